This is an optimization exercise on Yosys and OpenROAD, whose aim is small area, not a production implementation. RTL that was checked went through simulation tests only; none was proved equivalent to the original. Order is by start time. A run may have started before the one above it ended, and the first run may already hold edits. Not every run is shown, and edits may drop behaviour that the tests do not exercise. Only the layout flow was run in runs 6 and 11; the RTL was not checked for function there. Power and IR drop assume default switching activity.

==> design.v <==
module remessagizer
  ( CLK, RESET,
    packet, packetValid,
    message, messageValid );
   input               CLK;
   input               RESET;
   input [7:0]         packet;
   input               packetValid;
   output [7:0]        message;
   output reg          messageValid;
   localparam R    = 216;       
   localparam NTAP = 7;         
   reg [2:0]           hp;       
   reg                 indata;   
   reg [3:0]           prem;     
   reg [7:0]           mrem;     
   wire                dbyte  = packetValid & indata;
   wire                hbyte  = packetValid & ~indata & (hp == 3'd4) & (mrem == 8'd0);
   wire                wr     = dbyte | hbyte;           
   wire                done   = dbyte & (mrem == 8'd1);   
   always @(posedge CLK) begin
      if (RESET)
        mrem <= 8'd0;
      else if (hbyte)
        mrem <= packet;
      else if (dbyte)
        mrem <= mrem - 8'd1;
   end
   always @(posedge CLK) begin
      if (RESET | ~packetValid) begin
         hp <= 3'd0;
         indata <= 1'b0;
      end else if (~indata) begin
         hp <= hp + 3'd1;
         if (hp == 3'd5)
           prem <= packet[3:0];
         if (hp == 3'd7)
           indata <= 1'b1;
      end else begin
         prem <= prem - 4'd1;
         if (prem == 4'd1) begin
            indata <= 1'b0;
            hp <= 3'd4;
         end
      end
   end
   reg [7:0]           p_w;      
   reg [7:0]           h;        
   reg [4:0]           cnt;      
   reg [7:0]           drem;     
   wire                attap   = (h[4:0] == 5'd0);
   wire                start   = ~messageValid & (cnt != 5'd0) & attap;
   wire                consume = start | messageValid;
   wire                sweep   = (p_w <= h);    
   reg [8*R-1:0]       ring;
   wire [8*R-1:0]      ring_t;   
   wire [8*NTAP-1:0]   tapv;
   wire [7:0]          tapval = tapv[8*h[7:5] +: 8];
   assign message = messageValid ? tapval : 8'd0;
   genvar j;
   generate
      for (j = 0; j < R; j = j + 1) begin : st
         localparam P = (j + R - 1) % R;         
         wire [7:0] prev = ring_t[8*P +: 8];
         wire       clr;
         if (P % 32 == 0 && P / 32 < NTAP) begin : tap
            if (P == 0)
              assign clr = (consume & (h[7:5] == 3'd0)) | sweep;
            else
              assign clr = consume & (h[7:5] == P / 32);
            assign tapv[8*(P/32) +: 8] = prev;
         end else begin : notap
            assign clr = 1'b0;
         end
         wire       we = wr & (p_w == P);
         wire [7:0] nxt = (prev & {8{~clr}}) | (packet & {8{we}});
         assign ring_t[8*j +: 8] = ring[8*j +: 8] ^ {8{j % 2 == 1}};
         always @(posedge CLK)
           ring[8*j +: 8] <= nxt ^ {8{j % 2 == 1}};
      end
   endgenerate
   always @(posedge CLK) begin
      if (RESET) begin
         messageValid <= 1'b0;
         cnt <= 5'd0;
         p_w <= 8'd0;
         h <= 8'd0;
      end else begin
         cnt <= cnt + {4'd0, done} - {4'd0, start};
         if (start) begin
            drem <= tapval;
            messageValid <= 1'b1;
         end else if (messageValid) begin
            drem <= drem - 8'd1;
            if (drem == 8'd1)
              messageValid <= 1'b0;
         end
         if (~wr)
           p_w <= (p_w == R - 1) ? 8'd0 : p_w + 8'd1;
         if (~consume)
           h <= (h == R - 1) ? 8'd0 : h + 8'd1;
      end
   end
endmodule
==> run.sh <==
#!/bin/bash
# synth_recipe.tcl (not shown) runs the flow's synth.tcl, then flattens the netlist and writes it again
# the make line also repeats each setting of config.mk as NAME=value (left out here)
make -C /OpenROAD-flow-scripts/flow DESIGN_CONFIG=/design/flow/config.mk WORK_HOME=/design/flow/orfs CLKGATE_MAP_FILE= SYNTH_SCRIPT=/design/flow/synth_recipe.tcl finish
==> config.mk <==
export PLATFORM = sky130hd
export DESIGN_NAME = remessagizer
export DESIGN_NICKNAME = remessagizer
export VERILOG_FILES = /design/flow/design.v
export SDC_FILE = /design/flow/constraint.sdc
export NUM_CORES = 4
export LEC_CHECK = 0
export CAP_MARGIN = 20
export CORE_MARGIN = 10
export CORE_UTILIZATION = 40
export SLEW_MARGIN = 20
==> constraint.sdc <==
create_clock -name core_clock -period 10.0 [get_ports {CLK}]
set_input_delay 2.0000 -clock core_clock [delete_from_list [all_inputs] [get_ports {CLK}]]
set_output_delay 2.0000 -clock core_clock [all_outputs]
set_load 0.01 [all_outputs]
==> run_results.csv, run 1 <==
group,metric,value,unit
status,outcome,"finished clean",
clock_network,cts_tree,"done",
setup_path,required,8000,ps
logic_synthesis,syn_area_per_cell,11.39,um2
timing,rsz0062_at_grt,"no",
finish,diodes,0,
detailed_routing,viasPerCell,5.334,
logic_synthesis,synth_compound_area_share,18.92,%
pwr,p_per_area,251.1,mW/mm2
placement,gp_congestion,0.8725,
global_routing,use_met1,25.54,%
die,chipHeight,370.9,um
clock_network,cts_buffers,167,
setup_path,arrival,4160,ps
logic_synthesis,synth_xor_area_share,0.4268,%
finish,multiInputGateArea,0.01231,mm2
logic_synthesis,synth_largest_area_cell,"dfxtp_1",
logic_synthesis,synth_edf_count,12,
flow_run,maxCapViolations,0,
timing,timing.fmax,162.4,MHz
die,die_w,370.9,um
logic_synthesis,synth_fa_ha_area_share,0.8283,%
global_routing,grt_pass1_wl,199900,um
logic_synthesis,synth_area_leaders,"dfxtp_1, a21oi_1, o21ai_0, nor2_1, nand2_1",
timing,tns,0,ps
logic_synthesis,synth_top_family_by_area,"compound AO/OA/AOI/OAI gates",
global_routing,grt.total_usage,18.68,%
setup_path,cp-end-kind,"primary output",
logic_synthesis,ys_types,58,
finish,fillers,11230,
global_routing,grtUsageMet3,3.940,%
setup_path,cp_max_fo,15,
timing,period_needed,6156,ps
placement,place_area,0.05045,mm2
pwr,ir_worst_vdd,0.2627,mV
logic_synthesis,syn_nets,4368,
global_routing,antenna_found_initial,1,
pwr,p_total,14.04,mW
global_routing,met2_usage,29.12,%
global_routing,grt_max_degree,109,
timing,worst_slew_pin_slew,1183,ps
detailed_routing,route.detailed.drc,0,
logic_synthesis,synth_seq_area_share,72.36,%
logic_synthesis,ys_ff_latch,1774,
clock_network,ctsHoldBuffers,0,
min_path,min_path_type,"reg2reg",
clock_network,clk_pin_slew,60,ps
logic_synthesis,async_flop_share,0,%
clock_network,cts_max_level,4,
clock_network,post-cts-setup-buffer-count,0,
detailed_routing,drtIter0Drc,3034,
clock_network,ctsResizeCount,0,
die,ios,20,
detailed_routing,wl,131400,um
timing,hold_viol_final,0,
timing,fin_hold_ws,358.0,ps
timing,slew_violations,0,
die,core,0.1220,mm2
placement,dp_hpwl,70120,um
die,initial_core_util,40.35,%
logic_synthesis,synth.top_cell.area_share,71.63,%
finish,finalNetCount,4356,
clock_network,insertion_delay,780,ps
die,fp.dieArea,0.1376,mm2
clock_network,cts_root_buffer,"clkbuf_16",
logic_synthesis,synth_warnings,1,
clock_network,cts.sinks,1774,
pwr,leakage,20.69,nW
global_routing,gr-total-overflow,0,
logic_synthesis,netlist_area,0.04925,mm2
placement,portBuffers,19,
placement,place_inst,5768,
setup_path,crit_type,"reg2out",
detailed_routing,ant_nets,0,
placement,pre_cts_ws,4407,ps
timing,timing.final.crit_share,61.56,%
timing,setup_viol,0,
timing,finClkSkew,25.97,ps
logic_synthesis,muxShareOfSynthArea,0.6301,%
finish,finalNonFillerCells,6068,
finish,area_growth,13.58,%
detailed_routing,wire_per_inst,21.66,um
setup_path,worstSetupStartpointType,"flop",
global_routing,busiest_layer,"met2",
logic_synthesis,synthSimpleGateAreaFrac,3.935,%
logic_synthesis,syn_inst,4325,
global_routing,grt_pass1_vias,32370,
detailed_routing,num_vias,32370,
finish,layout-drive-gt1-share,8.373,%
finish,final_area,0.05594,mm2
timing,setup_ws,3844,ps
clock_network,clk_path_buf_depth,3,
die,fp-row-count,128,
detailed_routing,dr.pass1.iters,5,
finish,regArea,0.03563,mm2
finish,finish.utilization,45.84,%
timing,slew_headroom,21.15,%
logic_synthesis,dominantRegCellSynth,"dfxtp_1",
-- registers in the layout (all words and copies together) (netlist names) --
register / count
messageValid: 1
prem: 4
drem: 8
mrem: 8
ring: 1728
h: 8
indata: 1
hp: 3
p_w: 8
cnt: 5
-- cell usage after synthesis, types with 18 or more instances --
library cell / instances
nand2_1: 153
nor2b_1: 18
buf_2: 87
a21oi_1: 807
dfxtp_1: 1762
a21oi_2: 31
a22oi_1: 56
nor2_1: 166
inv_1: 27
o21ai_1: 83
clkbuf_1: 89
buf_6: 43
ha_1: 31
o21ai_0: 801
-- where the power goes --
part / internal (mW) / switching (mW) / total (mW)
Combinational: 0.150 / 0.237 / 0.386
Sequential: 7.33 / 0.0890 / 7.42
Clock: 3.54 / 2.69 / 6.24
-- layout by cell type (no fill, tap or decap), drive strengths merged, types with 3 or more instances in the layout --
master and count:
ha 31, nand3 14, nor3 14, clkbuf 238, nor2b 18, dfxtp 1762
clkinvlp 4, a22oi 56, mux4 8, a21o 4, inv 41, a21oi 838
clkinv 37, nand2b 6, o21ai 884, clkdlybuf4s50 19, nor4 6, a221o 8
mux2i 4, and4 3, or3 3, nand2 161, edfxtp 12, mux2 8
or4 3, nand4 4, xor2 8, and2 16, bufinv 6, buf 26
nor2 166, xnor2 16
-- final timing paths --
| path | depth (start not counted) | start | slack, ps | to |
|---|---|---|---|---|
| worst max-delay path | 6 | h[5]$_SDFFE_PP0N_ | 3840 | message[7] |
| worst min-delay path | 1 | ring[1193]$_DFF_P_ | 360 | ring[1201]$_DFF_P_ |
| worst max register to register | 5 | indata$_SDFF_PN0_ | 6290 | ring[265]$_DFF_P_ |
| worst min register to register | 1 | ring[1193]$_DFF_P_ | 360 | ring[1201]$_DFF_P_ |
-- layer usage --
metal  routed length, um  share of wire (%)
met2               58450                 44
met4                3804                2.9
met5                  13             0.0099
met1               59900                 46
met3                9250                7.0
-- area by class of cell --
cell class	count	share of cell area [%]
Multi-Input combinational cell	2298	22.00
Clock inverter	61	1.118
Timing Repair Buffer	45	0.7247
Tap cell	1625	3.635
Inverter	27	0.1812
Clock buffer	238	8.634
Sequential cell	1774	63.70
-- cell families after synthesis --
group | after synthesis
adders and majority gates | 32
and+or+nand+nor | 426
AOI/OAI and AO/OA | 1796
muxes | 20
DFF | 1774
buffers and inverters | 253
xor gates and xnor gates | 24
-- worst max-delay path: stages, from the launching register on --
cell and delay, ps:
dfxtp_1 890, inv_1 470, nor2_1 630, a221o_1 330
o21ai_0 300, nor2b_1 200, clkdlybuf4s50_1 550
==> run 2, diff against run 1 <==
--- a/design.v
+++ b/design.v
@@ -10,4 +10,6 @@
    output reg          messageValid;
-   localparam R    = 216;       
-   localparam NTAP = 7;         
+   localparam R    = 210;         
+   localparam D    = 4;           
+   localparam S    = 32;          
+   localparam NTAP = (R + S - 1) / S;
    reg [2:0]           hp;       
@@ -46,3 +48,33 @@
    end
+   reg [8*D-1:0]       dl;
+   reg [D-1:0]         f;
+   reg [D-1:0]         dd;       
+   wire [8*D-1:0]      age;
+   wire [D-1:0]        pend;
+   assign age  = {dl[8*D-1:8], packet};
+   assign pend = {f[D-1:1], wr};
    reg [7:0]           p_w;      
+   wire                portok = (p_w % D == 0);
+   wire                wnow   = portok & (pend != 0);
+   reg [D-1:0]         sel;      
+   reg [7:0]           wdata;
+   integer             i;
+   always @* begin
+      sel = 0;
+      for (i = 0; i < D; i = i + 1)
+        if (pend[i])
+          sel = 1 << i;
+      wdata = 8'd0;
+      for (i = 0; i < D; i = i + 1)
+        wdata = wdata | (age[8*i +: 8] & {8{sel[i]}});
+   end
+   always @(posedge CLK) begin
+      dl[8*D-1:8] <= age[8*D-9:0];
+      f[D-1:1] <= pend[D-2:0] & ~(sel[D-2:0] & {(D-1){wnow}});
+      dd[D-1:1] <= {dd[D-2:1], done};
+      if (RESET) begin
+         f[D-1:1] <= 0;
+         dd[D-1:1] <= 0;
+      end
+   end
    reg [7:0]           h;        
@@ -50,3 +82,4 @@
    reg [7:0]           drem;     
-   wire                attap   = (h[4:0] == 5'd0);
+   wire [7:0]          tapno   = h / S;
+   wire                attap   = (h % S == 0);
    wire                start   = ~messageValid & (cnt != 5'd0) & attap;
@@ -57,3 +90,3 @@
    wire [8*NTAP-1:0]   tapv;
-   wire [7:0]          tapval = tapv[8*h[7:5] +: 8];
+   wire [7:0]          tapval = tapv[8*tapno +: 8];
    assign message = messageValid ? tapval : 8'd0;
@@ -62,19 +95,25 @@
       for (j = 0; j < R; j = j + 1) begin : st
-         localparam P = (j + R - 1) % R;         
+         localparam P   = (j + R - 1) % R;       
+         localparam INV = ((P / D) % 2 == 1);    
          wire [7:0] prev = ring_t[8*P +: 8];
-         wire       clr;
-         if (P % 32 == 0 && P / 32 < NTAP) begin : tap
-            if (P == 0)
-              assign clr = (consume & (h[7:5] == 3'd0)) | sweep;
-            else
-              assign clr = consume & (h[7:5] == P / 32);
-            assign tapv[8*(P/32) +: 8] = prev;
-         end else begin : notap
-            assign clr = 1'b0;
+         assign ring_t[8*j +: 8] = ring[8*j +: 8] ^ {8{INV}};
+         if (P % D == 0) begin : port
+            wire       clr;
+            if (P % S == 0) begin : tap
+               if (P == 0)
+                 assign clr = (consume & (tapno == 0)) | sweep;
+               else
+                 assign clr = consume & (tapno == P / S);
+               assign tapv[8*(P/S) +: 8] = prev;
+            end else begin : notap
+               assign clr = 1'b0;
+            end
+            wire       we = wnow & (p_w == P);
+            wire [7:0] nxt = (prev & {8{~clr}}) | (wdata & {8{we}});
+            always @(posedge CLK)
+              ring[8*j +: 8] <= nxt ^ {8{INV}};
+         end else begin : plain
+            always @(posedge CLK)
+              ring[8*j +: 8] <= ring[8*P +: 8];
          end
-         wire       we = wr & (p_w == P);
-         wire [7:0] nxt = (prev & {8{~clr}}) | (packet & {8{we}});
-         assign ring_t[8*j +: 8] = ring[8*j +: 8] ^ {8{j % 2 == 1}};
-         always @(posedge CLK)
-           ring[8*j +: 8] <= nxt ^ {8{j % 2 == 1}};
       end
@@ -88,3 +127,3 @@
       end else begin
-         cnt <= cnt + {4'd0, done} - {4'd0, start};
+         cnt <= cnt + {4'd0, dd[D-1]} - {4'd0, start};
          if (start) begin
@@ -97,3 +136,3 @@
          end
-         if (~wr)
+         if (~wnow)
            p_w <= (p_w == R - 1) ? 8'd0 : p_w + 8'd1;
--- a/config.mk
+++ b/config.mk
@@ -10,2 +10,4 @@
 export CORE_UTILIZATION = 40
+export CTS_CLUSTER_DIAMETER = 60
+export CTS_CLUSTER_SIZE = 30
 export SLEW_MARGIN = 20
==> run 2 against run 1 <==
Against the previous run: still clean on timing, DRC and antenna; first-iteration DRC count shrank 50%; sequential power is 1% lower; sequential share of layout area up 14 points; die area is 16% lower; non-clock buffer count did not move; sequential cell count fell by 18; clock skew up 5.8 ps; clock-buffer cell count fell by 150; synthesized area is 17% lower; final cell count fell by 31%; critical path type unchanged; critical endpoint unchanged; largest cell class unchanged; largest power group unchanged; highest routed layer is now met4.
==> run_results.csv, run 2 <==
group,metric,value,unit
status,outcome,"finished clean",
pwr,p_per_area,254.5,mW/mm2
detailed_routing,route.detailed.drc,0,
finish,finalNetCount,2829,
pwr,clkPwrFrac,33.3,%
pwr,power_frac_comb,3.2,%
clock_network,clk_pin_slew,110,ps
timing,slew_violations,0,
min_path,hold_depth,0,
logic_synthesis,synth_seq_area_share,86.13,%
logic_synthesis,synth.most_common_cell,"dfxtp_1",
detailed_routing,viasPerCell,4.421,
global_routing,use_met1,19.03,%
min_path,min_path_type,"reg2reg",
finish,layout-drive-gt1-share,6.918,%
finish,largest-register,"ring",
timing,setup_viol,0,
min_path,hold_end,"ring[500]$_DFF_P_",
setup_path,crit_type,"reg2out",
detailed_routing,drtIter0Drc,1505,
pwr,p_seq_share,63.5,%
placement,dp_hpwl,46370,um
logic_synthesis,synth_warnings,1,
setup_path,r2r_slack,6710,ps
die,ios,20,
logic_synthesis,ys_types,60,
timing,slew_headroom,23.92,%
pwr,ir_worst_vdd,0.1662,mV
global_routing,busiest_layer,"met2",
finish,area_growth,10.89,%
min_path,hp-start,"ring[492]$_DFF_P_",
setup_path,rr_endpoint,"cnt[4]$_SDFF_PP0_",
setup_path,required,8000,ps
clock_network,clk_path_buf_depth,3,
logic_synthesis,synth_edf_count,12,
global_routing,grtUsageMet3,2.273,%
die,initial_core_util,40.25,%
setup_path,cp_max_fo,26,
detailed_routing,wl,77500,um
finish,final_common_cell,"dfxtp_1",
flow_run,maxCapViolations,0,
timing,worst_slew_pin_slew,1141,ps
placement,gp_congestion,0.7843,
logic_synthesis,dominantRegCellSynth,"dfxtp_1",
pwr,switchingPower,2.479,mW
pwr,p_total,11.56,mW
logic_synthesis,ys_ff_latch,1756,
pwr,switching_share,21.45,%
placement,portBuffers,19,
global_routing,gr-total-overflow,0,
pwr,p_int,9.078,mW
logic_synthesis,synth_largest_area_cell,"dfxtp_1",
setup_path,reg2reg_depth,14,
clock_network,cts_root_buffer,"clkbuf_16",
die,fp-row-count,117,
detailed_routing,ant_nets,0,
finish,diodes,0,
detailed_routing,dr.pass1.iters,6,
timing,tns,0,ps
timing,rsz0062_at_grt,"no",
clock_network,cts.sinks,1756,
logic_synthesis,syn_nets,2780,
setup_path,arrival,3280,ps
logic_synthesis,netlist_area,0.04095,mm2
setup_path,r2r-start,"cnt[3]$_SDFF_PP0_",
timing,period_needed,5276,ps
timing,timing.fmax,189.5,MHz
clock_network,ctsResizeCount,0,
finish,reg.largest.list,"ring: 1680 flops, dl: 24 flops",
global_routing,grt_max_degree,33,
placement,place_inst,4073,
setup_path,slowest_delay,670,ps
pwr,leakage,17.45,nW
timing,finClkSkew,31.76,ps
global_routing,met2_usage,20.06,%
die,fp.dieArea,0.1156,mm2
detailed_routing,wire_per_inst,18.45,um
clock_network,cts_tree,"done",
finish,finish.utilization,44.63,%
setup_path,crit_slowest_cell,"dfxtp_1",
setup_path,path_cells,"buf_4 > mux4_2 > a21oi_1 > and2_1 > clkdlybuf4s50_1",
die,core,0.1017,mm2
setup_path,cp-end-kind,"primary output",
logic_synthesis,synth.top_cell.area_share,85.25,%
clock_network,post-cts-setup-buffer-count,0,
die,chipHeight,340.0,um
logic_synthesis,syn_area_per_cell,14.96,um2
logic_synthesis,synth_area_leaders,"dfxtp_1, a21oi_1, o21ai_0, ha_1, edfxtp_1",
timing,timing.final.crit_share,52.76,%
global_routing,antenna_found_initial,1,
finish,largest_reg_flops,1680,
timing,hold_viol_final,0,
logic_synthesis,async_flop_share,0,%
global_routing,grt_pass1_vias,17870,
logic_synthesis,synthTopCellsByCount,"dfxtp_1, a21oi_1, o21ai_0",
finish,final_cell_mix,"dfxtp_1, a21oi_1, o21ai_0",
detailed_routing,num_vias,18570,
die,die_w,340.0,um
clock_network,cts_max_level,3,
global_routing,grt_pass1_wl,114700,um
finish,finalNonFillerCells,4201,
clock_network,cts_buffers,79,
logic_synthesis,syn_inst,2737,
global_routing,grt.total_usage,13.14,%
clock_network,insertion_delay,660,ps
clock_network,ctsHoldBuffers,0,
setup_path,worstSetupStartpointType,"flop",
-- run 2: cell count changes in the layout (fill, tap and decap cells not counted), moves of 55 or more --
cell,change
clkbuf_16,-90
o21ai_0,-620
a21oi_1,-571
o22ai_1,+55
nor2_1,-83
nand2_1,-76
o21ai_1,-78
-- run 2: area by class of cell --
cell class,instances,area (um2)
fill,8968,56330
sequential,1756,35270
multi-input combinational,864,5285
clock buffer,88,2082
tap,1368,1712
clock inverter,40,523.0
timing repair buffer,45,385.4
inverter,40,150.1
-- run 2: cell families (layout without fill, tap and decap cells) --
logic type | count (synthesis) | after routing | synth area share [%]
flip-flops | 1756 | 1756 | 86.13
AND/OR/NAND/NOR | 239 | 239 | 2.768
adder cells (fa/ha/maj) | 32 | 32 | 0.9960
XOR/XNOR | 26 | 26 | 0.5561
AO/OA/AOI/OAI | 549 | 549 | 7.769
multiplexers | 18 | 18 | 0.4980
buffers and inverters | 117 | 213 | 1.280
-- run 2: critical path, delay by kind of cell, from the launching register on --
family	cells	cell delay (ps)
multiplexers	1	380
buffers and inverters	2	940
AO/OA/AOI/OAI	1	420
flip-flops	1	670
AND/OR/NAND/NOR	1	190
-- run 2: worst max-delay path by stage --
stage / from / to
floorplan: h[6]$_SDFFE_PP0N_ / message[0]
global placement: packetValid / ring[1390]$_DFF_P_
detailed placement: packetValid / ring[1069]$_DFF_P_
CTS: h[6]$_SDFFE_PP0N_ / message[7]
global route: h[6]$_SDFFE_PP0N_ / message[7]
finish: h[6]$_SDFFE_PP0N_ / message[7]
-- run 2: power by group through the flow --
| stage | Sequential, mW | Combinational (mW) | Clock, mW |
|---|---|---|---|
| after floorplan | 7.45 | 0.252 | 0 |
| after global placement | 7.49 | 0.367 | 0 |
| after detailed placement | 7.49 | 0.374 | 0 |
| after CTS | 7.34 | 0.377 | 3.94 |
| after global routing | 7.36 | 0.425 | 4.20 |
| final | 7.33 | 0.374 | 3.85 |
-- run 2: metrics by stage --
stage                     setup slack (ps)  area, um2  hold slack (ps)
after global placement                4789      42790            309.5
final                                 4724      45410            317.0
after global routing                  4568      45410            325.2
after CTS                             4682      45410            322.9
after floorplan                       6260      40950            309.6
after detailed placement              4824      42810            312.1
-- run 2: routing by layer --
metal | up-vias | part of all wire [%]
met3 | 108 | 4.2
met5 | - | 0
met4 | 0 | 2.4
met1 | 8994 | 50
met2 | 317 | 43
li1 | 9153 | -
==> run 3, diff against run 2 <==
--- a/config.mk
+++ b/config.mk
@@ -10,4 +10,5 @@
 export CORE_UTILIZATION = 40
-export CTS_CLUSTER_DIAMETER = 60
-export CTS_CLUSTER_SIZE = 30
+export CTS_BUF_LIST = sky130_fd_sc_hd__clkbuf_8
+export CTS_CLUSTER_DIAMETER = 50
+export CTS_CLUSTER_SIZE = 18
 export SLEW_MARGIN = 20
==> run 3 against run 2 <==
Against the previous run: clock-buffer cell count increased by 34; setup slack got worse by 140 ps; critical path depth unchanged; first-iteration DRC count decreased by 4.4%; global-route usage about the same; non-clock buffer count unchanged; routed wire length increased by 0.15%; sequential cell count unchanged; maximum frequency decreased by 2.5%; via count increased by 0.95%; hold slack got worse by 5.3 ps; highest routed layer unchanged.
==> run_results.csv, run 3 <==
group,metric,value,unit
flow_run,maxCapViolations,0,
clock_network,cts_tree,"done",
die,fp-row-count,117,
placement,gp_congestion,0.7843,
min_path,min_path_type,"reg2reg",
detailed_routing,ant_nets,0,
global_routing,grt.total_usage,13.14,%
timing,period_needed,5413,ps
setup_path,cp_num_buf_inv,2,
die,chipHeight,340.0,um
detailed_routing,viasPerCell,4.434,
timing,slew_headroom,23.09,%
detailed_routing,dr.pass1.iters,7,
clock_network,clk_pin_slew,100,ps
logic_synthesis,netlist_area,0.04095,mm2
timing,setup_ws,4587,ps
logic_synthesis,ys_ff_latch,1756,
finish,largest-register,"ring",
setup_path,r2r_slack,6710,ps
die,ios,20,
global_routing,grt_pass1_vias,18220,
setup_path,crit_family,"buffers and inverters",
clock_network,cts_max_level,3,
clock_network,clk_path_buf_depth,3,
timing,hold_viol_final,0,
detailed_routing,wl,77620,um
global_routing,antenna_found_initial,2,
setup_path,rr_endpoint,"cnt[4]$_SDFF_PP0_",
clock_network,ctsResizeCount,0,
clock_network,cts.sinks,1756,
placement,place_inst,4073,
clock_network,cts_buffers,116,
detailed_routing,drtIter0Drc,1439,
die,fp.dieArea,0.1156,mm2
logic_synthesis,synth_edf_count,12,
logic_synthesis,dominantRegCellSynth,"dfxtp_1",
logic_synthesis,syn_inst,2737,
setup_path,worstSetupStartpointType,"flop",
logic_synthesis,synthTopCellsByCount,"dfxtp_1, a21oi_1, o21ai_0",
setup_path,slowest_delay,680,ps
timing,tns,0,ps
finish,layout-drive-gt1-share,7.590,%
die,core,0.1017,mm2
setup_path,cp-end-kind,"primary output",
placement,portBuffers,19,
finish,fillers,9027,
setup_path,cp_max_fo,26,
die,initial_core_util,40.25,%
clock_network,post-cts-setup-buffer-count,0,
logic_synthesis,async_flop_share,0,%
finish,finalNonFillerCells,4228,
global_routing,grt_pass1_wl,114800,um
logic_synthesis,synth.top_cell.area_share,85.25,%
finish,largest_reg_flops,1680,
setup_path,crit_slowest_cell,"dfxtp_1",
clock_network,insertion_delay,760,ps
global_routing,gr-total-overflow,0,
global_routing,grt_max_degree,33,
min_path,hp-start,"ring[651]$_DFF_P_",
min_path,hold_end,"ring[659]$_DFF_P_",
logic_synthesis,synth_area_leaders,"dfxtp_1, a21oi_1, o21ai_0, ha_1, edfxtp_1",
logic_synthesis,ys_types,60,
finish,area_growth,9.416,%
timing,setup_viol,0,
placement,dp_hpwl,46370,um
status,outcome,"finished clean",
setup_path,arrival,3410,ps
die,die_w,340.0,um
timing,rsz0062_at_grt,"no",
setup_path,required,8000,ps
logic_synthesis,syn_area_per_cell,14.96,um2
timing,timing.fmax,184.7,MHz
logic_synthesis,syn_nets,2780,
pwr,p_per_area,244.6,mW/mm2
logic_synthesis,synth_seq_area_share,86.13,%
finish,reg.largest.list,"ring: 1680 flops, dl: 24 flops",
setup_path,r2r-start,"cnt[3]$_SDFF_PP0_",
timing,worst_slew_pin_slew,1154,ps
logic_synthesis,synth.most_common_cell,"dfxtp_1",
min_path,hold_depth,0,
pwr,leakage,17.24,nW
timing,finClkSkew,35.19,ps
detailed_routing,route.detailed.drc,0,
setup_path,crit_type,"reg2out",
detailed_routing,wire_per_inst,18.36,um
logic_synthesis,synth_largest_area_cell,"dfxtp_1",
clock_network,cts_root_buffer,"clkbuf_8",
logic_synthesis,synth_warnings,1,
clock_network,ctsHoldBuffers,0,
finish,final_cell_mix,"dfxtp_1, a21oi_1, o21ai_0",
placement,pre_cts_ws,4824,ps
finish,final_common_cell,"dfxtp_1",
setup_path,reg2reg_depth,14,
pwr,ir_worst_vdd,0.1148,mV
detailed_routing,num_vias,18750,
setup_path,path_cells,"buf_4 > mux4_2 > a21oi_1 > and2_1 > clkdlybuf4s50_1",
timing,timing.final.crit_share,54.13,%
finish,finalNetCount,2866,
timing,slew_violations,0,
## run 3: cell counts after synthesis
Identical to the previous run, type by type.
## run 3: worst max-delay path by stage
stage / start / end / depth (start not counted)
floorplan: h[6]$_SDFFE_PP0N_ / message[0] / 6
global placement: packetValid / ring[1390]$_DFF_P_ / 6
detailed placement: packetValid / ring[1069]$_DFF_P_ / 6
CTS: h[6]$_SDFFE_PP0N_ / message[7] / 5
global route: h[6]$_SDFFE_PP0N_ / message[7] / 5
finish: h[6]$_SDFFE_PP0N_ / message[7] / 5
## run 3: area by class of cell
| class | count | area (um2) | area share [%] |
|---|---|---|---|
| Clock inverter | 32 | 321.6 | 0.7176 |
| Clock buffer | 122 | 1679 | 3.747 |
| Timing Repair Buffer | 45 | 385.4 | 0.8600 |
| Multi-Input combinational cell | 864 | 5285 | 11.79 |
| Sequential cell | 1756 | 35270 | 78.72 |
| Inverter | 40 | 150.1 | 0.3351 |
| Tap cell | 1368 | 1712 | 3.820 |
| Antenna cell | 1 | 2.502 | 0.005585 |
## run 3: metal layers
layer	wire length [um]	global-route usage, %	share of wire [%]	vias up
met2	33350	19.90	43	336
met1	38820	18.90	50	9080
met4	2244	4.433	2.9	0
met3	3202	2.257	4.1	136
met5	0	0	0	-
li1	-	-	-	9197
## run 3: worst reg2reg max path: stages (launching register included)
cell,delay [ps]
dfxtp_1,320
inv_1,80
ha_1,140
or4b_2,660
nand2_1,100
nor2_1,40
buf_4,220
ha_1,290
inv_1,30
ha_1,200
fa_1,440
a21oi_1,170
nor2_1,60
or3_1,330
a21oi_1,140
## run 3: logic make-up (layout without fill, tap and decap cells)
logic type / Yosys count / after routing / share of synthesized area (%)
AO/OA/AOI/OAI: 549 / 549 / 7.769
AND/OR/NAND/NOR: 239 / 239 / 2.768
XOR/XNOR: 26 / 26 / 0.5561
multiplexers: 18 / 18 / 0.4980
buffers and inverters: 117 / 239 / 1.280
adder cells (fa/ha/maj): 32 / 32 / 0.9960
flip-flops: 1756 / 1756 / 86.13
other: 0 / 1 / 0
## run 3: power breakdown
part	switching (mW)	internal, mW	total (mW)
clock	2.04	1.22	3.25
sequential	0.0951	7.24	7.33
combinational	0.207	0.169	0.375
total	2.34	8.62	11.0
## run 3: stage by stage
stage,area (um2),hold WS [ps],utilization [%],power [mW]
2_1_floorplan,40950,309.6,-,7.701
4_1_cts,44810,308.2,44.04,11.06
6_report,44810,311.7,44.04,10.96
5_1_grt,44810,310.2,44.04,11.39
3_5_place_dp,42810,312.1,42.07,7.869
3_3_place_gp,42790,309.5,42.06,7.858
==> run 4, diff against run 3 <==
--- a/config.mk
+++ b/config.mk
@@ -11,4 +11,4 @@
 export CTS_BUF_LIST = sky130_fd_sc_hd__clkbuf_8
-export CTS_CLUSTER_DIAMETER = 50
-export CTS_CLUSTER_SIZE = 18
+export CTS_CLUSTER_DIAMETER = 80
+export CTS_CLUSTER_SIZE = 20
 export SLEW_MARGIN = 20
==> run 4 against run 3 <==
Against the previous run: global-route usage barely moved; highest routed layer unchanged; largest cell class unchanged; routed wire length is 0.47% lower; power shrank 3.9%; still clean; synthesized cell count unchanged; maximum frequency down 1.1%; hold slack lost 12 ps; sequential power about the same; critical path depth stayed put.
==> run_results.csv, run 4 <==
group,metric,value,unit
timing,hold_viol_final,0,
finish,final_common_cell,"dfxtp_1",
logic_synthesis,synth.top_cell.area_share,85.25,%
detailed_routing,wire_per_inst,18.45,um
timing,slew_violations,0,
timing,setup_viol,0,
detailed_routing,route.detailed.drc,0,
die,ios,20,
clock_network,ctsHoldBuffers,0,
detailed_routing,top_layer_used,"met4",
pwr,p_per_area,238.0,mW/mm2
global_routing,grt_pass1_vias,18090,
logic_synthesis,ys_types,60,
logic_synthesis,synth_top_family_by_area,"compound AO/OA/AOI/OAI gates",
flow_run,maxCapViolations,0,
status,outcome,"finished clean",
logic_synthesis,synth_warnings,1,
timing,worst_slew_pin_slew,1135,ps
die,initial_core_util,40.25,%
clock_network,cts.sinks,1756,
clock_network,post-cts-setup-buffer-count,0,
logic_synthesis,synth_fa_ha_area_share,0.9960,%
detailed_routing,wl,77260,um
clock_network,cts_max_level,3,
timing,tns,0,ps
die,core,0.1017,mm2
logic_synthesis,ys_ff_latch,1756,
detailed_routing,viasPerCell,4.447,
global_routing,grt.total_usage,13.11,%
timing,timing.final.crit_share,54.73,%
detailed_routing,ant_nets,0,
logic_synthesis,syn_nets,2780,
setup_path,arrival,3470,ps
logic_synthesis,async_flop_share,0,%
global_routing,gr-total-overflow,0,
logic_synthesis,dominantRegCellSynth,"dfxtp_1",
detailed_routing,dr.pass1.iters,5,
timing,rsz0062_at_grt,"no",
logic_synthesis,synth_seq_area_share,86.13,%
setup_path,required,8000,ps
finish,regArea,0.03527,mm2
min_path,min_path_type,"reg2reg",
clock_network,cts_buffers,97,
finish,fillers,9090,
logic_synthesis,muxShareOfSynthArea,0.4980,%
logic_synthesis,synth_largest_area_cell,"dfxtp_1",
logic_synthesis,synth_xor_area_share,0.5560,%
logic_synthesis,synth_edf_count,12,
detailed_routing,drtIter0Drc,1413,
setup_path,worstSetupStartpointType,"flop",
setup_path,crit_type,"reg2out",
setup_path,cp_max_fo,26,
placement,gp_congestion,0.7843,
finish,largest-register,"ring",
global_routing,grt_pass1_wl,114600,um
finish,final_cell_mix,"dfxtp_1, a21oi_1, o21ai_0",
logic_synthesis,syn_area_per_cell,14.96,um2
clock_network,cts_root_buffer,"clkbuf_8",
logic_synthesis,synth.most_common_cell,"dfxtp_1",
finish,finish.utilization,43.50,%
timing,finClkSkew,42.33,ps
logic_synthesis,syn_inst,2737,
pwr,ir_worst_vdd,0.1091,mV
logic_synthesis,netlist_area,0.04095,mm2
detailed_routing,num_vias,18620,
logic_synthesis,synth_compound_area_share,7.769,%
global_routing,grt_max_degree,33,
clock_network,clk_pin_slew,120,ps
die,chipHeight,340.0,um
placement,portBuffers,19,
die,fp-row-count,117,
logic_synthesis,synth_area_leaders,"dfxtp_1, a21oi_1, o21ai_0, ha_1, edfxtp_1",
detailed_routing,wl_met3,3201,um
clock_network,insertion_delay,760,ps
detailed_routing,wirelength_met1,39030,um
finish,largest_reg_flops,1680,
pwr,leakage,16.94,nW
setup_path,cp-end-kind,"primary output",
finish,layout-drive-gt1-share,6.248,%
timing,timing.fmax,182.7,MHz
finish,area_growth,8.063,%
detailed_routing,dr_wl_met2,33050,um
timing,fin_hold_ws,299.3,ps
setup_path,path_cells,"buf_4 > mux4_2 > a21oi_1 > and2_1 > clkdlybuf4s50_1",
timing,slew_headroom,24.31,%
placement,dp_hpwl,46370,um
finish,reg.largest.list,"ring: 1680 flops, dl: 24 flops",
clock_network,clk_path_buf_depth,3,
clock_network,cts_tree,"done",
logic_synthesis,synthTopCellsByCount,"dfxtp_1, a21oi_1, o21ai_0",
timing,period_needed,5473,ps
clock_network,ctsResizeCount,0,
setup_path,slowest_delay,690,ps
finish,finalNetCount,2847,
logic_synthesis,synthSimpleGateAreaFrac,2.768,%
global_routing,antenna_found_initial,2,
die,die_w,340.0,um
finish,multiInputGateArea,0.005285,mm2
die,fp.dieArea,0.1156,mm2
pwr,p_total,10.53,mW
setup_path,crit_slowest_cell,"dfxtp_1",
run 4: cell counts after synthesis:
No cell type changed its count.
run 4: cell families (layout without fill, tap and decap cells):
logic type,after synthesis,after routing
other,0,3
buffers and inverters,117,197
multiplexers,18,18
AND/OR/NAND/NOR,239,239
flip-flops,1756,1756
XOR/XNOR,26,26
adder cells (fa/ha/maj),32,32
AO/OA/AOI/OAI,549,549
run 4: per-stage QoR:
| step | worst slack (ps) | cells | instance area (um2) |
|---|---|---|---|
| 2_1_floorplan | 6260 | 2737 | 40950 |
| 3_3_place_gp | 4789 | 4073 | 42790 |
| 3_5_place_dp | 4824 | 4073 | 42810 |
| 4_1_cts | 4550 | 4185 | 44250 |
| 5_1_grt | 4461 | 4186 | 44250 |
| 6_report | 4527 | 4188 | 44250 |
run 4: final cells by class:
class	count	area share [%]
Sequential cell	1756	79.71
Clock inverter	13	0.1781
Tap cell	1368	3.868
Multi-Input combinational cell	864	11.94
Inverter	40	0.3393
Antenna cell	3	0.01696
Timing Repair Buffer	45	0.8708
Clock buffer	99	3.079
run 4: path summary, 6_finish.rpt:
kind                          start           endpoint  slack [ps]  cells past startpoint
hold / removal    ring[460]$_DFF_P_  ring[468]$_DFF_P_         300                      0
hold reg to reg   ring[460]$_DFF_P_  ring[468]$_DFF_P_         300                      0
setup reg to reg  cnt[3]$_SDFF_PP0_  cnt[4]$_SDFF_PP0_        6700                     14
setup / recovery  h[6]$_SDFFE_PP0N_         message[7]        4530                      5
run 4: worst max-delay path, delay by kind of cell (launching register included):
kind            cells  cell delay (ps)
mux                 1              390
flops               1              690
simple gates        1              200
compound gates      1              480
buf+inv             2              940
run 4: per-layer routing:
layer,global-route usage [%],vias up
met2,19.82,295
li1,-,9134
met5,0,-
met3,2.407,111
met4,3.959,0
met1,18.94,9082
run 4: report_power, final:
| group | internal [mW] | leakage [nW] | total, mW | switching, mW |
|---|---|---|---|---|
| combinational | 0.169 | 1.57 | 0.373 | 0.205 |
| clock | 0.906 | 0.765 | 2.83 | 1.92 |
| sequential | 7.24 | 14.6 | 7.34 | 0.0954 |
| total | 8.31 | 16.9 | 10.5 | 2.22 |
==> run 5, diff against run 4 <==
--- a/design.v
+++ b/design.v
@@ -58,2 +58,4 @@
    wire                wnow   = portok & (pend != 0);
+   wire [7:0]          pa = 8'd1 << p_w[7:5];
+   wire [7:0]          pb = {8{wnow}} & (8'd1 << p_w[4:2]);
    reg [D-1:0]         sel;      
@@ -110,3 +112,3 @@
             end
-            wire       we = wnow & (p_w == P);
+            wire       we = pa[P/32] & pb[(P/D)%8];
             wire [7:0] nxt = (prev & {8{~clr}}) | (wdata & {8{we}});
--- a/config.mk
+++ b/config.mk
@@ -11,4 +11,4 @@
 export CTS_BUF_LIST = sky130_fd_sc_hd__clkbuf_8
-export CTS_CLUSTER_DIAMETER = 80
-export CTS_CLUSTER_SIZE = 20
+export CTS_CLUSTER_DIAMETER = 70
+export CTS_CLUSTER_SIZE = 19
 export SLEW_MARGIN = 20
==> run 5 against run 4 <==
Against the previous run: setup slack improved by 130 ps; power increased by 2.6%; die area decreased by 0.16%; sequential share of layout area about the same; synthesized area decreased by 0.17%; non-clock buffer count decreased by 8; synthesized cell count decreased by 0.11%; core utilization about the same; critical path type unchanged; largest power group unchanged.
==> run_results.csv, run 5 <==
group,metric,value,unit
logic_synthesis,async_flop_share,0,%
timing,setup_viol,0,
detailed_routing,wl,76370,um
global_routing,gr-total-overflow,0,
timing,worst_slew_pin_slew,1077,ps
logic_synthesis,synth.top_cell.area_share,85.40,%
finish,reg.largest.list,"ring: 1680 flops, dl: 24 flops",
placement,dp_hpwl,44860,um
setup_path,arrival,3350,ps
timing,period_needed,5346,ps
detailed_routing,ant_nets,0,
clock_network,clk_path_buf_depth,3,
logic_synthesis,syn_nets,2777,
finish,regArea,0.03527,mm2
logic_synthesis,synth_seq_area_share,86.28,%
die,chipHeight,339.7,um
logic_synthesis,synth_largest_area_cell,"dfxtp_1",
finish,largest-register,"ring",
logic_synthesis,ys_ff_latch,1756,
die,fp.dieArea,0.1154,mm2
setup_path,worstSetupStartpointType,"flop",
clock_network,ctsHoldBuffers,0,
setup_path,r2r_slack,6810,ps
setup_path,crit_family,"flip-flops",
logic_synthesis,syn_inst,2734,
clock_network,cts_root_buffer,"clkbuf_8",
detailed_routing,wire_per_inst,18.24,um
flow_run,maxCapViolations,0,
finish,fillers,9150,
timing,tns,0,ps
placement,pre_cts_ws,5291,ps
clock_network,post-cts-setup-buffer-count,0,
timing,setup_ws,4654,ps
status,outcome,"finished clean",
timing,timing.final.crit_share,53.46,%
die,core,0.1016,mm2
placement,gp_congestion,0.8236,
timing,slew_violations,0,
die,die_w,339.7,um
finish,finalNetCount,2847,
pwr,ir_worst_vdd,0.1167,mV
placement,portBuffers,19,
min_path,min_path_type,"reg2reg",
logic_synthesis,dominantRegCellSynth,"dfxtp_1",
finish,area_growth,8.177,%
clock_network,insertion_delay,770,ps
setup_path,required,8000,ps
logic_synthesis,synth_warnings,1,
logic_synthesis,syn_area_per_cell,14.95,um2
setup_path,crit_slowest_cell,"dfxtp_1",
clock_network,cts_tree,"done",
global_routing,grt.total_usage,12.90,%
detailed_routing,drtIter0Drc,1361,
logic_synthesis,synthTopCellsByCount,"dfxtp_1, a21oi_1, o21ai_0",
clock_network,cts.sinks,1756,
logic_synthesis,ys_types,58,
clock_network,ctsResizeCount,0,
setup_path,slowest_delay,1050,ps
global_routing,grt_max_degree,40,
global_routing,grt_pass1_wl,113400,um
clock_network,cts_buffers,104,
timing,hold_viol_final,0,
logic_synthesis,synth.most_common_cell,"dfxtp_1",
clock_network,clk_pin_slew,110,ps
clock_network,cts_max_level,3,
setup_path,cp-end-kind,"primary output",
die,initial_core_util,40.24,%
global_routing,grt_pass1_vias,18110,
logic_synthesis,synth_edf_count,12,
timing,slew_headroom,28.12,%
timing,timing.fmax,187.1,MHz
global_routing,antenna_found_initial,3,
timing,finClkSkew,75.79,ps
finish,final_cell_mix,"dfxtp_1, a21oi_1, o21ai_0",
finish,largest_reg_flops,1680,
detailed_routing,dr.pass1.iters,5,
logic_synthesis,synth_area_leaders,"dfxtp_1, a21oi_1, o21ai_0, ha_1, edfxtp_1",
setup_path,path_cells,"inv_1 > a21oi_1 > and2_1 > clkdlybuf4s50_1",
logic_synthesis,netlist_area,0.04088,mm2
detailed_routing,viasPerCell,4.503,
finish,final_common_cell,"dfxtp_1",
finish,finalNonFillerCells,4187,
die,fp-row-count,117,
setup_path,crit_type,"reg2out",
detailed_routing,num_vias,18850,
setup_path,cp_max_fo,28,
pwr,p_per_area,244.3,mW/mm2
finish,multiInputGateArea,0.005211,mm2
detailed_routing,route.detailed.drc,0,
finish,layout-drive-gt1-share,6.463,%
placement,place_inst,4066,
timing,rsz0062_at_grt,"no",
die,ios,20,
pwr,leakage,16.96,nW
setup_path,cp_num_buf_inv,2,
[run 5: cell types whose count changed in the layout (fill, tap and decap cells not counted), sizes merged, moves of 4 or more]
cell    change
a21o       +16
a21oi      +19
a221o       -8
a221oi      -8
buf         -8
clkbuf      +6
inv         -5
nor2       -18
nor3        -7
o21ai      +11
xnor2       -5
xor2        +4
[run 5: final timing paths]
path                            cells past startpoint           endpoint         startpoint
worst max-delay path                                4         message[7]  h[7]$_SDFFE_PP0N_
worst min-delay path                                0  ring[475]$_DFF_P_  ring[467]$_DFF_P_
worst max register to register                      6   ring[12]$_DFF_P_  h[7]$_SDFFE_PP0N_
worst min register to register                      0  ring[475]$_DFF_P_  ring[467]$_DFF_P_
[run 5: power by group]
group / leakage [nW] / switching, mW / internal [mW]
sequential: 14.6 / 0.124 / 7.34
clock: 0.813 / 1.96 / 0.970
combinational: 1.54 / 0.250 / 0.164
[run 5: cells by family (layout without fill, tap and decap cells)]
family	count (synthesis)	after routing	synth area share, %
buffers and inverters	108	190	1.279
XOR/XNOR	25	25	0.5356
adder cells (fa/ha/maj)	32	32	0.9977
AO/OA/AOI/OAI	565	565	7.648
other	0	3	0
AND/OR/NAND/NOR	231	231	2.788
multiplexers	17	17	0.4744
flip-flops	1756	1756	86.28
[run 5: layout make-up]
cell class              instances  area share, %
repair buffers                 37         0.7355
clock buffers                 105          3.268
flip-flops and latches       1756          79.76
multi-input cells             870          11.78
clock inverters                13         0.2744
well taps                    1368          3.870
inverters                      35         0.2970
diodes                          3        0.01697
[run 5: stage by stage]
| step | hold WS [ps] | utilization, % | cell area [um2] | power, mW |
|---|---|---|---|---|
| after CTS | 293.8 | 43.53 | 44220 | 10.90 |
| final | 298.1 | 43.53 | 44230 | 10.80 |
| after global placement | 309.6 | 41.98 | 42640 | 8.017 |
| after floorplan | 309.6 | - | 40880 | 7.815 |
| after global routing | 304.0 | 43.53 | 44220 | 11.22 |
| after detailed placement | 312.1 | 41.98 | 42650 | 8.018 |
[run 5: worst reg2reg max path, cell delays in order, from the launching register on]
cell and delay, ps:
dfxtp_1 1050, inv_1 360, ha_1 410, nand4_1 130, a21o_1 190, a211o_1 420
o22ai_1 480
[run 5: routing by layer]
layer,global-route usage (%),wire length [um]
met1,19.13,39000
met2,19.20,32160
met3,2.101,3401
met4,3.723,1811
met5,0,0
==> run 6, diff against run 5 <==
--- a/design.v
+++ b/design.v
@@ -16,3 +16,2 @@
    reg                 indata;   
-   reg [3:0]           prem;     
    reg [7:0]           mrem;     
@@ -36,12 +35,7 @@
          hp <= hp + 3'd1;
-         if (hp == 3'd5)
-           prem <= packet[3:0];
          if (hp == 3'd7)
            indata <= 1'b1;
-      end else begin
-         prem <= prem - 4'd1;
-         if (prem == 4'd1) begin
-            indata <= 1'b0;
-            hp <= 3'd4;
-         end
+      end else if (mrem == 8'd1) begin
+         indata <= 1'b0;
+         hp <= 3'd4;
       end
==> run 6 against run 5 <==
Against the previous run: still clean; routed wire length grew 3.2%; power is essentially flat; clock skew shrank 35 ps; combinational power grew 2%; hold slack gained 12 ps; design area grew 0.26%; sequential cell count shrank 4; synthesized area grew 0.72%; register-to-register slack lost 510 ps; critical endpoint unchanged; largest cell class unchanged.
==> run_results.csv, run 6 <==
group,metric,value,unit
status,outcome,"finished clean",
setup_path,crit_slowest_cell,"dfxtp_1",
pwr,p_int,8.492,mW
logic_synthesis,synth.most_common_cell,"dfxtp_1",
logic_synthesis,synth_fa_ha_area_share,0.8994,%
detailed_routing,viasPerCell,4.578,
logic_synthesis,synth_compound_area_share,7.973,%
min_path,hold_depth,0,
clock_network,post-cts-setup-buffer-count,0,
setup_path,worstSetupStartpointType,"flop",
timing,period_needed,5918,ps
timing,timing.final.crit_share,59.18,%
clock_network,cts_tree,"done",
logic_synthesis,syn_nets,2759,
pwr,p_per_area,243.6,mW/mm2
die,initial_core_util,40.36,%
global_routing,grt.total_usage,13.34,%
timing,slew_headroom,23.40,%
setup_path,crit_type,"reg2out",
pwr,leakage,16.89,nW
setup_path,path_cells,"buf_4 > mux2_2 > o221a_2 > a21oi_1 > and2_1 > clkdlybuf4s50_1",
setup_path,cp.depth,6,
setup_path,arrival,3920,ps
global_routing,grt_pass1_vias,19150,
timing,tns,0,ps
finish,finalNetCount,2795,
finish,largest_reg_flops,1680,
logic_synthesis,synth_top_family_by_area,"compound AO/OA/AOI/OAI gates",
logic_synthesis,muxShareOfSynthArea,0.5165,%
timing,slew_violations,0,
setup_path,slowest_delay,850,ps
logic_synthesis,synthSimpleGateAreaFrac,3.260,%
clock_network,ctsResizeCount,0,
min_path,min_path_type,"reg2reg",
detailed_routing,ant_nets,0,
detailed_routing,wl,78810,um
clock_network,clk_path_buf_depth,3,
clock_network,cts_root_buffer,"clkbuf_8",
logic_synthesis,netlist_area,0.04118,mm2
detailed_routing,drtIter0Drc,1263,
setup_path,crit_family,"buffers and inverters",
detailed_routing,num_vias,18940,
logic_synthesis,ys_types,65,
finish,final_cell_mix,"dfxtp_1, a21oi_1, o21ai_1",
detailed_routing,route.detailed.drc,0,
logic_synthesis,synth_xor_area_share,0.3403,%
timing,hold_viol_final,0,
pwr,p_seq_share,68.9,%
logic_synthesis,dominantRegCellSynth,"dfxtp_1",
setup_path,reg2reg_depth,12,
setup_path,cp_max_fo,23,
setup_path,required,8000,ps
timing,rsz0062_at_grt,"no",
detailed_routing,wire_per_inst,19.05,um
clock_network,cts_buffers,103,
timing,finClkSkew,40.45,ps
timing,timing.fmax,169.0,MHz
flow_run,maxCapViolations,0,
logic_synthesis,synthTopCellsByCount,"dfxtp_1, a21oi_1, o21ai_1",
logic_synthesis,synth.top_cell.area_share,84.78,%
finish,finalNonFillerCells,4137,
pwr,clkPwrFrac,27.2,%
global_routing,grt_pass1_wl,118500,um
die,die_w,340.9,um
clock_network,ctsHoldBuffers,0,
timing,setup_viol,0,
die,core,0.1020,mm2
timing,worst_slew_pin_slew,1149,ps
die,ios,20,
die,fp-row-count,117,
pwr,switching_share,21.37,%
clock_network,insertion_delay,750,ps
placement,portBuffers,19,
logic_synthesis,ys_ff_latch,1752,
placement,dp_hpwl,46470,um
clock_network,clk_pin_slew,120,ps
logic_synthesis,async_flop_share,0,%
logic_synthesis,synth_area_leaders,"dfxtp_1, a21oi_1, o21ai_1, ha_1, o22ai_1",
logic_synthesis,synth_warnings,1,
placement,gp_congestion,0.8065,
logic_synthesis,synth_largest_area_cell,"dfxtp_1",
pwr,ir_worst_vdd,0.1048,mV
setup_path,cp_num_buf_inv,2,
logic_synthesis,syn_area_per_cell,15.15,um2
placement,place_inst,4018,
pwr,switchingPower,2.308,mW
clock_network,cts.sinks,1752,
global_routing,gr-total-overflow,0,
detailed_routing,dr.pass1.iters,6,
pwr,power_frac_comb,3.9,%
global_routing,grt_max_degree,61,
logic_synthesis,syn_inst,2719,
clock_network,cts_max_level,3,
finish,layout-drive-gt1-share,8.382,%
finish,area_growth,7.678,%
die,fp.dieArea,0.1162,mm2
setup_path,cp-end-kind,"primary output",
finish,largest-register,"ring",
global_routing,antenna_found_initial,2,
logic_synthesis,synth_edf_count,8,
finish,reg.largest.list,"ring: 1680 flops, dl: 24 flops",
logic_synthesis,synth_seq_area_share,85.37,%
die,chipHeight,340.9,um
finish,final_common_cell,"dfxtp_1",
-- run 6: changes by cell type in the layout (fill, tap and decap cells not counted), moves of 9 or more --
cell and change:
or3_1 +25, o21ai_2 +32, a31oi_4 +9, nand2_1 -31, o21ai_0 -156, nor2_1 -34
nor3_4 +12, a22o_1 +9, nor3_2 +19, o21ai_1 +126, a21oi_2 -9, xnor2_1 -10
-- run 6: logic make-up after synthesis --
family	count (synthesis)
DFF	1752
AOI/OAI and AO/OA	563
and+or+nand+nor	207
buffers and inverters	133
adders and majority gates	29
muxes	19
xor gates and xnor gates	16
-- run 6: final cells by class --
class	count	area (um2)
Clock inverter	11	101.3
Antenna cell	1	2.502
Multi-Input combinational cell	834	5469
Fill cell	9123	57690
Inverter	26	97.59
Timing Repair Buffer	38	332.8
Tap cell	1368	1712
Clock buffer	107	1473
Sequential cell	1752	35150
-- run 6: per-stage QoR --
step / setup WS (ps) / hold WS [ps] / util [%] / cell area [um2] / power, mW
finish: 4082 / 309.7 / 43.46 / 44340 / 10.80
global route: 3895 / 313.8 / 43.46 / 44340 / 11.21
CTS: 4033 / 299.4 / 43.45 / 44340 / 10.90
detailed placement: 4677 / 312.1 / 41.91 / 42760 / 8.021
global placement: 4687 / 309.6 / 41.90 / 42760 / 7.991
floorplan: 6439 / 309.6 / - / 41180 / 7.802
-- run 6: path summary, 6_finish.rpt --
check,startpoint,to,slack (ps)
max,h[6]$_SDFFE_PP0N_,message[7],4080
min,ring[1617]$_DFF_P_,ring[1625]$_DFF_P_,310
max reg2reg,h[0]$_SDFFE_PP0N_,cnt[4]$_SDFF_PP0_,6300
min reg2reg,ring[1617]$_DFF_P_,ring[1625]$_DFF_P_,310
-- run 6: metal layers --
layer  GRT usage [%]  part of all wire [%]
met1           19.35                    50
met2           20.25                    43
met3           2.284                   4.1
met4           3.924                   2.6
met5               0                     0
-- run 6: power by group through the flow --
stage,Clock (mW),Sequential (mW),Combinational (mW)
after floorplan,0,7.53,0.276
after global placement,0,7.59,0.402
after detailed placement,0,7.60,0.424
after CTS,3.03,7.44,0.428
after global routing,3.27,7.47,0.477
final,2.94,7.44,0.424
==> run 7, diff against run 6 <==
--- a/design.v
+++ b/design.v
@@ -16,2 +16,3 @@
    reg                 indata;   
+   reg [3:0]           prem;     
    reg [7:0]           mrem;     
@@ -35,7 +36,12 @@
          hp <= hp + 3'd1;
+         if (hp == 3'd5)
+           prem <= packet[3:0];
          if (hp == 3'd7)
            indata <= 1'b1;
-      end else if (mrem == 8'd1) begin
-         indata <= 1'b0;
-         hp <= 3'd4;
+      end else begin
+         prem <= prem - 4'd1;
+         if (prem == 4'd1) begin
+            indata <= 1'b0;
+            hp <= 3'd4;
+         end
       end
--- a/config.mk
+++ b/config.mk
@@ -10,5 +10,4 @@
 export CORE_UTILIZATION = 40
-export CTS_BUF_LIST = sky130_fd_sc_hd__clkbuf_8
-export CTS_CLUSTER_DIAMETER = 70
-export CTS_CLUSTER_SIZE = 19
+export CTS_CLUSTER_DIAMETER = 45
+export CTS_CLUSTER_SIZE = 34
 export SLEW_MARGIN = 20
==> run 7 against run 6 <==
Against the previous run: power grew 21%; routed wire length shrank 1.8%; via count grew 0.77%; still clean on timing, DRC and antenna; largest cell class unchanged; setup slack gained 630 ps; register-to-register slack gained 550 ps; sequential cell count grew 4; largest power group unchanged; sequential power is essentially flat; critical path depth shrank 2; core utilization grew 2.8 points; global-route usage shrank 0.26 points.
==> run_results.csv, run 7 <==
group,metric,value,unit
die,initial_core_util,40.24,%
finish,layout-drive-gt1-share,9.674,%
finish,fillers,8849,
logic_synthesis,synth_seq_area_share,86.28,%
setup_path,r2r-start,"h[7]$_SDFFE_PP0N_",
setup_path,reg2reg_depth,6,
clock_network,ctsHoldBuffers,0,
setup_path,cp_max_fo,28,
finish,largest_reg_flops,1680,
die,die_w,339.7,um
finish,diodes,0,
timing,fin_hold_ws,307.7,ps
finish,area_growth,14.83,%
status,outcome,"finished clean",
logic_synthesis,synth.top_cell.area_share,85.40,%
setup_path,rr_endpoint,"ring[12]$_DFF_P_",
logic_synthesis,ys_types,58,
logic_synthesis,synthTopCellsByCount,"dfxtp_1, a21oi_1, o21ai_0",
placement,dp_hpwl,44860,um
clock_network,cts.sinks,1756,
clock_network,insertion_delay,710,ps
global_routing,antenna_found_initial,1,
timing,hold_viol_final,0,
timing,timing.fmax,189.1,MHz
timing,slew_headroom,23.59,%
detailed_routing,num_vias,19090,
die,fp.dieArea,0.1154,mm2
timing,rsz0062_at_grt,"no",
pwr,leakage,18.22,nW
logic_synthesis,netlist_area,0.04088,mm2
pwr,p_per_area,278.3,mW/mm2
setup_path,crit_start,"h[7]$_SDFFE_PP0N_",
global_routing,grt.total_usage,13.09,%
placement,place_area,0.04265,mm2
die,chipHeight,339.7,um
finish,final_area,0.04695,mm2
setup_path,required,8000,ps
clock_network,cts_max_level,3,
logic_synthesis,synth_edf_count,12,
global_routing,grt_max_degree,40,
global_routing,gr-total-overflow,0,
setup_path,cp-end-kind,"primary output",
logic_synthesis,synth.most_common_cell,"dfxtp_1",
finish,finalNetCount,2857,
detailed_routing,drtIter0Drc,1387,
clock_network,cts_root_buffer,"clkbuf_16",
finish,finalNonFillerCells,4283,
setup_path,worstSetupStartpointType,"flop",
min_path,hp-start,"ring[1625]$_DFF_P_",
logic_synthesis,syn_area_per_cell,14.95,um2
logic_synthesis,synth_warnings,1,
clock_network,post-cts-setup-buffer-count,0,
setup_path,r2r_slack,6850,ps
timing,worst_slew_pin_slew,1137,ps
timing,period_needed,5288,ps
timing,finClkSkew,41.53,ps
finish,largest-register,"ring",
setup_path,crit_type,"reg2out",
global_routing,grt_pass1_vias,18480,
detailed_routing,route.detailed.drc,0,
die,ios,20,
min_path,min_path_type,"reg2reg",
clock_network,cts_buffers,114,
placement,place_inst,4066,
finish,final_cell_mix,"dfxtp_1, a21oi_1, o21ai_0",
detailed_routing,dr.pass1.iters,5,
flow_run,maxCapViolations,0,
timing,timing.final.crit_share,52.88,%
placement,gp_congestion,0.8236,
logic_synthesis,synth_area_leaders,"dfxtp_1, a21oi_1, o21ai_0, ha_1, edfxtp_1",
detailed_routing,viasPerCell,4.456,
finish,reg.largest.list,"ring: 1680 flops, dl: 24 flops",
logic_synthesis,syn_nets,2777,
detailed_routing,ant_nets,0,
die,core,0.1016,mm2
setup_path,arrival,3290,ps
pwr,ir_worst_vdd,0.1374,mV
detailed_routing,wl,77370,um
placement,portBuffers,19,
detailed_routing,wire_per_inst,18.06,um
clock_network,clk_pin_slew,80,ps
die,fp-row-count,117,
min_path,hold_depth,0,
global_routing,grt_pass1_wl,115000,um
clock_network,cts_tree,"done",
clock_network,clk_path_buf_depth,3,
logic_synthesis,syn_inst,2734,
min_path,hold_end,"ring[1633]$_DFF_P_",
timing,setup_viol,0,
clock_network,ctsResizeCount,0,
logic_synthesis,synth_largest_area_cell,"dfxtp_1",
timing,slew_violations,0,
logic_synthesis,dominantRegCellSynth,"dfxtp_1",
logic_synthesis,async_flop_share,0,%
timing,tns,0,ps
logic_synthesis,ys_ff_latch,1756,
finish,final_common_cell,"dfxtp_1",
## run 7: cell types whose count changed after synthesis, sizes merged, moves of 8 or more
cell,before,now
buf,73,38
nor2,30,65
nor3,42,9
nand2,46,77
or3,32,6
a21oi,236,256
a21o,4,18
a31oi,11,0
xnor2,8,18
a22o,9,0
a31o,9,0
inv,26,35
o22ai,48,56
## run 7: cell families after synthesis
kind of cell | Yosys count | share of synthesized area [%]
buffers and inverters | 108 | 1.279
AND/OR/NAND/NOR | 231 | 2.788
flip-flops | 1756 | 86.28
XOR/XNOR | 25 | 0.5356
multiplexers | 17 | 0.4744
AO/OA/AOI/OAI | 565 | 7.648
adder cells (fa/ha/maj) | 32 | 0.9977
## run 7: layer usage
layer | vias to the layer above | track usage [%] | part of all wire, %
met4 | 0 | 3.741 | 2.3
li1 | 9274 | - | -
met3 | 133 | 3.104 | 5.6
met2 | 383 | 19.42 | 42
met1 | 9295 | 18.84 | 50
met5 | - | 0 | 0
## run 7: worst max-delay path by stage
| stage | end | slack (ps) | cells past startpoint |
|---|---|---|---|
| after floorplan | message[7] | 6480 | 5 |
| after global placement | ring[1452]$_DFF_P_ | 5350 | 7 |
| after detailed placement | ring[105]$_DFF_P_ | 5290 | 7 |
| after CTS | message[7] | 4710 | 4 |
| after global routing | message[7] | 4560 | 4 |
| final | message[7] | 4710 | 4 |
## run 7: metrics by stage
step                      power [mW]  setup slack (ps)  utilization, %
final                          13.07              4712           46.21
after CTS                      13.16              4707           46.21
after global routing           13.51              4559           46.21
after floorplan                7.815              6477               -
after detailed placement       8.018              5291           41.98
after global placement         8.017              5349           41.98
## run 7: where the power goes
group | leakage [nW] | switching [mW] | internal, mW
Sequential | 14.6 | 0.127 | 7.33
Combinational | 1.54 | 0.250 | 0.163
Clock | 2.07 | 2.68 | 2.52
Total | 18.2 | 3.05 | 10.0
## run 7: cell type report
type | instances | area [um2] | share of cell area (%)
clock buffer | 120 | 2949 | 6.282
clock inverter | 97 | 1344 | 2.862
inverter | 35 | 131.4 | 0.2798
multi-input combinational | 870 | 5211 | 11.10
sequential | 1756 | 35270 | 75.14
tap | 1368 | 1712 | 3.646
timing repair buffer | 37 | 325.3 | 0.6929
## run 7: worst max-delay path, cell delays in order (launching register included)
cell	delay, ps
dfxtp_1	1050
inv_1	360
a21oi_1	460
and2_1	190
clkdlybuf4s50_1	540
==> run 8, diff against run 7 <==
--- a/config.mk
+++ b/config.mk
@@ -10,4 +10,5 @@
 export CORE_UTILIZATION = 40
-export CTS_CLUSTER_DIAMETER = 45
-export CTS_CLUSTER_SIZE = 34
+export CTS_BUF_LIST = sky130_fd_sc_hd__clkbuf_4
+export CTS_CLUSTER_DIAMETER = 40
+export CTS_CLUSTER_SIZE = 10
 export SLEW_MARGIN = 20
==> run 8 against run 7 <==
Against the previous run: critical endpoint unchanged; largest cell class unchanged; global-route usage grew 0.16 points; sequential power is essentially flat; clock-buffer cell count grew 91; critical path type unchanged; register-to-register slack lost 110 ps.
==> run_results.csv, run 8 <==
group,metric,value,unit
detailed_routing,viasPerCell,4.491,
setup_path,worstSetupStartpointType,"flop",
detailed_routing,drtIter0Drc,1354,
finish,largest_reg_flops,1680,
die,fp-row-count,117,
placement,dp_hpwl,44860,um
placement,portBuffers,19,
timing,finClkSkew,85.78,ps
finish,final_common_cell,"dfxtp_1",
clock_network,cts_max_level,4,
pwr,ir_worst_vdd,0.1259,mV
die,fp.dieArea,0.1154,mm2
detailed_routing,route.detailed.drc,0,
finish,final_cell_mix,"dfxtp_1, a21oi_1, clkbuf_4",
setup_path,cp-end-kind,"primary output",
setup_path,cp_max_fo,28,
global_routing,grt_max_degree,40,
logic_synthesis,netlist_area,0.04088,mm2
clock_network,ctsHoldBuffers,0,
timing,timing.fmax,174.4,MHz
logic_synthesis,ys_ff_latch,1756,
detailed_routing,ant_nets,0,
logic_synthesis,async_flop_share,0,%
clock_network,post-cts-setup-buffer-count,0,
global_routing,antenna_found_initial,3,
finish,area_growth,9.102,%
logic_synthesis,synth_area_leaders,"dfxtp_1, a21oi_1, o21ai_0, ha_1, edfxtp_1",
timing,period_needed,5734,ps
clock_network,cts_root_buffer,"clkbuf_4",
logic_synthesis,ys_types,58,
flow_run,maxCapViolations,0,
timing,hold_viol_final,0,
logic_synthesis,dominantRegCellSynth,"dfxtp_1",
setup_path,path_cells,"inv_1 > a21oi_1 > and2_1 > clkdlybuf4s50_1",
clock_network,insertion_delay,1120,ps
global_routing,gr-total-overflow,0,
min_path,min_path_type,"reg2reg",
logic_synthesis,synth.top_cell.area_share,85.40,%
global_routing,grt_pass1_vias,18900,
placement,pre_cts_ws,5291,ps
detailed_routing,dr.pass1.iters,6,
setup_path,slowest_delay,1070,ps
global_routing,grt_pass1_wl,115500,um
timing,rsz0062_at_grt,"no",
logic_synthesis,synth_seq_area_share,86.28,%
finish,layout-drive-gt1-share,10.38,%
die,chipHeight,339.7,um
logic_synthesis,synth_largest_area_cell,"dfxtp_1",
setup_path,crit_slowest_cell,"dfxtp_1",
setup_path,required,8000,ps
clock_network,ctsResizeCount,0,
detailed_routing,wl,77400,um
clock_network,clk_path_buf_depth,3,
clock_network,clk_pin_slew,100,ps
die,ios,20,
die,core,0.1016,mm2
pwr,p_per_area,248.9,mW/mm2
setup_path,arrival,3730,ps
clock_network,cts_buffers,201,
finish,finalNetCount,2944,
status,outcome,"finished clean",
timing,setup_viol,0,
finish,largest-register,"ring",
timing,setup_ws,4266,ps
logic_synthesis,synth.most_common_cell,"dfxtp_1",
detailed_routing,wire_per_inst,17.93,um
setup_path,r2r_slack,6740,ps
pwr,leakage,17.28,nW
timing,slew_violations,0,
logic_synthesis,synthTopCellsByCount,"dfxtp_1, a21oi_1, o21ai_0",
placement,gp_congestion,0.8236,
logic_synthesis,syn_inst,2734,
logic_synthesis,syn_area_per_cell,14.95,um2
clock_network,cts.sinks,1756,
timing,timing.final.crit_share,57.34,%
finish,reg.largest.list,"ring: 1680 flops, dl: 24 flops",
logic_synthesis,synth_warnings,1,
die,initial_core_util,40.24,%
timing,slew_headroom,26.57,%
logic_synthesis,synth_edf_count,12,
clock_network,cts_tree,"done",
die,die_w,339.7,um
setup_path,crit_type,"reg2out",
timing,worst_slew_pin_slew,1100,ps
timing,tns,0,ps
logic_synthesis,syn_nets,2777,
detailed_routing,num_vias,19380,
global_routing,grt.total_usage,13.25,%
run 8: metal layers:
metal  vias up  share of wire (%)  global-route usage (%)
met4         0                2.1                   5.006
met2       466                 42                   19.18
li1       9419                  -                       -
met1      9369                 50                   18.92
met5         -                  0                       0
met3       127                5.8                   3.282
run 8: power breakdown:
group,internal [mW],switching [mW],leakage (nW)
clock network,1.16,2.07,1.13
registers,7.33,0.124,14.6
logic,0.163,0.250,1.54
run 8: area by class of cell:
class | count | area, um2
clock buffers | 211 | 1584
diodes | 9 | 22.52
fillers | 9169 | 56990
well taps | 1368 | 1712
repair buffers | 37 | 325.3
clock inverters | 30 | 345.3
multi-input cells | 870 | 5211
flip-flops and latches | 1756 | 35270
inverters | 35 | 131.4
run 8: critical path: cells and delay by family (launching register included):
| kind | cells | cell delay (ps) |
|---|---|---|
| flip-flops | 1 | 1070 |
| buffers and inverters | 2 | 900 |
| AO/OA/AOI/OAI | 1 | 460 |
| AND/OR/NAND/NOR | 1 | 180 |
run 8: logic make-up (layout without fill, tap and decap cells):
logic type | after synthesis | count (layout) | share of synthesized area, %
other | 0 | 9 | 0
adder cells (fa/ha/maj) | 32 | 32 | 0.9977
XOR/XNOR | 25 | 25 | 0.5356
AND/OR/NAND/NOR | 231 | 231 | 2.788
multiplexers | 17 | 17 | 0.4744
buffers and inverters | 108 | 313 | 1.279
AO/OA/AOI/OAI | 565 | 565 | 7.648
flip-flops | 1756 | 1756 | 86.28
run 8: through the flow:
step	cells	instance area [um2]	hold WS (ps)	util (%)	total power [mW]
after floorplan	2734	40880	309.6	-	7.815
after global placement	4066	42640	309.6	41.98	8.017
after detailed placement	4066	42650	312.1	41.98	8.018
after CTS	4307	44580	244.3	43.88	11.22
after global routing	4315	44600	256.7	43.90	11.58
final	4316	44610	264.3	43.91	11.10
run 8: final timing paths:
check                                        from           endpoint  cells past startpoint
worst min-delay path            ring[529]$_DFF_P_  ring[537]$_DFF_P_                      0
worst max-delay path            h[7]$_SDFFE_PP0N_         message[7]                      4
worst min register to register  ring[529]$_DFF_P_  ring[537]$_DFF_P_                      0
worst max register to register  h[7]$_SDFFE_PP0N_   ring[12]$_DFF_P_                      6
==> run 9, diff against run 8 <==
--- a/config.mk
+++ b/config.mk
@@ -10,5 +10,5 @@
 export CORE_UTILIZATION = 40
-export CTS_BUF_LIST = sky130_fd_sc_hd__clkbuf_4
-export CTS_CLUSTER_DIAMETER = 40
-export CTS_CLUSTER_SIZE = 10
+export CTS_BUF_LIST = sky130_fd_sc_hd__clkbuf_4 sky130_fd_sc_hd__clkbuf_8
+export CTS_CLUSTER_DIAMETER = 60
+export CTS_CLUSTER_SIZE = 14
 export SLEW_MARGIN = 20
==> run 9 against run 8 <==
Against the previous run: die area unchanged; sequential cell count stayed put; largest cell class unchanged; clock-buffer cell count down 64; via count fell by 2.0%; combinational power about the same; design area grew 0.68%; sequential share of layout area is 0.54 points lower; hold slack better by 24 ps.
==> run_results.csv, run 9 <==
group,metric,value,unit
global_routing,grt.total_usage,13.14,%
setup_path,cp-end-kind,"primary output",
clock_network,ctsHoldBuffers,0,
setup_path,cp.depth,4,
detailed_routing,dr.pass1.iters,5,
pwr,leakage,17.32,nW
setup_path,crit_slowest_cell,"dfxtp_1",
logic_synthesis,netlist_area,0.04088,mm2
timing,timing.fmax,185.0,MHz
finish,area_growth,9.848,%
clock_network,cts.sinks,1756,
logic_synthesis,synth.most_common_cell,"dfxtp_1",
flow_run,maxCapViolations,0,
logic_synthesis,synth_warnings,1,
timing,period_needed,5406,ps
clock_network,post-cts-setup-buffer-count,0,
pwr,switching_share,21.74,%
logic_synthesis,async_flop_share,0,%
placement,portBuffers,19,
logic_synthesis,synth_seq_area_share,86.28,%
placement,pre_cts_ws,5291,ps
global_routing,grt_pass1_vias,18520,
logic_synthesis,syn_inst,2734,
die,chipHeight,339.7,um
clock_network,clk_path_buf_depth,3,
logic_synthesis,syn_area_per_cell,14.95,um2
global_routing,antenna_found_initial,2,
detailed_routing,num_vias,19000,
detailed_routing,route.detailed.drc,0,
clock_network,cts_root_buffer,"clkbuf_8",
clock_network,clk_pin_slew,90,ps
timing,timing.final.crit_share,54.06,%
die,core,0.1016,mm2
timing,tns,0,ps
finish,final_common_cell,"dfxtp_1",
pwr,switchingPower,2.469,mW
clock_network,cts_max_level,4,
setup_path,r2r_slack,6820,ps
setup_path,endpoint,"message[7]",
setup_path,slowest_delay,1040,ps
global_routing,gr-total-overflow,0,
pwr,p_int,8.889,mW
placement,dp_hpwl,44860,um
timing,hold_viol_final,0,
detailed_routing,drtIter0Drc,1460,
clock_network,cts_buffers,143,
finish,reg.largest.list,"ring: 1680 flops, dl: 24 flops",
status,outcome,"finished clean",
die,ios,20,
detailed_routing,viasPerCell,4.489,
finish,fillers,9099,
logic_synthesis,synth_area_leaders,"dfxtp_1, a21oi_1, o21ai_0, ha_1, edfxtp_1",
clock_network,insertion_delay,850,ps
setup_path,reg2reg_depth,6,
die,initial_core_util,40.24,%
clock_network,ctsResizeCount,0,
setup_path,worstSetupStartpointType,"flop",
setup_path,cp_num_buf_inv,2,
timing,rsz0062_at_grt,"no",
finish,final_area,0.04491,mm2
finish,largest_reg_flops,1680,
timing,setup_ws,4594,ps
detailed_routing,wl,76870,um
timing,finClkSkew,58.42,ps
die,fp-row-count,117,
setup_path,r2r-start,"h[7]$_SDFFE_PP0N_",
setup_path,crit_family,"flip-flops",
detailed_routing,wire_per_inst,18.16,um
placement,place_area,0.04265,mm2
die,fp.dieArea,0.1154,mm2
clock_network,cts_tree,"done",
pwr,ir_worst_vdd,0.1173,mV
die,die_w,339.7,um
logic_synthesis,syn_nets,2777,
logic_synthesis,dominantRegCellSynth,"dfxtp_1",
timing,setup_viol,0,
finish,final_cell_mix,"dfxtp_1, a21oi_1, o21ai_0",
pwr,p_per_area,252.9,mW/mm2
logic_synthesis,synthTopCellsByCount,"dfxtp_1, a21oi_1, o21ai_0",
pwr,clkPwrFrac,30.7,%
global_routing,grt_max_degree,40,
logic_synthesis,ys_ff_latch,1756,
pwr,p_seq_share,65.6,%
timing,slew_violations,0,
setup_path,rr_endpoint,"ring[12]$_DFF_P_",
logic_synthesis,synth_edf_count,12,
logic_synthesis,synth.top_cell.area_share,85.40,%
setup_path,cp_max_fo,28,
logic_synthesis,ys_types,58,
global_routing,grt_pass1_wl,114500,um
finish,finalNetCount,2886,
detailed_routing,ant_nets,0,
placement,gp_congestion,0.8236,
finish,largest-register,"ring",
logic_synthesis,synth_largest_area_cell,"dfxtp_1",
min_path,min_path_type,"reg2reg",
setup_path,path_cells,"inv_1 > a21oi_1 > and2_1 > clkdlybuf4s50_1",
setup_path,crit_start,"h[7]$_SDFFE_PP0N_",
timing,slew_headroom,28.12,%
pwr,power_frac_comb,3.6,%
finish,layout-drive-gt1-share,8.071,%
setup_path,arrival,3410,ps
timing,worst_slew_pin_slew,1077,ps
setup_path,required,8000,ps
setup_path,crit_type,"reg2out",
run 9: power by group through the flow:
stage | clock network (mW) | registers (mW) | logic (mW)
5_1_grt | 3.86 | 7.49 | 0.461
4_1_cts | 3.61 | 7.46 | 0.407
6_report | 3.49 | 7.46 | 0.413
2_1_floorplan | 0 | 7.55 | 0.260
3_3_place_gp | 0 | 7.62 | 0.397
3_5_place_dp | 0 | 7.61 | 0.403
run 9: how the worst min path moves through the flow:
stage | slack [ps] | cells after the start | startpoint | endpoint
4_1_cts | 280 | 0 | ring[858]$_DFF_P_ | ring[866]$_DFF_P_
5_1_grt | 290 | 0 | ring[858]$_DFF_P_ | ring[866]$_DFF_P_
3_5_place_dp | 310 | 0 | ring[1374]$_DFF_P_ | ring[1382]$_DFF_P_
2_1_floorplan | 310 | 0 | ring[1672]$_DFF_P_ | ring[0]$_DFF_P_
3_3_place_gp | 310 | 0 | ring[1427]$_DFF_P_ | ring[1435]$_DFF_P_
6_report | 290 | 0 | ring[749]$_DFF_P_ | ring[757]$_DFF_P_
run 9: cell families (layout without fill, tap and decap cells):
group | count (synthesis) | in the layout | synth area share (%)
xor+xnor | 25 | 25 | 0.5356
fa+ha+maj | 32 | 32 | 0.9977
other cells | 0 | 2 | 0
mux | 17 | 17 | 0.4744
flops | 1756 | 1756 | 86.28
simple gates | 231 | 231 | 2.788
buf+inv | 108 | 236 | 1.279
compound gates | 565 | 565 | 7.648
run 9: per-layer routing:
| layer | global-route usage [%] | vias to the layer above | share of wire, % |
|---|---|---|---|
| li1 | - | 9233 | - |
| met2 | 19.22 | 387 | 42 |
| met5 | 0 | - | 0 |
| met4 | 4.451 | 0 | 2.1 |
| met1 | 18.82 | 9258 | 50 |
| met3 | 3.238 | 119 | 5.4 |
run 9: area by class of cell:
| type | instances | area [um2] | area share, % |
|---|---|---|---|
| clock inverter | 17 | 254.0 | 0.5656 |
| antenna | 2 | 5.005 | 0.01114 |
| multi-input combinational | 870 | 5211 | 11.60 |
| clock buffer | 147 | 1998 | 4.449 |
| tap | 1368 | 1712 | 3.811 |
| timing repair buffer | 37 | 325.3 | 0.7244 |
| sequential | 1756 | 35270 | 78.54 |
| inverter | 35 | 131.4 | 0.2925 |
run 9: through the flow:
stage,utilization [%],cells,power (mW),hold WS (ps)
2_1_floorplan,-,2734,7.815,309.6
3_3_place_gp,41.98,4066,8.017,309.6
3_5_place_dp,41.98,4066,8.018,312.1
4_1_cts,44.20,4230,11.48,275.1
5_1_grt,44.20,4231,11.81,289.1
6_report,44.21,4232,11.36,288.2
run 9: worst reg2reg max path, cell delays in order (launching register included):
cell,delay [ps]
dfxtp_1,1040
inv_1,360
ha_1,410
nand4_1,120
a21o_1,190
a211o_1,430
o22ai_1,470
==> run 10, diff against run 9 <==
--- a/config.mk
+++ b/config.mk
@@ -10,5 +10,5 @@
 export CORE_UTILIZATION = 40
-export CTS_BUF_LIST = sky130_fd_sc_hd__clkbuf_4 sky130_fd_sc_hd__clkbuf_8
-export CTS_CLUSTER_DIAMETER = 60
-export CTS_CLUSTER_SIZE = 14
+export CTS_BUF_LIST = sky130_fd_sc_hd__clkbuf_8
+export CTS_CLUSTER_DIAMETER = 90
+export CTS_CLUSTER_SIZE = 19
 export SLEW_MARGIN = 20
==> run 10 against run 9 <==
Against the previous run: design area shrank 1.7%; sequential cell count is the same; register-to-register slack lost 20 ps; combinational power is essentially flat; synthesized cell count is the same; non-clock buffer count is the same; power shrank 5.4%; sequential share of layout area grew 1.4 points; critical endpoint unchanged; largest cell class unchanged.
==> run_results.csv, run 10 <==
group,metric,value,unit
finish,area_growth,7.987,%
logic_synthesis,syn_nets,2777,
setup_path,cp-end-kind,"primary output",
global_routing,antenna_found_initial,2,
timing,hold_viol_final,0,
pwr,ir_worst_vdd,0.1034,mV
logic_synthesis,synth_top_family_by_area,"compound AO/OA/AOI/OAI gates",
timing,period_needed,5362,ps
setup_path,worstSetupStartpointType,"flop",
clock_network,cts_tree,"done",
clock_network,post-cts-setup-buffer-count,0,
timing,rsz0062_at_grt,"no",
detailed_routing,wire_per_inst,18.18,um
clock_network,clk_path_buf_depth,3,
finish,final_area,0.04415,mm2
finish,final_common_cell,"dfxtp_1",
detailed_routing,num_vias,18690,
timing,worst_slew_pin_slew,1086,ps
placement,place_area,0.04265,mm2
clock_network,insertion_delay,770,ps
logic_synthesis,synth.most_common_cell,"dfxtp_1",
placement,gp_congestion,0.8236,
logic_synthesis,synth.top_cell.area_share,85.40,%
placement,pre_cts_ws,5291,ps
min_path,min_path_type,"reg2reg",
die,fp-row-count,117,
finish,largest-register,"ring",
detailed_routing,wl,76030,um
finish,finalNetCount,2845,
finish,largest_reg_flops,1680,
logic_synthesis,synth_warnings,1,
timing,fin_hold_ws,312.9,ps
setup_path,slowest_delay,1060,ps
logic_synthesis,muxShareOfSynthArea,0.4744,%
setup_path,path_cells,"inv_1 > a21oi_1 > and2_1 > clkdlybuf4s50_1",
setup_path,crit_slowest_cell,"dfxtp_1",
detailed_routing,dr.pass1.iters,5,
pwr,leakage,16.94,nW
timing,setup_ws,4638,ps
global_routing,grt_max_degree,40,
timing,slew_violations,0,
clock_network,ctsResizeCount,0,
logic_synthesis,ys_types,58,
logic_synthesis,synth_edf_count,12,
logic_synthesis,syn_inst,2734,
logic_synthesis,synth_area_leaders,"dfxtp_1, a21oi_1, o21ai_0, ha_1, edfxtp_1",
detailed_routing,viasPerCell,4.470,
logic_synthesis,synth_compound_area_share,7.648,%
timing,slew_headroom,27.49,%
clock_network,cts_buffers,102,
finish,reg.largest.list,"ring: 1680 flops, dl: 24 flops",
global_routing,grt_pass1_wl,112700,um
setup_path,required,8000,ps
die,core,0.1016,mm2
die,ios,20,
logic_synthesis,synthSimpleGateAreaFrac,2.788,%
logic_synthesis,synth_largest_area_cell,"dfxtp_1",
clock_network,cts_max_level,3,
detailed_routing,ant_nets,0,
finish,final_cell_mix,"dfxtp_1, a21oi_1, o21ai_0",
detailed_routing,drtIter0Drc,1442,
setup_path,crit_type,"reg2out",
timing,finClkSkew,54.44,ps
status,outcome,"finished clean",
global_routing,grt.total_usage,12.85,%
logic_synthesis,dominantRegCellSynth,"dfxtp_1",
min_path,hold_depth,0,
detailed_routing,route.detailed.drc,0,
logic_synthesis,async_flop_share,0,%
finish,layout-drive-gt1-share,6.226,%
global_routing,grt_pass1_vias,17970,
finish,finish.utilization,43.46,%
placement,dp_hpwl,44860,um
die,chipHeight,339.7,um
timing,setup_viol,0,
global_routing,gr-total-overflow,0,
logic_synthesis,synthTopCellsByCount,"dfxtp_1, a21oi_1, o21ai_0",
die,die_w,339.7,um
logic_synthesis,synth_seq_area_share,86.28,%
setup_path,cp_max_fo,28,
pwr,p_per_area,243.3,mW/mm2
setup_path,reg2reg_depth,6,
clock_network,ctsHoldBuffers,0,
timing,timing.fmax,186.5,MHz
clock_network,cts.sinks,1756,
clock_network,clk_pin_slew,120,ps
logic_synthesis,netlist_area,0.04088,mm2
logic_synthesis,synth_fa_ha_area_share,0.9977,%
logic_synthesis,synth_xor_area_share,0.5356,%
placement,portBuffers,19,
logic_synthesis,ys_ff_latch,1756,
setup_path,arrival,3360,ps
die,initial_core_util,40.24,%
timing,timing.final.crit_share,53.62,%
logic_synthesis,syn_area_per_cell,14.95,um2
die,fp.dieArea,0.1154,mm2
flow_run,maxCapViolations,0,
clock_network,cts_root_buffer,"clkbuf_8",
timing,tns,0,ps
finish,fillers,9142,
## run 10: cell counts after synthesis
Identical to the previous run, type by type.
## run 10: stage by stage
stage	instances	total power, mW
6_report	4182	10.74
5_1_grt	4180	11.16
4_1_cts	4179	10.84
3_5_place_dp	4066	8.018
3_3_place_gp	4066	8.017
2_1_floorplan	2734	7.815
## run 10: routing by layer
metal	wire, um	vias to the layer above	global-route usage, %
li1	-	9124	-
met5	0	-	0
met3	3740	113	2.502
met2	32090	345	19.06
met1	38500	9111	18.86
met4	1705	0	3.686
## run 10: report_power, final
group / switching (mW) / total (mW) / internal (mW)
combinational: 0.248 / 0.411 / 0.163
sequential: 0.125 / 7.46 / 7.34
clock: 1.92 / 2.87 / 0.947
total: 2.30 / 10.7 / 8.45
## run 10: worst paths after layout
check | from | endpoint | slack (ps)
max | h[7]$_SDFFE_PP0N_ | message[7] | 4640
min | ring[830]$_DFF_P_ | ring[838]$_DFF_P_ | 310
max reg2reg | h[7]$_SDFFE_PP0N_ | ring[12]$_DFF_P_ | 6800
min reg2reg | ring[830]$_DFF_P_ | ring[838]$_DFF_P_ | 310
## run 10: cells by family (layout without fill, tap and decap cells)
logic type,after synthesis,after routing
simple gates,231,231
flops,1756,1756
buf+inv,108,185
mux,17,17
fa+ha+maj,32,32
xor+xnor,25,25
other cells,0,3
compound gates,565,565
## run 10: cell type report
class | instances | area (um2) | area share, %
antenna | 3 | 7.507 | 0.01700
tap | 1368 | 1712 | 3.877
clock inverter | 9 | 57.56 | 0.1304
clock buffer | 104 | 1431 | 3.242
timing repair buffer | 37 | 325.3 | 0.7368
sequential | 1756 | 35270 | 79.90
multi-input combinational | 870 | 5211 | 11.80
inverter | 35 | 131.4 | 0.2976
## run 10: worst max-delay path: cells and delay by family, from the launching register on
| kind | cells | cell delay (ps) |
|---|---|---|
| and+or+nand+nor | 1 | 180 |
| DFF | 1 | 1060 |
| AOI/OAI and AO/OA | 1 | 450 |
| buffers and inverters | 2 | 890 |
==> run 11, diff against run 10 <==
--- a/design.v
+++ b/design.v
@@ -16,3 +16,2 @@
    reg                 indata;   
-   reg [3:0]           prem;     
    reg [7:0]           mrem;     
@@ -36,12 +35,7 @@
          hp <= hp + 3'd1;
-         if (hp == 3'd5)
-           prem <= packet[3:0];
          if (hp == 3'd7)
            indata <= 1'b1;
-      end else begin
-         prem <= prem - 4'd1;
-         if (prem == 4'd1) begin
-            indata <= 1'b0;
-            hp <= 3'd4;
-         end
+      end else if (mrem == 8'd1) begin
+         indata <= 1'b0;
+         hp <= 3'd4;
       end
==> run 11 against run 10 <==
Against the previous run: still clean on timing, DRC and antenna; critical path depth up 2; sequential power barely moved; setup slack got worse by 570 ps; die area grew 0.68%; critical path type unchanged.
==> run_results.csv, run 11 <==
group,metric,value,unit
timing,slew_violations,0,
min_path,hp-start,"ring[1656]$_DFF_P_",
logic_synthesis,synthTopCellsByCount,"dfxtp_1, a21oi_1, o21ai_1",
status,outcome,"finished clean",
die,ios,20,
timing,timing.final.crit_share,59.36,%
global_routing,antenna_found_initial,2,
die,initial_core_util,40.36,%
setup_path,rr_endpoint,"cnt[4]$_SDFF_PP0_",
logic_synthesis,synth_warnings,1,
placement,portBuffers,19,
detailed_routing,wl_met3,3197,um
finish,final_area,0.04429,mm2
finish,layout-drive-gt1-share,8.285,%
logic_synthesis,dominantRegCellSynth,"dfxtp_1",
pwr,ir_worst_vdd,0.09360,mV
finish,final_cell_mix,"dfxtp_1, a21oi_1, o21ai_1",
logic_synthesis,syn_area_per_cell,15.15,um2
min_path,min_path_type,"reg2reg",
flow_run,maxCapViolations,0,
finish,regArea,0.03515,mm2
setup_path,cp-end-kind,"primary output",
timing,finClkSkew,28.04,ps
timing,tns,0,ps
die,die_w,340.9,um
detailed_routing,num_vias,18880,
setup_path,r2r-start,"h[0]$_SDFFE_PP0N_",
timing,rsz0062_at_grt,"no",
clock_network,clk_path_buf_depth,3,
finish,reg.largest.list,"ring: 1680 flops, dl: 24 flops",
global_routing,gr-total-overflow,0,
detailed_routing,wire_per_inst,19.10,um
placement,place_area,0.04276,mm2
finish,largest_reg_flops,1680,
pwr,p_per_area,242.9,mW/mm2
clock_network,post-cts-setup-buffer-count,0,
logic_synthesis,syn_nets,2759,
logic_synthesis,synth_largest_area_cell,"dfxtp_1",
logic_synthesis,syn_inst,2719,
setup_path,r2r_slack,6320,ps
timing,period_needed,5936,ps
detailed_routing,wl,78940,um
placement,gp_congestion,0.8065,
detailed_routing,route.detailed.drc,0,
min_path,hold_end,"ring[1664]$_DFF_P_",
global_routing,grt_pass1_vias,19120,
finish,finalNetCount,2794,
clock_network,cts_max_level,3,
detailed_routing,wirelength_met1,39690,um
setup_path,required,8000,ps
clock_network,insertion_delay,750,ps
clock_network,cts.sinks,1752,
global_routing,grt.total_usage,13.31,%
setup_path,crit_type,"reg2out",
setup_path,reg2reg_depth,12,
logic_synthesis,synth_seq_area_share,85.37,%
timing,slew_headroom,22.59,%
clock_network,cts_buffers,102,
finish,largest-register,"ring",
finish,fillers,9104,
global_routing,grt_max_degree,61,
clock_network,cts_tree,"done",
setup_path,cp_max_fo,23,
logic_synthesis,synth.top_cell.area_share,84.78,%
placement,dp_hpwl,46470,um
finish,area_growth,7.541,%
die,chipHeight,340.9,um
finish,multiInputGateArea,0.005469,mm2
global_routing,grt_pass1_wl,118400,um
detailed_routing,top_layer_used,"met4",
logic_synthesis,async_flop_share,0,%
timing,timing.fmax,168.5,MHz
logic_synthesis,netlist_area,0.04118,mm2
timing,hold_viol_final,0,
clock_network,cts_root_buffer,"clkbuf_8",
die,fp.dieArea,0.1162,mm2
pwr,leakage,16.86,nW
logic_synthesis,synth_edf_count,8,
die,core,0.1020,mm2
clock_network,ctsHoldBuffers,0,
die,fp-row-count,117,
logic_synthesis,synth_area_leaders,"dfxtp_1, a21oi_1, o21ai_1, ha_1, o22ai_1",
clock_network,ctsResizeCount,0,
setup_path,arrival,3940,ps
detailed_routing,dr.pass1.iters,5,
logic_synthesis,ys_types,65,
detailed_routing,dr_wl_met2,34030,um
min_path,hold_depth,0,
clock_network,clk_pin_slew,110,ps
logic_synthesis,ys_ff_latch,1752,
detailed_routing,ant_nets,0,
detailed_routing,drtIter0Drc,1250,
setup_path,worstSetupStartpointType,"flop",
timing,worst_slew_pin_slew,1161,ps
finish,final_common_cell,"dfxtp_1",
detailed_routing,viasPerCell,4.569,
timing,setup_viol,0,
logic_synthesis,synth.most_common_cell,"dfxtp_1",
## run 11: final cells by class
cell class	count	share of cell area [%]
multi-input combinational	834	12.35
tap	1368	3.865
sequential	1752	79.38
inverter	26	0.2204
clock buffer	102	3.170
timing repair buffer	38	0.7515
antenna	1	0.005651
clock inverter	12	0.2571
## run 11: worst max path at each step
stage	from	end	slack [ps]	cells after the start
after floorplan	h[6]$_SDFFE_PP0N_	message[7]	6440	5
after global placement	packetValid	ring[1391]$_DFF_P_	4690	5
after detailed placement	packetValid	ring[1070]$_DFF_P_	4680	6
after CTS	h[6]$_SDFFE_PP0N_	message[7]	4030	6
after global routing	h[5]$_SDFFE_PP0N_	message[7]	3880	5
final	h[6]$_SDFFE_PP0N_	message[7]	4060	6
## run 11: kinds of logic (layout without fill, tap and decap cells)
logic type / count (synthesis) / count (layout) / synth area share [%]
xor gates and xnor gates: 16 / 16 / 0.3403
and+or+nand+nor: 207 / 207 / 3.260
muxes: 19 / 19 / 0.5165
AOI/OAI and AO/OA: 563 / 563 / 7.973
other: 0 / 1 / 0
adders and majority gates: 29 / 29 / 0.8994
DFF: 1752 / 1752 / 85.37
buffers and inverters: 133 / 178 / 1.644
## run 11: per-stage QoR
stage | setup WS (ps) | power (mW) | util [%] | std cells | hold slack (ps)
after floorplan | 6439 | 7.802 | - | 2719 | 309.6
after global placement | 4687 | 7.991 | 41.90 | 4018 | 309.6
after detailed placement | 4677 | 8.021 | 41.91 | 4018 | 312.1
after CTS | 4030 | 10.85 | 43.40 | 4132 | 308.8
after global routing | 3884 | 11.16 | 43.40 | 4133 | 315.8
final | 4064 | 10.76 | 43.40 | 4133 | 316.8
## run 11: power breakdown
part           switching, mW  leakage, nW  internal, mW
combinational          0.238         1.50         0.187
clock                   1.95        0.797         0.943
sequential             0.136         14.6          7.30
## run 11: routing by layer
metal,vias up,GRT usage (%)
met3,143,2.151
met2,407,20.28
li1,9062,-
met4,0,3.870
met5,-,0
met1,9272,19.34
## run 11: worst max-delay path: stages, from the launching register on
cell and delay (ps):
dfxtp_1 860, buf_4 400, mux2_2 370, o221a_2 250
a21oi_1 520, and2_1 210, clkdlybuf4s50_1 550
==> run 12, diff against run 11 <==
--- a/design.v
+++ b/design.v
@@ -16,2 +16,3 @@
    reg                 indata;   
+   reg [3:0]           prem;     
    reg [7:0]           mrem;     
@@ -35,7 +36,12 @@
          hp <= hp + 3'd1;
+         if (hp == 3'd5)
+           prem <= packet[3:0];
          if (hp == 3'd7)
            indata <= 1'b1;
-      end else if (mrem == 8'd1) begin
-         indata <= 1'b0;
-         hp <= 3'd4;
+      end else begin
+         prem <= prem - 4'd1;
+         if (prem == 4'd1) begin
+            indata <= 1'b0;
+            hp <= 3'd4;
+         end
       end
--- a/config.mk
+++ b/config.mk
@@ -11,4 +11,4 @@
 export CTS_BUF_LIST = sky130_fd_sc_hd__clkbuf_8
-export CTS_CLUSTER_DIAMETER = 90
-export CTS_CLUSTER_SIZE = 19
+export CTS_CLUSTER_DIAMETER = 120
+export CTS_CLUSTER_SIZE = 18
 export SLEW_MARGIN = 20
==> run 12 against run 11 <==
Against the previous run: still clean; synthesized cell count is 0.55% higher; via count is 0.64% lower; setup slack better by 550 ps; global-route usage is 0.38 points lower; core utilization is 0.14 points higher; combinational power is 3% lower; sequential share of layout area is 0.36 points higher; sequential cell count is 4 higher; register-to-register slack better by 460 ps; clock-buffer cell count is 6 higher; design area is 0.11% lower; maximum frequency is 10% higher; highest routed layer unchanged.
==> run_results.csv, run 12 <==
group,metric,value,unit
status,outcome,"finished clean",
finish,largest-register,"ring",
placement,gp_congestion,0.8236,
setup_path,crit_family,"flip-flops",
clock_network,cts_max_level,3,
setup_path,path_cells,"inv_1 > a21oi_1 > and2_1 > clkdlybuf4s50_1",
clock_network,ctsHoldBuffers,0,
logic_synthesis,synth.most_common_cell,"dfxtp_1",
die,core,0.1016,mm2
logic_synthesis,syn_area_per_cell,14.95,um2
setup_path,reg2reg_depth,6,
detailed_routing,top_layer_used,"met4",
clock_network,cts_buffers,107,
detailed_routing,num_vias,18760,
placement,pre_cts_ws,5291,ps
global_routing,grt.total_usage,12.93,%
detailed_routing,dr_wl_met2,31850,um
die,initial_core_util,40.24,%
detailed_routing,wl_met3,3327,um
logic_synthesis,synth.top_cell.area_share,85.40,%
timing,period_needed,5391,ps
pwr,p_total,10.82,mW
logic_synthesis,ys_types,58,
timing,hold_viol_final,0,
min_path,hold_depth,0,
global_routing,antenna_found_initial,3,
setup_path,worstSetupStartpointType,"flop",
timing,worst_slew_pin_slew,1070,ps
timing,setup_viol,0,
detailed_routing,wirelength_met1,39300,um
setup_path,cp.depth,4,
die,chipHeight,339.7,um
timing,timing.fmax,185.5,MHz
clock_network,clk_path_buf_depth,3,
timing,finClkSkew,67.33,ps
logic_synthesis,synthTopCellsByCount,"dfxtp_1, a21oi_1, o21ai_0",
clock_network,cts_tree,"done",
detailed_routing,drtIter0Drc,1254,
logic_synthesis,dominantRegCellSynth,"dfxtp_1",
finish,layout-drive-gt1-share,6.461,%
global_routing,grt_max_degree,40,
finish,largest_reg_flops,1680,
detailed_routing,dr.pass1.iters,5,
setup_path,crit_slowest_cell,"dfxtp_1",
detailed_routing,ant_nets,0,
clock_network,cts_root_buffer,"clkbuf_8",
timing,tns,0,ps
pwr,clkPwrFrac,27.2,%
pwr,ir_worst_vdd,0.1178,mV
timing,slew_headroom,28.55,%
setup_path,cp_max_fo,28,
detailed_routing,wire_per_inst,18.20,um
pwr,p_per_area,244.5,mW/mm2
clock_network,ctsResizeCount,0,
setup_path,cp-end-kind,"primary output",
logic_synthesis,syn_inst,2734,
timing,setup_ws,4609,ps
global_routing,gr-total-overflow,0,
finish,reg.largest.list,"ring: 1680 flops, dl: 24 flops",
clock_network,cts.sinks,1756,
logic_synthesis,ys_ff_latch,1756,
placement,dp_hpwl,44860,um
clock_network,clk_pin_slew,120,ps
timing,fin_hold_ws,306.8,ps
finish,finalNetCount,2850,
setup_path,required,8000,ps
logic_synthesis,synth_area_leaders,"dfxtp_1, a21oi_1, o21ai_0, ha_1, edfxtp_1",
pwr,power_frac_comb,3.8,%
min_path,min_path_type,"reg2reg",
pwr,switchingPower,2.332,mW
detailed_routing,route.detailed.drc,0,
logic_synthesis,synth_seq_area_share,86.28,%
die,die_w,339.7,um
logic_synthesis,synth_warnings,1,
logic_synthesis,synth_largest_area_cell,"dfxtp_1",
logic_synthesis,async_flop_share,0,%
die,fp-row-count,117,
finish,final_common_cell,"dfxtp_1",
die,fp.dieArea,0.1154,mm2
setup_path,cp_num_buf_inv,2,
setup_path,crit_type,"reg2out",
placement,portBuffers,19,
global_routing,grt_pass1_wl,113600,um
die,ios,20,
clock_network,insertion_delay,800,ps
timing,timing.final.crit_share,53.91,%
finish,area_growth,8.199,%
detailed_routing,wl,76230,um
logic_synthesis,netlist_area,0.04088,mm2
flow_run,maxCapViolations,0,
setup_path,arrival,3390,ps
setup_path,slowest_delay,1050,ps
global_routing,grt_pass1_vias,18080,
clock_network,post-cts-setup-buffer-count,0,
pwr,p_int,8.485,mW
logic_synthesis,syn_nets,2777,
logic_synthesis,synth_edf_count,12,
pwr,leakage,16.98,nW
finish,final_cell_mix,"dfxtp_1, a21oi_1, o21ai_0",
pwr,p_seq_share,69.0,%
timing,slew_violations,0,
pwr,switching_share,21.56,%
timing,rsz0062_at_grt,"no",
detailed_routing,viasPerCell,4.479,
## run 12: path summary, 6_finish.rpt
path	startpoint	end	slack (ps)
setup / recovery	h[7]$_SDFFE_PP0N_	message[7]	4610
hold / removal	ring[494]$_DFF_P_	ring[502]$_DFF_P_	310
hold reg to reg	ring[494]$_DFF_P_	ring[502]$_DFF_P_	310
setup reg to reg	h[7]$_SDFFE_PP0N_	ring[12]$_DFF_P_	6780
## run 12: cell families after synthesis
family | Yosys count | share of synthesized area (%)
compound gates | 565 | 7.648
xor+xnor | 25 | 0.5356
fa+ha+maj | 32 | 0.9977
buf+inv | 108 | 1.279
flops | 1756 | 86.28
mux | 17 | 0.4744
simple gates | 231 | 2.788
## run 12: cell type report
cell class / instances / area [um2]
fill: 9144 / 57360
sequential: 1756 / 35270
multi-input combinational: 870 / 5211
tap: 1368 / 1712
clock buffer: 108 / 1486
timing repair buffer: 37 / 325.3
inverter: 35 / 131.4
clock inverter: 11 / 86.33
antenna: 4 / 10.01
## run 12: layer usage
layer  vias to the layer above  GRT usage, %
li1                       9132             -
met1                      9181         19.16
met2                       338         19.05
met3                       112         2.196
met4                         0         4.050
met5                         -             0
## run 12: through the flow
stage / util (%) / instance area, um2 / std cells
2_1_floorplan: - / 40880 / 2734
3_3_place_gp: 41.98 / 42640 / 4066
3_5_place_dp: 41.98 / 42650 / 4066
4_1_cts: 43.53 / 44230 / 4185
5_1_grt: 43.54 / 44230 / 4187
6_report: 43.54 / 44240 / 4189
## run 12: power by group through the flow
stage / Combinational (mW) / Clock, mW / Sequential, mW
global placement: 0.397 / 0 / 7.62
detailed placement: 0.403 / 0 / 7.61
CTS: 0.407 / 3.04 / 7.46
finish: 0.412 / 2.95 / 7.46
floorplan: 0.260 / 0 / 7.55
global route: 0.458 / 3.29 / 7.49

[static timing again, ports no longer ideal]
No port has a modelled driver above. Below, the same layouts with a new extraction and two added sets of constraints. Step 1, drivers: a clkbuf_16 drives CLK and a buf_2 each remaining input, both assumed. Step 2, shift: input delay + t, output delay - t, t = (earliest + latest rising clock arrival at the registers) / 2. This alone moves slack from input paths to output paths. Three values: no drivers, after step 1, after step 2; two values: the first two.
| run | shift t [ns] | setup slack, ns | worst setup path after step 2 | cell pins on the clock port's net |
|---|---|---|---|---|
| run 1 | 0.845 | 3.844 / 3.767 / 4.287 | input to register | 1 |
| run 2 | 0.711 | 4.724 / 4.657 / 4.836 | input to register | 1 |
| run 3 | 0.795 | 4.587 / 4.523 / 4.829 | input to register | 1 |
| run 4 | 0.804 | 4.527 / 4.464 / 4.814 | input to register | 1 |
| run 5 | 0.799 | 4.654 / 4.592 / 5.331 | input to register | 1 |
| run 6 | 0.796 | 4.082 / 4.019 / 4.638 | input to register | 1 |
| run 7 | 0.752 | 4.712 / 4.649 / 5.328 | input to register | 1 |
| run 8 | 1.141 | 4.266 / 4.203 / 5.327 | input to register | 1 |
| run 9 | 0.885 | 4.594 / 4.533 / 5.327 | input to register | 1 |
| run 10 | 0.798 | 4.638 / 4.578 / 5.328 | input to register | 1 |
| run 11 | 0.804 | 4.064 / 3.999 / 4.609 | input to register | 1 |
| run 12 | 0.828 | 4.609 / 4.546 / 5.333 | input to register | 1 |
After both steps setup and hold are still met in every run listed.
